Background: an optimization exercise with open tools, aiming at small area. Do not read the settings as production practice.
At most, simulation tests tie the RTL to the original design; equivalence was not proved.
Order is by start time. A run may have started before the one above it ended, and the first run may already hold edits.
Some runs may be left out. An edit can pass the tests and still lose a function that they never use.
No functional check of the RTL was part of runs 1 and 2.

==> flow/design.v <==
`timescale 1ns / 1ps
module Compx_4_Mull(
input clk ,
input [24:0] ar,
input [24:0] ai,
input [15:0] br,
input [15:0] bi,
output [31:0] pr,    
output [31:0] pi
);
reg signed [24:0]	ar_d, ai_d;
reg signed [15:0]	br_d, bi_d;
always @(posedge clk)
  begin
    ar_d <= ar;
    ai_d <= ai;
    br_d <= br;
    bi_d <= bi;
  end
reg signed [40:0]	arbr;
reg signed [40:0]	arbi;
reg signed [40:0]	aibr;
reg signed [40:0]	aibi;
always @(posedge clk)
 begin
    arbr <= ar_d*br_d;
    arbi <= ar_d*bi_d;
    aibr <= ai_d*br_d;
    aibi <= ai_d*bi_d;
 end
reg signed [40:0]	Mulr;
reg signed [40:0]	Muli;
always @(posedge clk)
 begin
    Mulr <= arbr - aibi;
    Muli <= arbi + aibr;
 end
assign pr = Mulr[40:9];    
assign pi = Muli[40:9];
endmodule
`timescale 1ns / 1ps
module Multi_line(
input clk ,
input rstn,
  input   [127:0]M_AXIS_MM2S_0_tdata,
  input   M_AXIS_MM2S_0_tvalid,
  input [4:0] MemRDcount,
  input        SampleValid,
  input [63:0] Sampledata,
  input        CalcOn,
  output[31:0] OutSumr, 
  output[31:0] OutSumi 
    );
reg [31:0] LineMEM [0:64];
reg [31:0] Out_LineMEM;
reg [5:0] MemWRcount;
always @(posedge clk or negedge rstn)
	if (!rstn) MemWRcount <= 5'h00;
     else if (M_AXIS_MM2S_0_tvalid) MemWRcount <= MemWRcount + 1;	
always @(posedge clk) 
	if (M_AXIS_MM2S_0_tvalid) LineMEM[MemWRcount] <= M_AXIS_MM2S_0_tdata[31:0];
always @(posedge clk) 	
	Out_LineMEM <= LineMEM[MemRDcount];
reg [63:0] Sampledata1;
reg [63:0] Sampledata2;
always @(posedge clk or negedge rstn)
	if (!rstn) begin 
		 Sampledata1 <= 64'h0000000000000000;
		 Sampledata2 <= 64'h0000000000000000;
			end 
	 else  begin 
		 Sampledata1 <= Sampledata;
		 Sampledata2 <= Sampledata1;
			end 
wire [31:0] Mulr;	
wire [31:0] Muli;	
Compx_4_Mull Compx_4_Mull_inst(
.clk(clk) ,
.ar(Sampledata1[24: 0]),
.ai(Sampledata1[56:32]),
.br(Out_LineMEM[15: 0]),
.bi(Out_LineMEM[31:16]),
.pr(Mulr),    
.pi(Muli)
);
reg [31:0] Sumr;	
reg [31:0] Sumi;	
always @(posedge clk or negedge rstn)
    if (!rstn) begin 
         Sumr <= 32'h00000000;	
         Sumi <= 32'h00000000;	
            end
     else if (!(SampleValid || CalcOn)) begin 
         Sumr <= 32'h00000000;	
         Sumi <= 32'h00000000;	
            end
     else  begin 
         Sumr <= Sumr + Mulr;	
         Sumi <= Sumi + Muli;	
            end
  assign OutSumr = Sumr; 
  assign OutSumi = Sumi;
endmodule
==> flow/run.sh <==
#!/bin/bash
# synth_recipe.tcl (not shown) runs the flow's synth.tcl, then flattens the netlist and writes it again
# the make line also repeats each setting of config.mk as NAME=value (left out here)
make -C /OpenROAD-flow-scripts/flow DESIGN_CONFIG=/design/flow/config.mk WORK_HOME=/design/flow/orfs CLKGATE_MAP_FILE= SYNTH_SCRIPT=/design/flow/synth_recipe.tcl finish
==> flow/config.mk <==
export PLATFORM = sky130hd
export DESIGN_NAME = Multi_line
export DESIGN_NICKNAME = Multi_line
export VERILOG_FILES = /design/flow/design.v
export SDC_FILE = /design/flow/constraint.sdc
export NUM_CORES = 4
export LEC_CHECK = 0
export CAP_MARGIN = 20
export CORE_MARGIN = 2
export CORE_UTILIZATION = 40
export SLEW_MARGIN = 20
==> flow/constraint.sdc <==
create_clock -name core_clock -period 10.0 [get_ports {clk}]
set_input_delay 2.0000 -clock core_clock [delete_from_list [all_inputs] [get_ports {clk}]]
set_output_delay 2.0000 -clock core_clock [all_outputs]
set_load 0.01 [all_outputs]
==> results of run 1 <==
worst max path at each step:
stage / start / end / slack, ns / cells after the start
2_1_floorplan: Compx_4_Mull_inst.bi_d[7] / Compx_4_Mull_inst.arbi[37] / 3.63 / 26
3_3_place_gp: Compx_4_Mull_inst.bi_d[2] / Compx_4_Mull_inst.arbi[37] / 2.27 / 21
3_5_place_dp: Compx_4_Mull_inst.bi_d[2] / Compx_4_Mull_inst.arbi[37] / 2.23 / 21
4_1_cts: Compx_4_Mull_inst.bi_d[2] / Compx_4_Mull_inst.arbi[37] / 2.16 / 21
5_1_grt: Compx_4_Mull_inst.bi_d[3] / Compx_4_Mull_inst.arbi[37] / 1.74 / 21
6_report: Compx_4_Mull_inst.bi_d[3] / Compx_4_Mull_inst.arbi[37] / 2.05 / 21
per-layer routing:
layer  vias up  share of wire [%]  GRT usage, %  wire (microns)
li1      29830                  -             -               -
met1     35700                 41          25.5          115000
met2      1984                 50          34.7          140000
met3       498                6.6          3.48           18400
met4        20                2.6          5.47            7410
met5         -              0.046             0             128
Yosys cell counts (212+ instances only):
| cell type | count | area (sq um) |
|---|---|---|
| xnor2_1 | 212 | 1860 |
| inv_1 | 1841 | 6910 |
| dfxtp_1 | 342 | 6850 |
| nor2_1 | 294 | 1100 |
| nand2_1 | 986 | 3700 |
| edfxtp_1 | 1024 | 30700 |
| ha_1 | 541 | 6770 |
| mux4_2 | 320 | 7210 |
| a21oi_1 | 215 | 1080 |
| clkbuf_1 | 391 | 1470 |
| and2_1 | 648 | 4050 |
| fa_1 | 1554 | 31100 |
stage by stage:
stage | utilization, % | hold WS, ns | setup slack, ns
2_1_floorplan | - | 0.310 | 3.63
3_3_place_gp | 42.2 | 0.310 | 2.27
3_5_place_dp | 42.2 | 0.312 | 2.23
4_1_cts | 44.2 | 0.310 | 2.16
5_1_grt | 44.2 | 0.321 | 1.74
6_report | 44.2 | 0.317 | 2.05
state kept, by name (all words and copies together), names as in the netlist, 32 cells and up:
signal	count
LineMEM	1024
Out_LineMEM	32
Compx_4_Mull_inst.aibi	41
Compx_4_Mull_inst.arbi	41
Compx_4_Mull_inst.arbr	41
Sampledata1	50
Compx_4_Mull_inst.Muli	32
Sumi	32
Compx_4_Mull_inst.Mulr	32
Sumr	32
Compx_4_Mull_inst.aibr	41
area by class of cell:
cell class / instances / share of cell area, %
antenna: 6 / 0.0122
clock buffer: 211 / 3.74
clock inverter: 91 / 0.713
inverter: 1842 / 5.61
multi-input combinational: 5598 / 51.1
sequential: 1486 / 33.0
tap: 3724 / 3.78
timing repair buffer: 287 / 2.08
placed cells by master (no fill, tap or decap), types with 13 or more instances in the layout:
master	count
nand3_1	52
nor3_1	50
clkinv_1	20
fa_1	1554
a211oi_1	33
nand2_1	986
nor2b_1	24
o211ai_1	19
mux4_2	320
and2_1	648
mux2_2	33
xor2_1	77
clkdlybuf4s50_1	146
bufinv_16	13
ha_1	541
a21oi_1	215
o21a_1	29
dfxtp_1	311
a31oi_1	19
dfrtp_1	120
dfxtp_2	29
buf_4	131
nor2_1	261
o21ai_1	46
o21ai_0	74
nor2_4	33
edfxtp_1	1024
o21bai_1	37
inv_1	1841
clkinv_2	28
clkbuf_1	27
and3_1	21
a21o_1	112
nand4_1	25
clkbuf_16	176
nand2b_1	51
xnor2_1	212
kinds of logic (layout without fill, tap and decap cells):
| family | after synthesis | in the layout | synth area share, % |
|---|---|---|---|
| xor+xnor | 289 | 289 | 2.26 |
| mux | 354 | 354 | 6.79 |
| fa+ha+maj | 2095 | 2095 | 33.9 |
| other cells | 0 | 6 | 0 |
| buf+inv | 2255 | 2431 | 7.57 |
| compound gates | 673 | 673 | 3.88 |
| flops | 1486 | 1486 | 36.3 |
| simple gates | 2187 | 2187 | 9.30 |
==> results.cfg, run 1 <==
[yosys]
ys_warn_count = 2
syn_inst = 9339
ys_seq_area_share_pct = 36.3
synthDistinctLibCells = 77
postSynthAreaPerCell_sq_um = 12.0
synth_nets = 11636
synth_edf_count = 1024
synth-seq-cells = 1486
synth.cell_area_sq_um = 112000
async_flop_share_pct = 8.08
synthFlopType = edfxtp_1

[final_layout]
num-fill-cells = 25516
drive_above_1_share_pct = 8.82
design_area_sq_um = 123000
syn_to_final_growth_pct = 10.3
nets = 11685
multi_input_area_sq_um = 63000
seqCellArea_sq_um = 40600
finalNonFillerCells = 13245

[sta]
hold_viol = 0
tns_ns = 0
setup-violations-final = 0
rsz0062_at_grt = no
fin_crit_sh_pct = 79.5
finClkSkew_ns = 0.0950
drv_slew = 0
max-slew-margin-rel_pct = 23.7
fin_crit_ns = 7.95
max_freq_mhz = 126
worstMarginPinSlew_ns = 1.14

[worst_setup_path]
end_kind = flop
cp_common_cell = fa_1
path_cells = nand2_1 > fa_1 > fa_1 > fa_1 > inv_1 > fa_1 > fa_1 > inv_1 > fa_1 > inv_1 > ha_1 > nand4_1 > o22ai_1 > a221oi_1 > a31oi_1 > a221oi_1 > o21ai_1 > o21ai_2 > o21ai_1 > a221oi_1 > xnor2_1
critPathTopFamily = adder cells
r2r_end = Compx_4_Mull_inst.arbi[37]
timing.rr.start = Compx_4_Mull_inst.bi_d[3]
required_ns = 10.70
crit_fanout = 39
worst_path_max_delay_cell = dfxtp_2
critPathMaxStageDelay_ns = 1.05
crit_path_start_kind = flop
worst-setup-path-type = reg2reg
crit_arrival_ns = 8.65
crit_buf_inv = 3
reg2reg_slack_ns = 2.05
rr_worst_depth = 21

[hold_path]
hp-start = Out_LineMEM[12]
hp-class = reg2reg
whs_endpoint = Compx_4_Mull_inst.br_d[12]
hold_path_depth = 0

[detailed_routing]
drt_iter0_drc = 4650
drc_errors = 0
vias_per_cell = 5.14
vias = 68032
dr.pass1.iters = 6
totalWireLength_mm = 281
wl_per_cell_microns = 21.2
drtAntennaViolNets = 0

[clock_network]
cts_root_buffer = clkbuf_16
clkTransAtPathRegs_ns = 0.07
cts_buffer_depth = 4
clock_sinks = 1486
cts_resized = 0
cts_buffers = 173
postCtsSetupBuffers = 0
htree_levels = 4
cts_tree = built
holdBufCountCts = 0
clkLatencyLatePin_ns = 0.86

[floorplanning]
floorplan.rows = 194
start_util_pct = 40.1
core-area_sq_um = 279000
fp.dieH_microns = 533
ios = 266
die_area_sq_um = 284000
die_x_microns = 533

[global_routing]
grt_pass1_vias = 74394
antenna_found_initial = 28
grt_use_total_pct = 19.9
grt_max_degree = 137
gr-total-overflow = 0
grt_pass1_wl_mm = 434

[place]
gp_congestion = 0.890
dp_hpwl_mm = 202
placed_cells_incl_taps = 12935
place.port_buffers = 155
dpl_cell_area_sq_um = 118000

[run_status]
outcome = complete, no violations

[flow_run]
maxCapViolations = 0
Power of run 1 is not shown: default switching activity piles up to over one toggle a cycle in this logic, so the estimate is an artifact.
==> run 2: too many edits to list; what changed since run 1 <==
flow/design.v: 103 -> 9242 lines; modules unchanged: 0
  Compx_4_Mull: edited, 39 -> 9177 lines, shown in part
  Multi_line: edited, 62 -> 63 lines
==> module Compx_4_Mull, changes in run 2, first 102 of 9208 lines <==
@@ -1,39 +1,9177 @@
 module Compx_4_Mull(
-input clk ,
 input [24:0] ar,
 input [24:0] ai,
 input [15:0] br,
 input [15:0] bi,
-output [31:0] pr,    
+output [31:0] pr,
 output [31:0] pi
 );
-reg signed [24:0]	ar_d, ai_d;
-reg signed [15:0]	br_d, bi_d;
-always @(posedge clk)
-  begin
-    ar_d <= ar;
-    ai_d <= ai;
-    br_d <= br;
-    bi_d <= bi;
-  end
-reg signed [40:0]	arbr;
-reg signed [40:0]	arbi;
-reg signed [40:0]	aibr;
-reg signed [40:0]	aibi;
-always @(posedge clk)
- begin
-    arbr <= ar_d*br_d;
-    arbi <= ar_d*bi_d;
-    aibr <= ai_d*br_d;
-    aibi <= ai_d*bi_d;
- end
-reg signed [40:0]	Mulr;
-reg signed [40:0]	Muli;
-always @(posedge clk)
- begin
-    Mulr <= arbr - aibi;
-    Muli <= arbi + aibr;
- end
-assign pr = Mulr[40:9];    
+wire re0_p0_0;
+wire re0_p0_1;
+wire re0_p0_2;
+wire re0_p0_3;
+wire re0_p0_4;
+wire re0_p0_5;
+wire re0_p0_6;
+wire re0_p0_7;
+wire re0_p0_8;
+wire re0_p0_9;
+wire re0_p0_10;
+wire re0_p0_11;
+wire re0_p0_12;
+wire re0_p0_13;
+wire re0_p0_14;
+wire re0_p0_15;
+wire re0_p1_0;
+wire re0_p1_1;
+wire re0_p1_2;
+wire re0_p1_3;
+wire re0_p1_4;
+wire re0_p1_5;
+wire re0_p1_6;
+wire re0_p1_7;
+wire re0_p1_8;
+wire re0_p1_9;
+wire re0_p1_10;
+wire re0_p1_11;
+wire re0_p1_12;
+wire re0_p1_13;
+wire re0_p1_14;
+wire re0_p1_15;
+wire re0_p2_0;
+wire re0_p2_1;
+wire re0_p2_2;
+wire re0_p2_3;
+wire re0_p2_4;
+wire re0_p2_5;
+wire re0_p2_6;
+wire re0_p2_7;
+wire re0_p2_8;
+wire re0_p2_9;
+wire re0_p2_10;
+wire re0_p2_11;
+wire re0_p2_12;
+wire re0_p2_13;
+wire re0_p2_14;
+wire re0_p2_15;
+wire re0_p3_0;
+wire re0_p3_1;
+wire re0_p3_2;
+wire re0_p3_3;
+wire re0_p3_4;
+wire re0_p3_5;
+wire re0_p3_6;
+wire re0_p3_7;
+wire re0_p3_8;
+wire re0_p3_9;
+wire re0_p3_10;
+wire re0_p3_11;
+wire re0_p3_12;
+wire re0_p3_13;
+wire re0_p3_14;
==> module Multi_line as of run 2 <==
module Multi_line(
input clk ,
input rstn,
  input   [127:0]M_AXIS_MM2S_0_tdata,
  input   M_AXIS_MM2S_0_tvalid,
  input [4:0] MemRDcount,
  input        SampleValid,
  input [63:0] Sampledata,
  input        CalcOn,
  output[31:0] OutSumr,
  output[31:0] OutSumi
    );
reg [31:0] LineMEM [0:31];
reg [5:0] MemWRcount;
always @(posedge clk or negedge rstn)
	if (!rstn) MemWRcount <= 6'h00;
     else if (M_AXIS_MM2S_0_tvalid) MemWRcount <= MemWRcount + 1;
always @(posedge clk)
	if (M_AXIS_MM2S_0_tvalid && !MemWRcount[5]) LineMEM[MemWRcount[4:0]] <= M_AXIS_MM2S_0_tdata[31:0];
reg [49:0] Samp;
reg [31:0] Coef;
always @(posedge clk)
	Samp <= {Sampledata[56:32], Sampledata[24:0]};
always @(posedge clk or negedge rstn)
	if (!rstn) Coef <= 32'h00000000;
	else Coef <= LineMEM[MemRDcount];
wire [31:0] Mulr;
wire [31:0] Muli;
Compx_4_Mull Compx_4_Mull_inst(
.ar(Samp[24: 0]),
.ai(Samp[49:25]),
.br(Coef[15: 0]),
.bi(Coef[31:16]),
.pr(Mulr),
.pi(Muli)
);
reg [31:0] P2r, P2i;
always @(posedge clk) begin
	P2r <= Mulr; P2i <= Muli;
end
reg [31:0] P3r, P3i, P4r, P4i;
always @(posedge clk) begin
	P3r <= P2r; P3i <= P2i;
	P4r <= P3r; P4i <= P3i;
end
reg [31:0] Sumr;
reg [31:0] Sumi;
always @(posedge clk or negedge rstn)
    if (!rstn) begin
         Sumr <= 32'h00000000;
         Sumi <= 32'h00000000;
            end
     else if (!(SampleValid || CalcOn)) begin
         Sumr <= 32'h00000000;
         Sumi <= 32'h00000000;
            end
     else  begin
         Sumr <= Sumr + P4r;
         Sumi <= Sumi + P4i;
            end
  assign OutSumr = Sumr;
  assign OutSumi = Sumi;
endmodule
==> results.cfg, run 2 <==
[worst_setup_path]
worst-setup-path-type = reg2reg
required_ns = 10.67
end_kind = flop
crit_arrival_ns = 8.51
crit_path_start_kind = flop
crit_fanout = 27

[global_routing]
antenna_found_initial = 18
gr-total-overflow = 0
grt_use_total_pct = 23.0
grt_pass1_vias = 65706
grt_max_degree = 93
grt_pass1_wl_mm = 423

[detailed_routing]
vias = 60377
totalWireLength_mm = 282
drtAntennaViolNets = 0
drc_errors = 0
drt_iter0_drc = 5536
dr.pass1.iters = 6
vias_per_cell = 5.43
wl_per_cell_microns = 25.3

[floorplanning]
die_x_microns = 498
start_util_pct = 40.2
die_area_sq_um = 248000
fp.dieH_microns = 498
core-area_sq_um = 243000
floorplan.rows = 181
ios = 266

[sta]
finClkSkew_ns = 0.0778
max-slew-margin-rel_pct = 22.6
rsz0062_at_grt = no
worstMarginPinSlew_ns = 1.16
tns_ns = 0
worst_slack_ns = 2.16
setup-violations-final = 0
fin_crit_ns = 7.84
hold_viol = 0
fin_crit_sh_pct = 78.4
drv_slew = 0
max_freq_mhz = 128

[yosys]
synth_nets = 9626
synthTopCellsByArea = edfxtp_1 31%, fa_1 30%, mux4_2 7.4%
synth_common_cells = 1459 x inv_1, 1442 x fa_1, 1059 x nand2_1
async_flop_share_pct = 7.46
synth.cell_area_sq_um = 97700
synth_edf_count = 1024
ys_seq_area_share_pct = 39.1
synth.top_cell.area_share_pct = 31.5
yosysMostFrequentCell = inv_1
ys_warn_count = 1
synthDistinctLibCells = 87
syn_inst = 7793
yosys.area.top_type = edfxtp_1
postSynthAreaPerCell_sq_um = 12.5
synthFlopType = edfxtp_1
synth-seq-cells = 1368

[clock_network]
clkTransAtPathRegs_ns = 0.06
cts_buffers = 142
cts_resized = 0
postCtsSetupBuffers = 0
htree_levels = 4
cts_buffer_depth = 3
cts_tree = built
holdBufCountCts = 0
clock_sinks = 1368
cts_root_buffer = clkbuf_16
clkLatencyLatePin_ns = 0.84

[final_layout]
finalNonFillerCells = 11126
num-fill-cells = 21985
largest_reg_flops = 1024
post-route-util_pct = 44.4
nets = 9639
final_common_cell = inv_1
final_cell_mix = 1459 x inv_1, 1442 x fa_1, 1059 x nand2_1, 1024 x edfxtp_1, 638 x and2_1
syn_to_final_growth_pct = 10.4
drive_above_1_share_pct = 10.3

[run_status]
outcome = complete, no violations

[hold_path]
hp-class = reg2reg

[place]
gp_congestion = 0.889
place.port_buffers = 155
dp_hpwl_mm = 180
placed_cells_incl_taps = 10863
pre_cts_ws_ns = 2.22

[flow_run]
maxCapViolations = 0
[run 2: cell families (layout without fill, tap and decap cells)]
| kind of cell | count (synthesis) | after routing | synth area share (%) |
|---|---|---|---|
| xor+xnor | 108 | 108 | 0.968 |
| compound gates | 429 | 429 | 3.07 |
| simple gates | 2005 | 2005 | 9.79 |
| mux | 359 | 359 | 7.82 |
| fa+ha+maj | 1631 | 1631 | 32.0 |
| flops | 1368 | 1368 | 39.1 |
| buf+inv | 1893 | 2021 | 7.31 |
| other cells | 0 | 3 | 0 |
[run 2: worst paths after layout]
check                         start        to  slack (ns)  depth (start not counted)
setup / recovery           Coef[10]   P2i[30]        2.16                         23
hold / removal              P2r[21]   P3r[21]        0.27                          0
setup reg to reg           Coef[10]   P2i[30]        2.16                         23
hold reg to reg             P2r[21]   P3r[21]        0.27                          0
max in group asynchronous      rstn  Coef[19]        7.62                          2
min in group asynchronous      rstn  Sumr[11]        1.19                          1
[run 2: metrics by stage]
stage | hold slack, ns | area [sq um]
CTS | 0.279 | 108000
floorplan | 0.310 | 97700
global placement | 0.311 | 103000
global route | 0.278 | 108000
finish | 0.274 | 108000
detailed placement | 0.312 | 103000
[run 2: layer usage]
| layer | track usage, % | wire [microns] | up-vias |
|---|---|---|---|
| li1 | - | - | 24720 |
| met1 | 30.1 | 110000 | 32014 |
| met2 | 38.0 | 136000 | 2958 |
| met5 | 0 | 78 | - |
| met4 | 7.94 | 11100 | 12 |
| met3 | 4.72 | 24900 | 673 |
[run 2: worst max-delay path: stages (launching register included)]
cell and delay [ns]:
dfrtp_2 0.90, buf_4 0.58, nand2_1 0.16, fa_1 0.57, inv_1 0.06, fa_1 0.50
fa_1 0.52, inv_1 0.06, fa_1 0.54, inv_1 0.05, fa_1 0.38, fa_1 0.49
inv_1 0.05, fa_1 0.53, inv_1 0.06, ha_1 0.38, and3_1 0.25, and2b_1 0.24
a31oi_1 0.19, o211ai_1 0.15, a41oi_4 0.28, o21ai_4 0.13, a21o_1 0.22, a311o_1 0.35
[run 2: final cells by class]
cell class	instances	area, sq um	share of cell area (%)
Antenna cell	3	7.51	0.00696
Clock buffer	175	3710	3.44
Clock inverter	84	1120	1.04
Inverter	1459	5480	5.08
Multi-Input combinational cell	4532	52600	48.8
Sequential cell	1368	38200	35.4
Tap cell	3202	4010	3.72
Timing Repair Buffer	303	2680	2.49
Power of run 2 is left out for the same reason.
## Run 3: large edit since run 2, in outline
flow/design.v: 9242 -> 5070 lines; modules unchanged: 1
  Compx_4_Mull: edited, 9177 -> 5005 lines, shown in part
==> module Compx_4_Mull as of run 3, first 115 of 5005 lines <==
module Compx_4_Mull(
input [24:0] ar,
input [24:0] ai,
input [15:0] br,
input [15:0] bi,
output [31:0] pr,
output [31:0] pi
);
wire re0_0_one;
wire re0_0_two;
wire re0_0_neg;
wire re0_0_y0;
wire re0_0_y1;
wire re0_0_y2;
wire re0_0_y3;
wire re0_0_y4;
wire re0_0_y5;
wire re0_0_y6;
wire re0_0_y7;
wire re0_0_y8;
wire re0_0_y9;
wire re0_0_y10;
wire re0_0_y11;
wire re0_0_y12;
wire re0_0_y13;
wire re0_0_y14;
wire re0_0_y15;
wire re0_0_y16;
wire re0_0_y17;
wire re0_0_y18;
wire re0_0_y19;
wire re0_0_y20;
wire re0_0_y21;
wire re0_0_y22;
wire re0_0_y23;
wire re0_0_y24;
wire re0_0_y25;
wire re0_1_one;
wire re0_1_two;
wire re0_1_neg;
wire re0_1_y0;
wire re0_1_y1;
wire re0_1_y2;
wire re0_1_y3;
wire re0_1_y4;
wire re0_1_y5;
wire re0_1_y6;
wire re0_1_y7;
wire re0_1_y8;
wire re0_1_y9;
wire re0_1_y10;
wire re0_1_y11;
wire re0_1_y12;
wire re0_1_y13;
wire re0_1_y14;
wire re0_1_y15;
wire re0_1_y16;
wire re0_1_y17;
wire re0_1_y18;
wire re0_1_y19;
wire re0_1_y20;
wire re0_1_y21;
wire re0_1_y22;
wire re0_1_y23;
wire re0_1_y24;
wire re0_1_y25;
wire re0_2_one;
wire re0_2_two;
wire re0_2_neg;
wire re0_2_y0;
wire re0_2_y1;
wire re0_2_y2;
wire re0_2_y3;
wire re0_2_y4;
wire re0_2_y5;
wire re0_2_y6;
wire re0_2_y7;
wire re0_2_y8;
wire re0_2_y9;
wire re0_2_y10;
wire re0_2_y11;
wire re0_2_y12;
wire re0_2_y13;
wire re0_2_y14;
wire re0_2_y15;
wire re0_2_y16;
wire re0_2_y17;
wire re0_2_y18;
wire re0_2_y19;
wire re0_2_y20;
wire re0_2_y21;
wire re0_2_y22;
wire re0_2_y23;
wire re0_2_y24;
wire re0_2_y25;
wire re0_3_one;
wire re0_3_two;
wire re0_3_neg;
wire re0_3_y0;
wire re0_3_y1;
wire re0_3_y2;
wire re0_3_y3;
wire re0_3_y4;
wire re0_3_y5;
wire re0_3_y6;
wire re0_3_y7;
wire re0_3_y8;
wire re0_3_y9;
wire re0_3_y10;
wire re0_3_y11;
wire re0_3_y12;
wire re0_3_y13;
wire re0_3_y14;
wire re0_3_y15;
wire re0_3_y16;
--- a/flow/config.mk
+++ b/flow/config.mk
@@ -5,7 +5,9 @@
 export SDC_FILE = /design/flow/constraint.sdc
 export NUM_CORES = 4
 export LEC_CHECK = 0
+export ABC_AREA = 1
 export CAP_MARGIN = 20
 export CORE_MARGIN = 2
-export CORE_UTILIZATION = 40
+export CORE_UTILIZATION = 65
+export CTS_BUF_LIST = sky130_fd_sc_hd__clkbuf_8
 export SLEW_MARGIN = 20
==> results.cfg, run 3 <==
[hold_path]
hold_path_depth = 0
hp-class = reg2reg
hp-start = P3i[17]
whs_endpoint = P4i[17]

[final_layout]
nets = 10133
final_common_cell = inv_1
final_cell_mix = 1238 x inv_1, 1092 x nand2_1, 1024 x edfxtp_1, 826 x xor2_1, 813 x nor2_1
largest_reg_flops = 1024
syn_to_final_growth_pct = 7.74
post-route-util_pct = 70.6
drive_above_1_share_pct = 7.24

[floorplanning]
die_x_microns = 379
core-area_sq_um = 140000
die_area_sq_um = 144000
floorplan.rows = 137
ios = 266
fp.dieH_microns = 379
start_util_pct = 65.5

[detailed_routing]
drc_errors = 0
drt_iter0_drc = 8640
dr.pass1.iters = 9
vias_per_cell = 6.42
vias = 71032
totalWireLength_mm = 288
wl_per_cell_microns = 26.0
drtAntennaViolNets = 0

[worst_setup_path]
worst_path_max_delay_cell = dfrtp_1
crit_fanout = 35
end_kind = flop
worst-setup-path-type = reg2reg
r2r_end = P2i[14]
crit_path_start_kind = flop
path_cells = nor2_1 > nor2_2 > inv_2 > buf_4 > o22ai_1 > xor2_1 > fa_1 > inv_1 > fa_1 > fa_1 > fa_1 > inv_1 > fa_1 > fa_1 > inv_1 > ha_1 > a21oi_1 > o21ai_0 > a21oi_1 > nand3_1 > xor2_1
reg2reg_slack_ns = 2.21
cp_common_cell = fa_1
timing.rr.start = Coef[27]
rr_worst_depth = 21
required_ns = 10.79
critPathMaxStageDelay_ns = 1.03
crit_arrival_ns = 8.57

[clock_network]
cts_root_buffer = clkbuf_8
htree_levels = 4
cts_buffers = 214
cts_buffer_depth = 3
postCtsSetupBuffers = 0
cts_resized = 0
cts_tree = built
clock_sinks = 1368
clkLatencyLatePin_ns = 1.03
holdBufCountCts = 0
clkTransAtPathRegs_ns = 0.06

[global_routing]
grt_pass1_wl_mm = 430
antenna_found_initial = 13
grt_pass1_vias = 70399
grt_max_degree = 237
gr-total-overflow = 0
grt_use_total_pct = 40.1

[sta]
tns_ns = 0
max_freq_mhz = 128
worstMarginPinSlew_ns = 1.20
fin_crit_sh_pct = 77.9
fin_crit_ns = 7.79
max-slew-margin-rel_pct = 20.1
drv_slew = 0
rsz0062_at_grt = no
finClkSkew_ns = 0.130
hold_viol = 0
setup-violations-final = 0

[yosys]
ys_seq_area_share_pct = 41.7
synth.cell_area_sq_um = 91500
synth.top_cell.area_share_pct = 33.6
synth_nets = 10210
synth_edf_count = 1024
synthFlopType = edfxtp_1
yosysMostFrequentCell = inv_1
syn_inst = 9086
synthTopCellsByArea = edfxtp_1 34%, fa_1 15%, xor2_1 7.9%
synthDistinctLibCells = 45
synth_common_cells = 1164 x inv_1, 1097 x nand2_1, 1024 x edfxtp_1
ys_warn_count = 1
async_flop_share_pct = 7.46
postSynthAreaPerCell_sq_um = 10.1
synth-seq-cells = 1368
yosys.area.top_type = edfxtp_1

[place]
gp_congestion = 1.00
place.port_buffers = 155
dp_hpwl_mm = 182

[run_status]
outcome = complete, no violations

[flow_run]
maxCapViolations = 0
==> run 3: cell types whose count changed after synthesis, sizes merged, moves of 144 or more <==
cell and change:
nand3 +229, mux4 -320, xor2 +781, inv -275, nor2 +714, o21bai +261, o21ai +287, and2 -635
o22ai +769, o221ai +223, buf +337, fa -734, clkbuf -144
==> run 3: cells by family (layout without fill, tap and decap cells) <==
logic type,after synthesis,after routing,share of synthesized area (%)
xor gates and xnor gates,837,837,8.01
adders and majority gates,922,922,18.4
DFF,1368,1368,41.7
buffers and inverters,1813,1917,8.29
and+or+nand+nor,2260,2260,9.79
AOI/OAI and AO/OA,1886,1886,13.8
other,0,3,0
==> run 3: how the worst max path moves through the flow <==
stage,from,endpoint
global placement,Coef[27],P2i[27]
floorplan,Coef[21],P2i[29]
finish,Coef[27],P2i[14]
detailed placement,Coef[17],P2i[30]
CTS,Coef[17],P2i[30]
global route,Coef[27],P2i[19]
==> run 3: critical path, delay by kind of cell, from the launching register on <==
family	cells	cell delay, ns
simple gates	3	1.21
flops	1	1.03
fa+ha+maj	7	3.03
xor+xnor	2	0.39
compound gates	4	1.03
buf+inv	5	0.90
==> run 3: per-layer routing <==
metal | global-route usage, % | share of wire, %
met1 | 51.9 | 36
met2 | 59.8 | 44
met3 | 12.7 | 13
met4 | 23.1 | 7.0
met5 | 0.0343 | 0.023
==> run 3: layout make-up <==
class / count / area (sq um)
timing repair buffer: 334 / 2900
clock inverter: 158 / 1250
antenna: 3 / 7.51
sequential: 1368 / 38200
tap: 1876 / 2350
fill: 10538 / 41100
clock buffer: 239 / 3290
multi-input combinational: 5905 / 46200
inverter: 1186 / 4460
==> run 3: per-stage QoR <==
step           setup slack [ns]  hold slack [ns]  instance area, sq um  cells
2_1_floorplan              4.46            0.310                 91500   9086
3_3_place_gp               2.62            0.310                 94100  10668
3_5_place_dp               2.52            0.312                 94100  10668
4_1_cts                    2.54            0.244                 98600  11065
5_1_grt                    2.08            0.230                 98600  11068
6_report                   2.21            0.216                 98600  11069
Power of run 3 is left out for the same reason.
==> run 4, diff against run 3 <==
==> flow/flow/run.sh (new file) <==
#!/bin/bash
# Own flow: the standard layout (standard.sh), except that the synthesis maps
# the combinational logic with an area-oriented ABC script (flow/abc_area.script)
# instead of ORFS's delay-oriented one. Registers, FA extraction and every later
# step are ORFS's own.
set -euo pipefail
W=$(pwd)
rm -rf "$W/scripts_area"
cp -r "$FLOW_HOME/scripts" "$W/scripts_area"
cp "$W/flow/abc_area.script" "$W/scripts_area/abc_speed.script"
bash standard.sh SCRIPTS_DIR="$W/scripts_area" synth > "$W/flow_synth.log" 2>&1
bash standard.sh finish > "$W/flow_finish.log" 2>&1
==> flow/flow/abc_area.script (new file) <==
strash
dch
amap
==> flow/standard.sh (new file) <==
#!/bin/bash
# synth_recipe.tcl (not shown) runs the flow's synth.tcl, then flattens the netlist and writes it again
# the make line also repeats each setting of config.mk as NAME=value (left out here)
make -C /OpenROAD-flow-scripts/flow DESIGN_CONFIG=/design/flow/config.mk WORK_HOME=/design/flow/orfs CLKGATE_MAP_FILE= SYNTH_SCRIPT=/design/flow/synth_recipe.tcl "${@:-finish}"
==> flow/config.mk (replaced) <==
export PLATFORM = sky130hd
export DESIGN_NAME = Multi_line
export DESIGN_NICKNAME = Multi_line
export VERILOG_FILES = /design/flow/design.v
export SDC_FILE = /design/flow/constraint.sdc
export NUM_CORES = 4
export LEC_CHECK = 0
export CAP_MARGIN = 20
export CORE_MARGIN = 2
export CORE_UTILIZATION = 40
export SLEW_MARGIN = 20
removed: flow/run.sh
==> results.cfg, run 4 <==
[global_routing]
gr-total-overflow = 0
grt_use_total_pct = 28.2
grt_pass1_vias = 68984
grt_max_degree = 222
grt_pass1_wl_mm = 454
antenna_found_initial = 17

[detailed_routing]
dr.pass1.iters = 9
totalWireLength_mm = 307
drc_errors = 0
wl_per_cell_microns = 27.3
vias = 69739
drtAntennaViolNets = 0
drt_iter0_drc = 8623
vias_per_cell = 6.22

[final_layout]
num-fill-cells = 19459
final_common_cell = edfxtp_1
final_cell_mix = 1024 x edfxtp_1, 876 x clkinv_1, 831 x o21ai_0, 819 x o22ai_1, 708 x fa_1
nets = 9415
syn_to_final_growth_pct = 14.3
drive_above_1_share_pct = 6.38
largest_reg_flops = 1024

[floorplanning]
start_util_pct = 40.2
die_area_sq_um = 214000
core-area_sq_um = 209000
die_x_microns = 462
floorplan.rows = 168
ios = 266
fp.dieH_microns = 462

[worst_setup_path]
cp-startpoint = Coef[17]
end_kind = flop
crit_path_start_kind = flop
r2r_end = P2i[31]
worst_path_max_delay_cell = or2_2
critPathMaxStageDelay_ns = 0.82
worst-path-stages = 26
critPathTopFamily = adder cells
cp_common_cell = fa_1
crit_fanout = 37
rr_worst_depth = 26
timing.rr.start = Coef[17]
required_ns = 10.66
crit_arrival_ns = 9.25
worst-setup-path-type = reg2reg
reg2reg_slack_ns = 1.41
crit_buf_inv = 7

[sta]
fin_crit_sh_pct = 85.9
max_freq_mhz = 116
max-slew-margin-rel_pct = 13.7
hold_viol = 0
tns_ns = 0
drv_slew = 0
rsz0062_at_grt = no
worstMarginPinSlew_ns = 1.29
fin_crit_ns = 8.59
setup-violations-final = 0
finClkSkew_ns = 0.0404

[hold_path]
hp-start = P3r[27]
whs_endpoint = P4r[27]
hold_path_depth = 0
hp-class = reg2reg

[place]
place.port_buffers = 155
dp_hpwl_mm = 195
gp_congestion = 0.951

[clock_network]
clkLatencyLatePin_ns = 0.81
clock_sinks = 1368
cts_resized = 0
cts_buffers = 148
cts_tree = built
clkTransAtPathRegs_ns = 0.06
cts_buffer_depth = 3
cts_root_buffer = clkbuf_16
htree_levels = 4
holdBufCountCts = 0
postCtsSetupBuffers = 0

[yosys]
yosys.area.top_type = edfxtp_1
synth_nets = 8913
syn_inst = 7789
postSynthAreaPerCell_sq_um = 10.8
synthDistinctLibCells = 41
synth_common_cells = 1024 x edfxtp_1, 867 x clkinv_1, 833 x o22ai_1
ys_seq_area_share_pct = 45.4
async_flop_share_pct = 7.46
synth_edf_count = 1024
synthTopCellsByArea = edfxtp_1 37%, fa_1 17%, o22ai_1 6.2%
synthFlopType = edfxtp_1
ys_warn_count = 1
yosysMostFrequentCell = edfxtp_1
synth.cell_area_sq_um = 84100
synth.top_cell.area_share_pct = 36.6
synth-seq-cells = 1368

[run_status]
outcome = complete, no violations

[flow_run]
maxCapViolations = 0
run 4: cell types whose count changed after synthesis, sizes merged, moves of 245 or more:
cell | previous run | this run
nand2 | 1100 | 602
o21ai | 353 | 831
o21bai | 275 | 1
buf | 374 | 0
nand3 | 261 | 16
clkbuf | 253 | 0
a21oi | 173 | 518
a22oi | 1 | 378
inv | 1184 | 0
xor2 | 826 | 0
clkinv | 2 | 867
run 4: worst max path at each step:
| stage | to | slack (ns) |
|---|---|---|
| floorplan | P2r[31] | 0.48 |
| finish | P2i[31] | 1.41 |
| global placement | P2i[31] | 1.81 |
| global route | P2r[16] | 1.12 |
| detailed placement | P2i[31] | 1.80 |
| CTS | P2i[31] | 1.76 |
run 4: kinds of logic (layout without fill, tap and decap cells):
| kind of cell | Yosys count | in the layout | synth area share (%) |
|---|---|---|---|
| flip-flops | 1368 | 1368 | 45.4 |
| buffers and inverters | 867 | 1489 | 3.87 |
| AO/OA/AOI/OAI | 3164 | 3164 | 23.5 |
| adder cells (fa/ha/maj) | 922 | 922 | 20.0 |
| AND/OR/NAND/NOR | 1468 | 1468 | 7.18 |
| other | 0 | 5 | 0 |
run 4: worst reg2reg max path: cells and delay by family (launching register included):
kind            cells  cell delay (ns)
simple gates        7             2.15
buf+inv             7             1.47
fa+ha+maj           7             3.53
compound gates      5             0.93
flops               1             0.38
run 4: area by class of cell:
| class | instances | area (sq um) | area share, % |
|---|---|---|---|
| clock inverters | 93 | 972 | 1.01 |
| clock buffers | 177 | 3930 | 4.09 |
| diodes | 5 | 12.5 | 0.0130 |
| repair buffers | 352 | 3110 | 3.23 |
| multi-input cells | 5554 | 43100 | 44.9 |
| inverters | 867 | 3270 | 3.41 |
| well taps | 2805 | 3510 | 3.65 |
| flip-flops and latches | 1368 | 38200 | 39.7 |
run 4: layer usage:
metal	routed length [microns]	vias up	GRT usage, %
li1	-	30621	-
met1	116000	33932	35.2
met2	139000	4140	44.8
met3	31100	1030	6.58
met4	21200	16	16.2
met5	115	-	0
run 4: metrics by stage:
step / utilization [%] / hold slack [ns] / instances / setup slack [ns] / cell area, sq um
after CTS: 45.9 / 0.307 / 11215 / 1.76 / 96100
final: 45.9 / 0.307 / 11221 / 1.41 / 96100
after floorplan: - / 0.310 / 7789 / 0.483 / 84100
after detailed placement: 43.6 / 0.312 / 10945 / 1.80 / 91200
after global placement: 43.6 / 0.310 / 10944 / 1.81 / 91200
after global routing: 45.9 / 0.317 / 11217 / 1.12 / 96100
Power of run 4 is left out for the same reason.
==> run 5, diff against run 4 <==
==> flow/flow/run.sh (replaced) <==
#!/bin/bash
# Own flow: the standard layout (standard.sh) with these changes:
#  - synthesis maps the combinational logic with an area-oriented ABC script
#    (flow/abc_area.script) instead of ORFS's delay-oriented one;
#  - after Yosys extracts full adders, flow/fa_polarity.py flips adders (a full
#    adder is self-dual) so that fewer inverters are left between them;
#  - adders ($lcu) use Yosys's Sklansky prefix map instead of Kogge-Stone;
#  - ports are buffered with buf_1, and CTS uses small clock buffers and no
#    dummy loads.
# Registers (dfflibmap) and every other step are ORFS's own.
set -euo pipefail
W=$(pwd)
rm -rf "$W/scripts_area"
cp -r "$FLOW_HOME/scripts" "$W/scripts_area"
cp "$W/flow/abc_area.script" "$W/scripts_area/abc_speed.script"
python3 "$W/flow/patch_synth.py" "$W/scripts_area/synth.tcl" "$W/flow/fa_polarity.py"
bash standard.sh SCRIPTS_DIR="$W/scripts_area" \
  "SYNTH_OPERATIONS_ARGS=-extra-map +/choices/sklansky.v" synth > "$W/flow_synth.log" 2>&1
bash standard.sh \
  "BUFFER_PORTS_ARGS=-buffer_cell sky130_fd_sc_hd__buf_1" \
  "CTS_ARGS=-sink_clustering_enable -repair_clock_nets -dont_use_dummy_load -buf_list {sky130_fd_sc_hd__clkbuf_4 sky130_fd_sc_hd__clkbuf_8}" \
  finish > "$W/flow_finish.log" 2>&1
==> flow/flow/fa_polarity.py (new file) <==
#!/usr/bin/env python3
"""Choose the polarity of each extracted full adder ($fa) to save inverters.

A full adder is self-dual: FA(~a, ~b, ~c) = (~carry, ~sum). Yosys's
extract_fa picks each adder's polarity on its own, which leaves inverters
between adders that cannot be merged into anything. This pass flips adders
(complementing all three inputs and both outputs, which leaves the logic
unchanged) so that fewer inverters remain between them.

usage: fa_polarity.py IN.json OUT.json TOP
"""
import json, sys

src, dst, top = sys.argv[1], sys.argv[2], sys.argv[3]
d = json.load(open(src))
m = d["modules"][top]
cells = m["cells"]

next_bit = [max([b for n in m["netnames"].values() for b in n["bits"] if isinstance(b, int)] +
                [b for c in cells.values() for v in c["connections"].values() for b in v if isinstance(b, int)]) + 1]
def new_bit():
    b = next_bit[0]; next_bit[0] += 1
    return b

drv = {}
users = {}
for cn, c in cells.items():
    for p, bits in c["connections"].items():
        out = c.get("port_directions", {}).get(p) == "output"
        for b in bits:
            if not isinstance(b, int):
                continue
            if out:
                drv[b] = (cn, p)
            else:
                users.setdefault(b, []).append((cn, p))
portbits = set()
for pn, p in m["ports"].items():
    for b in p["bits"]:
        if isinstance(b, int):
            portbits.add(b)

fas = [cn for cn, c in cells.items() if c["type"] == "$fa" and int(str(c["parameters"].get("WIDTH", "1")), 2 if set(str(c["parameters"].get("WIDTH", "1"))) <= set("01") else 10) == 1]
faset = set(fas)
fa_out = {}
for cn in fas:
    c = cells[cn]
    fa_out[c["connections"]["X"][0]] = (cn, "X")
    fa_out[c["connections"]["Y"][0]] = (cn, "Y")

def resolve(b):
    inv = 0
    while isinstance(b, int) and b in drv and cells[drv[b][0]]["type"] == "$_NOT_":
        b = cells[drv[b][0]]["connections"]["A"][0]
        inv ^= 1
    return b, inv

# input literals of each adder
lit = {cn: {p: resolve(cells[cn]["connections"][p][0]) for p in "ABC"} for cn in fas}
EXT_LOGIC = 0.3   # an inversion at an edge to/from other logic is usually merged by ABC
EXT_HARD = 1.0

def is_hard(b):
    if b in portbits:
        return True
    if b in drv:
        t = cells[drv[b][0]]["type"]
        return t.startswith("$_DFF") or t.startswith("$_SDFF") or t.startswith("$_DLATCH") or "DFF" in t or t.startswith("$_ALDFF")
    return True

# outside consumers of each adder output (needing the true value)
def outside_users(b):
    res = []
    stack = [(b, 0)]
    seen = set()
    while stack:
        x, inv = stack.pop()
        if (x, inv) in seen:
            continue
        seen.add((x, inv))
        if x in portbits:
            res.append(("port", inv))
        for cn, p in users.get(x, []):
            t = cells[cn]["type"]
            if t == "$_NOT_":
                stack.append((cells[cn]["connections"]["Y"][0], inv ^ 1))
            elif cn in faset:
                pass
            else:
                hard = t.startswith("$_DFF") or "DFF" in t
                res.append(("hard" if hard else "logic", inv))
    return res

outs = {}
for b, (cn, p) in fa_out.items():
    u = outside_users(b)
    if u:
        outs.setdefault(cn, []).append(u)

fanout = {cn: [] for cn in fas}   # (consumer fa, pin)
for cn in fas:
    for p, (b, inv) in lit[cn].items():
        if b in fa_out:
            fanout[fa_out[b][0]].append((cn, p))

flip = {cn: 0 for cn in fas}

def fixed(cn):
    # an adder with a constant input is mapped to a half adder: keep it as it is
    return any(not isinstance(cells[cn]["connections"][p][0], int) for p in "ABC")

def edge_cost(cn, p):
    b, inv = lit[cn][p]
    if not isinstance(b, int):
        return 0.0
    if b in fa_out:
        g = fa_out[b][0]
        return 1.0 if (inv ^ flip[g] ^ flip[cn]) else 0.0
    if inv ^ flip[cn]:
        return EXT_HARD if is_hard(b) else EXT_LOGIC
    return 0.0

def out_cost(cn):
    s = 0.0
    for u in outs.get(cn, []):
        # one inverter serves all users of a net; count the worst
        need = [k for k, inv in u if (inv ^ flip[cn]) == 0 and flip[cn]] if False else None
        if flip[cn]:
            s += max((EXT_HARD if k != "logic" else EXT_LOGIC) for k, inv in u)
    return s

def local_cost(cn):
    s = sum(edge_cost(cn, p) for p in "ABC")
    s += sum(edge_cost(f, p) for f, p in fanout[cn])
    s += out_cost(cn)
    return s

def total():
    return sum(edge_cost(cn, p) for cn in fas for p in "ABC") + sum(out_cost(cn) for cn in fas)

before = total()
for it in range(50):
    changed = 0
    for cn in fas:
        if fixed(cn):
            continue
        c0 = local_cost(cn)
        flip[cn] ^= 1
        c1 = local_cost(cn)
        if c1 < c0 - 1e-9:
            changed += 1
        else:
            flip[cn] ^= 1
    if not changed:
        break
after = total()
sys.stderr.write(f"fa_polarity: {len(fas)} adders, {sum(flip.values())} flipped, cost {before:.1f} -> {after:.1f}\n")

# rewrite
phys = {}   # original output bit -> physical bit of the adder pin
notcache = {}
cnt = [0]
def add_not(a, y):
    cnt[0] += 1
    name = f"$fa_polarity$not{cnt[0]}"
    cells[name] = {"hide_name": 1, "type": "$_NOT_", "parameters": {}, "attributes": {},
                   "port_directions": {"A": "input", "Y": "output"},
                   "connections": {"A": [a], "Y": [y]}}
def not_of(b):
    if b not in notcache:
        y = new_bit()
        add_not(b, y)
        notcache[b] = y
    return notcache[b]

for cn in fas:
    if flip[cn]:
        c = cells[cn]
        for p in "XY":
            ob = c["connections"][p][0]
            pb = new_bit()
            c["connections"][p] = [pb]
            phys[ob] = pb
            add_not(pb, ob)   # keeps the original net's true value for other users
            notcache[pb] = ob
for cn in fas:
    c = cells[cn]
    for p in "ABC":
        b, inv = lit[cn][p]
        inv ^= flip[cn]
        if isinstance(b, int) and b in fa_out:
            g = fa_out[b][0]
            inv ^= flip[g]
            b = phys.get(b, b)
        if not isinstance(b, int):
            if inv and b in ("0", "1"):
                b = "1" if b == "0" else "0"
            c["connections"][p] = [b]
        else:
            c["connections"][p] = [not_of(b) if inv else b]
json.dump(d, open(dst, "w"))
==> flow/flow/patch_synth.py (new file) <==
#!/usr/bin/env python3
"""Insert the adder polarity pass after extract_fa in a copy of ORFS's synth.tcl.
usage: patch_synth.py SYNTH_TCL FA_POLARITY_PY"""
import sys
p, py = sys.argv[1], sys.argv[2]
t = open(p).read()
anchor = "  dont_use_lower_left_out_adders\n"
assert t.count(anchor) == 1
hook = anchor + f"""  write_json $::env(RESULTS_DIR)/fa_pre.json
  exec $::env(PYTHON_EXE) {py} $::env(RESULTS_DIR)/fa_pre.json $::env(RESULTS_DIR)/fa_post.json $::env(DESIGN_NAME) >@ stdout 2>@ stderr
  design -reset
  read_json $::env(RESULTS_DIR)/fa_post.json
  hierarchy -top $::env(DESIGN_NAME)
"""
open(p, "w").write(t.replace(anchor, hook))
--- a/flow/config.mk
+++ b/flow/config.mk
@@ -7,5 +7,6 @@
 export LEC_CHECK = 0
 export CAP_MARGIN = 20
 export CORE_MARGIN = 2
-export CORE_UTILIZATION = 40
+export CORE_UTILIZATION = 60
+export PLACE_DENSITY_LB_ADDON = 0.2
 export SLEW_MARGIN = 20
==> results.cfg, run 5 <==
[run_status]
outcome = complete, no violations

[floorplanning]
die_x_microns = 367
die_area_sq_um = 135000
floorplan.rows = 133
fp.dieH_microns = 367
ios = 266
core-area_sq_um = 131000
start_util_pct = 60.3

[final_layout]
design_area_sq_um = 86700
final_common_cell = edfxtp_1
nets = 8368
largest_reg_flops = 1024
drive_above_1_share_pct = 7.10
final_cell_mix = 1024 x edfxtp_1, 809 x o22ai_1, 809 x o21ai_0, 720 x fa_1, 575 x nor2_1
syn_to_final_growth_pct = 9.66

[yosys]
synth_common_cells = 1024 x edfxtp_1, 823 x o22ai_1, 809 x o21ai_0
async_flop_share_pct = 7.46
yosys.area.top_type = edfxtp_1
yosysMostFrequentCell = edfxtp_1
postSynthAreaPerCell_sq_um = 11.8
synthFlopType = edfxtp_1
synth-seq-cells = 1368
synth_edf_count = 1024
ys_warn_count = 1
synth_nets = 7820
synthTopCellsByArea = edfxtp_1 39%, fa_1 18%, o22ai_1 6.5%
synthDistinctLibCells = 40
synth.top_cell.area_share_pct = 38.9
ys_seq_area_share_pct = 48.2
syn_inst = 6684
synth.cell_area_sq_um = 79100

[place]
place.port_buffers = 155
gp_congestion = 1.02
dpl_cell_area_sq_um = 83800
dp_hpwl_mm = 158

[worst_setup_path]
reg2reg_slack_ns = 1.37
crit_path_start_kind = flop
crit_fanout = 45
rr_worst_depth = 27
end_kind = flop
crit_arrival_ns = 9.36
required_ns = 10.74
worst-setup-path-type = reg2reg

[hold_path]
hp-class = reg2reg
hold_path_depth = 0

[clock_network]
cts_buffers = 207
clkLatencyLatePin_ns = 0.99
cts_root_buffer = clkbuf_8
postCtsSetupBuffers = 0
clock_sinks = 1368
cts_tree = built
clkTransAtPathRegs_ns = 0.06
holdBufCountCts = 0
cts_buffer_depth = 3
htree_levels = 4
cts_resized = 0

[detailed_routing]
vias_per_cell = 7.09
drt_iter0_drc = 8772
dr.pass1.iters = 8
drtAntennaViolNets = 0
totalWireLength_mm = 253
wl_per_cell_microns = 28.2
drc_errors = 0
vias = 63757

[sta]
fin_crit_ns = 8.63
rsz0062_at_grt = no
drv_slew = 0
max-slew-margin-rel_pct = 2.95
setup-violations-final = 0
fin_crit_sh_pct = 86.3
worstMarginPinSlew_ns = 1.46
max_freq_mhz = 116
finClkSkew_ns = 0.167
tns_ns = 0
hold_viol = 0

[global_routing]
antenna_found_initial = 11
grt_pass1_wl_mm = 381
grt_pass1_vias = 63403
gr-total-overflow = 0
grt_max_degree = 220
grt_use_total_pct = 37.3

[flow_run]
maxCapViolations = 0
[run 5: changes by cell type after synthesis, sizes merged, moves of 12 or more]
cell,change
nand4,-75
a21oi,-106
nand2,-62
o21ai,-22
o32ai,+15
a221oi,-12
o21a,-93
nor2,-22
fa,+12
a22oi,-17
clkinv,-667
o31ai,-22
[run 5: cells by family after synthesis]
family / share of synthesized area (%)
DFF: 48.2
adders and majority gates: 21.6
AOI/OAI and AO/OA: 22.5
and+or+nand+nor: 6.75
buffers and inverters: 0.949
[run 5: final cells by class]
class	count	area, sq um
fillers	9700	44400
clock buffers	207	2850
multi-input cells	5116	40600
well taps	1755	2200
inverters	200	769
repair buffers	339	2110
diodes	3	7.51
flip-flops and latches	1368	38200
[run 5: stage by stage]
stage	cells	util (%)	setup slack [ns]	hold slack, ns
floorplan	6684	-	0.00508	0.310
global placement	8776	63.9	1.58	0.310
detailed placement	8778	63.9	1.50	0.312
CTS	8985	66.1	1.50	0.294
global route	8988	66.1	0.829	0.303
finish	8988	66.1	1.37	0.305
[run 5: worst paths after layout]
kind,from,to
max in group asynchronous,rstn,Coef[25]
max,Coef[19],P2i[24]
min,P2r[9],P3r[9]
min reg2reg,P2r[9],P3r[9]
max reg2reg,Coef[19],P2i[24]
min in group asynchronous,rstn,Sumr[3]
[run 5: worst max-delay path, stage by stage (launching register included)]
cell	delay, ns
dfrtp_2	0.61
buf_4	0.52
nor2_1	0.21
or2_2	0.58
o22ai_1	0.31
nor2_1	0.07
a21oi_1	0.18
fa_1	0.48
fa_1	0.54
fa_1	0.45
fa_1	0.44
fa_1	0.47
fa_1	0.40
ha_1	0.37
a21oi_1	0.21
nor2_1	0.07
a211oi_1	0.36
or3_1	0.16
nor3b_1	0.43
nor3_1	0.09
a2111oi_0	0.30
o21ai_0	0.15
a31oi_1	0.20
buf_4	0.22
clkinv_1	0.09
fa_1	0.39
nor2_1	0.12
a21oi_1	0.05
[run 5: routing by layer]
metal | track usage [%] | vias to the layer above | part of all wire, %
li1 | - | 27312 | -
met4 | 19.8 | 12 | 5.9
met1 | 47.0 | 30606 | 35
met5 | 0 | - | 0.032
met3 | 11.1 | 1151 | 13
met2 | 58.5 | 4676 | 46
Power of run 5 is left out for the same reason.
==> run 6: too many edits to list; what changed since run 5 <==
flow/design.v: 5070 -> 4482 lines; modules unchanged: 0
  Compx_4_Mull: edited, 5005 -> 4407 lines, shown in part
  Multi_line: edited, 63 -> 73 lines
==> module Compx_4_Mull, changes in run 6, first 104 of 8739 lines <==
@@ -1,907 +1,1001 @@
 module Compx_4_Mull(
-input [24:0] ar,
-input [24:0] ai,
-input [15:0] br,
-input [15:0] bi,
+input [24:0] ar,      
+input [25:0] sp,      
+input [25:0] sm,      
+input [15:0] br,      
+input [15:0] bi,      
+input [16:0] bt,      
 output [31:0] pr,
 output [31:0] pi
 );
-wire re0_0_one;
-wire re0_0_two;
-wire re0_0_neg;
-wire re0_0_y0;
-wire re0_0_y1;
-wire re0_0_y2;
-wire re0_0_y3;
-wire re0_0_y4;
-wire re0_0_y5;
-wire re0_0_y6;
-wire re0_0_y7;
-wire re0_0_y8;
-wire re0_0_y9;
-wire re0_0_y10;
-wire re0_0_y11;
-wire re0_0_y12;
-wire re0_0_y13;
-wire re0_0_y14;
-wire re0_0_y15;
-wire re0_0_y16;
-wire re0_0_y17;
-wire re0_0_y18;
-wire re0_0_y19;
-wire re0_0_y20;
-wire re0_0_y21;
-wire re0_0_y22;
-wire re0_0_y23;
-wire re0_0_y24;
-wire re0_0_y25;
-wire re0_1_one;
-wire re0_1_two;
-wire re0_1_neg;
-wire re0_1_y0;
-wire re0_1_y1;
-wire re0_1_y2;
-wire re0_1_y3;
-wire re0_1_y4;
-wire re0_1_y5;
-wire re0_1_y6;
-wire re0_1_y7;
-wire re0_1_y8;
-wire re0_1_y9;
-wire re0_1_y10;
-wire re0_1_y11;
-wire re0_1_y12;
-wire re0_1_y13;
-wire re0_1_y14;
-wire re0_1_y15;
-wire re0_1_y16;
-wire re0_1_y17;
-wire re0_1_y18;
-wire re0_1_y19;
-wire re0_1_y20;
-wire re0_1_y21;
-wire re0_1_y22;
-wire re0_1_y23;
-wire re0_1_y24;
-wire re0_1_y25;
-wire re0_2_one;
-wire re0_2_two;
-wire re0_2_neg;
-wire re0_2_y0;
-wire re0_2_y1;
-wire re0_2_y2;
-wire re0_2_y3;
-wire re0_2_y4;
-wire re0_2_y5;
-wire re0_2_y6;
-wire re0_2_y7;
-wire re0_2_y8;
-wire re0_2_y9;
-wire re0_2_y10;
-wire re0_2_y11;
-wire re0_2_y12;
-wire re0_2_y13;
-wire re0_2_y14;
-wire re0_2_y15;
-wire re0_2_y16;
-wire re0_2_y17;
-wire re0_2_y18;
-wire re0_2_y19;
-wire re0_2_y20;
-wire re0_2_y21;
-wire re0_2_y22;
-wire re0_2_y23;
-wire re0_2_y24;
-wire re0_2_y25;
-wire re0_3_one;
-wire re0_3_two;
==> module Multi_line, changes in run 6 <==
@@ -17,20 +17,30 @@
      else if (M_AXIS_MM2S_0_tvalid) MemWRcount <= MemWRcount + 1;
 always @(posedge clk)
 	if (M_AXIS_MM2S_0_tvalid && !MemWRcount[5]) LineMEM[MemWRcount[4:0]] <= M_AXIS_MM2S_0_tdata[31:0];
-reg [49:0] Samp;
-reg [31:0] Coef;
+wire signed [24:0] ar = Sampledata[24:0];
+wire signed [24:0] ai = Sampledata[56:32];
+wire signed [25:0] sp = ar + ai;
+wire signed [25:0] sm = ai - ar;
+wire [31:0] Rd = LineMEM[MemRDcount];
+wire signed [15:0] br = Rd[15:0];
+wire signed [15:0] bi = Rd[31:16];
+wire signed [16:0] bt = br + bi;
+reg [76:0] Samp;
+reg [48:0] Coef;
 always @(posedge clk)
-	Samp <= {Sampledata[56:32], Sampledata[24:0]};
+	Samp <= {ar, sp, sm};
 always @(posedge clk or negedge rstn)
-	if (!rstn) Coef <= 32'h00000000;
-	else Coef <= LineMEM[MemRDcount];
+	if (!rstn) Coef <= 49'h0;
+	else Coef <= {br, bi, bt};
 wire [31:0] Mulr;
 wire [31:0] Muli;
 Compx_4_Mull Compx_4_Mull_inst(
-.ar(Samp[24: 0]),
-.ai(Samp[49:25]),
-.br(Coef[15: 0]),
-.bi(Coef[31:16]),
+.ar(Samp[76:52]),
+.sp(Samp[51:26]),
+.sm(Samp[25:0]),
+.br(Coef[48:33]),
+.bi(Coef[32:17]),
+.bt(Coef[16:0]),
 .pr(Mulr),
 .pi(Muli)
 );
==> results.cfg, run 6 <==
[place]
place.port_buffers = 155
gp_congestion = 0.999
dp_hpwl_mm = 154
dpl_cell_area_sq_um = 82800
pre_cts_ws_ns = 0.821

[sta]
setup-violations-final = 0
drv_slew = 0
finClkSkew_ns = 0.152
tns_ns = 0
fin_crit_ns = 9.33
max-slew-margin-rel_pct = 24.8
fin_crit_sh_pct = 93.3
max_freq_mhz = 107
rsz0062_at_grt = no
worstMarginPinSlew_ns = 1.13
hold_viol = 0
worst_slack_ns = 0.672

[detailed_routing]
drtAntennaViolNets = 0
drt_iter0_drc = 7034
drc_errors = 0
wl_per_cell_microns = 26.9
dr.pass1.iters = 7
totalWireLength_mm = 237
vias = 59331
vias_per_cell = 6.73

[worst_setup_path]
critPathMaxStageDelay_ns = 0.89
end_kind = flop
timing.rr.start = Coef[5]
crit_arrival_ns = 9.99
reg2reg_slack_ns = 0.67
required_ns = 10.66
cp_common_cell = fa_1
critPathTopFamily = adder cells
rr_worst_depth = 30
r2r_end = P2r[23]
crit_path_start_kind = flop
worst_path_max_delay_cell = fa_1
crit_fanout = 37
worst-setup-path-type = reg2reg
crit_buf_inv = 9

[global_routing]
antenna_found_initial = 8
grt_pass1_wl_mm = 354
grt_pass1_vias = 58297
grt_use_total_pct = 35.6
gr-total-overflow = 0
grt_max_degree = 247

[clock_network]
htree_levels = 4
cts_resized = 0
cts_root_buffer = clkbuf_8
postCtsSetupBuffers = 0
clock_sinks = 1411
clkTransAtPathRegs_ns = 0.06
clkLatencyLatePin_ns = 0.94
cts_tree = built
cts_buffers = 211
cts_buffer_depth = 3
holdBufCountCts = 0

[flow_run]
maxCapViolations = 0

[hold_path]
hold_path_depth = 0
hp-class = reg2reg
hp-start = P3r[26]
whs_endpoint = P4r[26]

[yosys]
synth_top_family_by_area = adder cells
yosys.area.top_type = edfxtp_1
synth.cell_area_sq_um = 78300
async_flop_share_pct = 8.43
yosysMostFrequentCell = edfxtp_1
synthDistinctLibCells = 40
synthMuxAreaShare_pct = 0
ys_warn_count = 1
synth_nets = 7663
ys_seq_area_share_pct = 50.0
synthFlopType = edfxtp_1
synthAdderAreaFrac_pct = 21.1
synth_common_cells = 1024 x edfxtp_1, 699 x o21ai_0, 689 x o22ai_1
synthSimpleGateAreaFrac_pct = 6.62
postSynthAreaPerCell_sq_um = 12.0
synth-seq-cells = 1411
synthXorXnorAreaFrac_pct = 0.0672
synth_edf_count = 1024
synth_compound_area_share_pct = 20.7
synthTopCellsByArea = edfxtp_1 39%, fa_1 16%, dfxtp_1 6.9%
synth.top_cell.area_share_pct = 39.3
syn_inst = 6519

[floorplanning]
die_area_sq_um = 133000
fp.dieH_microns = 365
ios = 266
core-area_sq_um = 129000
floorplan.rows = 132
start_util_pct = 60.4
die_x_microns = 365

[final_layout]
final_common_cell = edfxtp_1
largest_reg_flops = 1024
drive_above_1_share_pct = 6.72
nets = 8210
design_area_sq_um = 85700
syn_to_final_growth_pct = 9.56
post-route-util_pct = 66.2
final_cell_mix = 1024 x edfxtp_1, 699 x o21ai_0, 674 x o22ai_1, 633 x fa_1, 557 x nor2_1

[run_status]
outcome = complete, no violations
==> run 6: changes by cell type in the layout (fill, tap and decap cells not counted), sizes merged, moves of 21 or more <==
cell	delta
o22ai	-134
clkinv	+120
o21ai	-110
nand2	-100
ha	+95
fa	-87
dfxtp	+26
o32ai	-21
==> run 6: how the worst max path moves through the flow <==
| stage | start | endpoint | depth (start not counted) |
|---|---|---|---|
| finish | Coef[5] | P2r[23] | 30 |
| global route | Coef[5] | P2r[23] | 30 |
| CTS | Coef[5] | P2r[23] | 30 |
| detailed placement | Coef[5] | P2r[23] | 30 |
| global placement | Coef[5] | P2r[23] | 30 |
| floorplan | MemRDcount[0] | Coef[16] | 19 |
==> run 6: metal layers <==
metal,GRT usage (%),wire length [microns],vias to the layer above
li1,-,-,26415
met1,44.3,86300,28747
met2,56.4,110000,3407
met3,7.21,22600,758
met4,24.7,18400,4
met5,0,31,-
==> run 6: worst register-to-register path: cells and delay by family, from the launching register on <==
kind / cells / cell delay [ns]
compound gates: 5 / 1.16
fa+ha+maj: 10 / 4.69
buf+inv: 9 / 2.07
flops: 1 / 0.32
simple gates: 6 / 0.93
==> run 6: through the flow <==
step	instances	hold slack (ns)
finish	8811	0.227
global route	8809	0.232
CTS	8806	0.252
detailed placement	8595	0.312
global placement	8594	0.310
floorplan	6519	0.310
==> run 6: area by class of cell <==
class,instances,area (sq um)
antenna,5,12.5
clock buffer,211,2900
fill,9740,43700
inverter,313,1190
multi-input combinational,4795,38300
sequential,1411,39100
tap,1742,2180
timing repair buffer,334,2020
==> run 6: kinds of logic after synthesis <==
logic type | count (synthesis)
fa+ha+maj | 942
xor+xnor | 6
buf+inv | 313
flops | 1411
simple gates | 1258
compound gates | 2589
Power of run 6 is left out for the same reason.
==> run 7, diff against run 6 <==
==> flow/design.v: back to that of run 3 <==
--- a/flow/flow/run.sh
+++ b/flow/flow/run.sh
@@ -5,7 +5,7 @@
 #  - after Yosys extracts full adders, flow/fa_polarity.py flips adders (a full
 #    adder is self-dual) so that fewer inverters are left between them;
 #  - adders ($lcu) use Yosys's Sklansky prefix map instead of Kogge-Stone;
-#  - ports are buffered with buf_1, and CTS uses small clock buffers and no
+#  - ports are buffered with buf_1, and CTS uses clkbuf_4 buffers and no
 #    dummy loads.
 # Registers (dfflibmap) and every other step are ORFS's own.
 set -euo pipefail
@@ -18,5 +18,5 @@
   "SYNTH_OPERATIONS_ARGS=-extra-map +/choices/sklansky.v" synth > "$W/flow_synth.log" 2>&1
 bash standard.sh \
   "BUFFER_PORTS_ARGS=-buffer_cell sky130_fd_sc_hd__buf_1" \
-  "CTS_ARGS=-sink_clustering_enable -repair_clock_nets -dont_use_dummy_load -buf_list {sky130_fd_sc_hd__clkbuf_4 sky130_fd_sc_hd__clkbuf_8}" \
+  "CTS_ARGS=-sink_clustering_enable -repair_clock_nets -dont_use_dummy_load -buf_list sky130_fd_sc_hd__clkbuf_4" \
   finish > "$W/flow_finish.log" 2>&1
--- a/flow/config.mk
+++ b/flow/config.mk
@@ -5,8 +5,8 @@
 export SDC_FILE = /design/flow/constraint.sdc
 export NUM_CORES = 4
 export LEC_CHECK = 0
-export CAP_MARGIN = 20
+export CAP_MARGIN = 10
 export CORE_MARGIN = 2
 export CORE_UTILIZATION = 60
 export PLACE_DENSITY_LB_ADDON = 0.2
-export SLEW_MARGIN = 20
+export SLEW_MARGIN = 10
==> results.cfg, run 7 <==
[run_status]
outcome = complete, no violations

[yosys]
synth-seq-cells = 1368
synthFlopType = edfxtp_1
ys_warn_count = 1
synthDistinctLibCells = 40
syn_inst = 6684
synth.top_cell.area_share_pct = 38.9
synth_nets = 7820
postSynthAreaPerCell_sq_um = 11.8
synth_edf_count = 1024
ys_seq_area_share_pct = 48.2
synth.cell_area_sq_um = 79100
yosysMostFrequentCell = edfxtp_1
yosys.area.top_type = edfxtp_1
synthTopCellsByArea = edfxtp_1 39%, fa_1 18%, o22ai_1 6.5%
synth_common_cells = 1024 x edfxtp_1, 823 x o22ai_1, 809 x o21ai_0
async_flop_share_pct = 7.46

[sta]
drv_slew = 0
rsz0062_at_grt = no
tns_ns = 0
max-slew-margin-rel_pct = 15.6
fin_crit_sh_pct = 87.8
fin_crit_ns = 8.78
setup-violations-final = 0
hold_viol = 0
finClkSkew_ns = 0.161
max_freq_mhz = 114
worstMarginPinSlew_ns = 1.27

[detailed_routing]
wl_per_cell_microns = 27.8
drtAntennaViolNets = 0
drc_errors = 0
vias = 64557
drt_iter0_drc = 8783
vias_per_cell = 7.07
dr.pass1.iters = 10
totalWireLength_mm = 254

[worst_setup_path]
critPathTopFamily = adder cells
worst-path-stages = 26
timing.rr.start = Coef[19]
reg2reg_slack_ns = 1.22
crit_fanout = 45
worst-setup-path-type = reg2reg
end_kind = flop
worst_path_max_delay_cell = o22ai_4
crit_buf_inv = 3
crit_end = P2i[24]
rr_worst_depth = 26
crit_arrival_ns = 9.91
r2r_end = P2i[24]
cp-startpoint = Coef[19]
crit_path_start_kind = flop
cp_common_cell = fa_1
critPathMaxStageDelay_ns = 0.68
required_ns = 11.13

[clock_network]
clock_sinks = 1368
cts_root_buffer = clkbuf_4
clkTransAtPathRegs_ns = 0.06
htree_levels = 5
cts_tree = built
cts_buffer_depth = 4
holdBufCountCts = 0
cts_buffers = 349
cts_resized = 0
clkLatencyLatePin_ns = 1.33
postCtsSetupBuffers = 0

[final_layout]
design_area_sq_um = 86500
largest_reg_flops = 1024
final_common_cell = edfxtp_1
drive_above_1_share_pct = 8.64
finalNonFillerCells = 9137
nets = 8512
final_cell_mix = 1024 x edfxtp_1, 809 x o22ai_1, 809 x o21ai_0, 720 x fa_1, 575 x nor2_1
num-fill-cells = 9918
syn_to_final_growth_pct = 9.36

[place]
dp_hpwl_mm = 158
dpl_cell_area_sq_um = 83800
gp_congestion = 1.02
place.port_buffers = 155
placed_cells_incl_taps = 8776

[floorplanning]
fp.dieH_microns = 367
core-area_sq_um = 131000
floorplan.rows = 133
die_area_sq_um = 135000
ios = 266
start_util_pct = 60.3
die_x_microns = 367

[global_routing]
grt_max_degree = 220
grt_pass1_wl_mm = 383
antenna_found_initial = 19
grt_pass1_vias = 64860
grt_use_total_pct = 37.5
gr-total-overflow = 0

[hold_path]
hp-class = reg2reg
hp-start = P2r[21]

[flow_run]
maxCapViolations = 0
==> run 7: cell count changes in the layout (fill, tap and decap cells not counted), moves of 21 or more <==
cell	delta
fa_1	+87
clkinv_1	-120
ha_1	-95
o22ai_1	+135
o32ai_1	+21
dfrtp_1	-31
dfxtp_1	-26
clkbuf_8	-211
o21ai_0	+110
clkbuf_4	+350
nand2_1	+100
or2_0	-21
==> run 7: routing by layer <==
layer | wire length, microns | vias up | global-route usage [%]
met5 | 162 | - | 0
li1 | - | 27749 | -
met2 | 115000 | 4944 | 58.1
met4 | 15700 | 22 | 21.3
met3 | 34300 | 1206 | 11.3
met1 | 88500 | 30636 | 47.0
==> run 7: logic make-up (layout without fill, tap and decap cells) <==
family / count (synthesis) / after routing / synth area share [%]
compound gates: 2854 / 2854 / 22.5
flops: 1368 / 1368 / 48.2
simple gates: 1328 / 1328 / 6.75
fa+ha+maj: 934 / 934 / 21.6
buf+inv: 200 / 890 / 0.949
other cells: 0 / 8 / 0
==> run 7: worst register-to-register path: cells and delay by family (launching register included) <==
| family | cells | cell delay, ns |
|---|---|---|
| AOI/OAI and AO/OA | 9 | 2.47 |
| adders and majority gates | 8 | 3.54 |
| buffers and inverters | 3 | 0.84 |
| DFF | 1 | 0.62 |
| and+or+nand+nor | 6 | 1.15 |
==> run 7: area by class of cell <==
cell class / instances / area (sq um) / area share (%)
antenna: 8 / 20.0 / 0.0231
clock buffer: 349 / 2620 / 3.03
inverter: 200 / 769 / 0.890
multi-input combinational: 5116 / 40600 / 47.0
sequential: 1368 / 38200 / 44.1
tap: 1755 / 2200 / 2.54
timing repair buffer: 341 / 2090 / 2.42
==> run 7: metrics by stage <==
stage	setup slack, ns	util (%)	hold slack, ns
finish	1.22	66.0	0.273
global route	0.796	66.0	0.262
CTS	1.47	65.9	0.265
detailed placement	1.51	63.9	0.312
global placement	1.58	63.9	0.310
floorplan	0.00508	-	0.310
==> run 7: worst min-delay path by stage <==
stage	depth (start not counted)	endpoint	slack, ns
floorplan	0	P3i[0]	0.31
global placement	0	P3r[1]	0.31
detailed placement	0	P3i[25]	0.31
CTS	0	P3r[21]	0.26
global route	0	P3r[21]	0.26
finish	0	P3r[21]	0.27
Power of run 7 is left out for the same reason.
==> run 8, diff against run 7 <==
==> flow/design.v: back to that of run 6 <==
==> flow/flow/abc_area.script (replaced) <==
strash
dc2
dc2
dch -f
amap
==> results.cfg, run 8 <==
[place]
place.port_buffers = 155
gp_congestion = 1.03
dpl_cell_area_sq_um = 84400
dp_hpwl_mm = 158

[sta]
fin_crit_ns = 10.47
finClkSkew_ns = 0.164
worstMarginPinSlew_ns = 1.40
max_freq_mhz = 95.5
hold_viol = 0
worst_slack_ns = -0.472
drv_slew = 0
fin_crit_sh_pct = 105
tns_ns = -2.76
rsz0062_at_grt = yes
max-slew-margin-rel_pct = 6.65
setup-violations-final = 8

[detailed_routing]
drc_errors = 0
dr.pass1.iters = 8
drtAntennaViolNets = 0
totalWireLength_mm = 241
vias = 61409
drt_iter0_drc = 8342
wl_per_cell_microns = 26.6
vias_per_cell = 6.78

[global_routing]
grt_use_total_pct = 36.4
gr-total-overflow = 0
grt_max_degree = 209
grt_pass1_wl_mm = 357
grt_pass1_vias = 59353
antenna_found_initial = 15

[floorplanning]
floorplan.rows = 131
fp.dieH_microns = 363
core-area_sq_um = 128000
die_x_microns = 363
die_area_sq_um = 131000
start_util_pct = 60.5
ios = 266

[clock_network]
clock_sinks = 1411
clkTransAtPathRegs_ns = 0.06
clkLatencyLatePin_ns = 1.28
cts_tree = built
cts_buffers = 357
htree_levels = 5
cts_buffer_depth = 4
cts_root_buffer = clkbuf_4

[yosys]
postSynthAreaPerCell_sq_um = 12.3
synth.top_cell.area_share_pct = 39.9
synth.cell_area_sq_um = 77100
syn_inst = 6284
ys_seq_area_share_pct = 50.7
synthDistinctLibCells = 40
yosysMostFrequentCell = edfxtp_1
synth-seq-cells = 1411
ys_warn_count = 1
synthTopCellsByArea = edfxtp_1 40%, fa_1 16%, dfxtp_1 7.0%
synth_edf_count = 1024
yosys.area.top_type = edfxtp_1
synth_common_cells = 1024 x edfxtp_1, 766 x nor2_1, 731 x o22ai_1
synthFlopType = edfxtp_1
async_flop_share_pct = 8.43
synth_nets = 7428

[worst_setup_path]
cp_common_cell = a21o_1
end_kind = flop
cp-startpoint = Coef[3]
worst-setup-path-type = reg2reg
crit_fanout = 8
crit_arrival_ns = 11.55
required_ns = 11.08
rr_worst_depth = 53
timing.rr.start = Coef[3]
critPathMaxStageDelay_ns = 0.53
crit_path_start_kind = flop
worst_path_max_delay_cell = fa_1

[final_layout]
design_area_sq_um = 88600
nets = 8529
largest_reg_flops = 1024
final_cell_mix = 1024 x edfxtp_1, 707 x nor2_1, 698 x o22ai_1, 606 x fa_1, 542 x buf_4
syn_to_final_growth_pct = 14.8
final_common_cell = edfxtp_1
drive_above_1_share_pct = 15.9

[run_status]
outcome = finished with violations
so.violations = setup timing

[flow_run]
maxCapViolations = 0

[hold_path]
hp-class = reg2reg
hold_path_depth = 0
hp-start = P2i[0]
run 8: logic make-up (layout without fill, tap and decap cells):
kind of cell | after synthesis | in the layout | synth area share, %
adders and majority gates | 942 | 942 | 21.4
DFF | 1411 | 1411 | 50.7
and+or+nand+nor | 1222 | 1222 | 6.34
other | 0 | 12 | 0
buffers and inverters | 273 | 1372 | 1.33
AOI/OAI and AO/OA | 2436 | 2436 | 20.2
run 8: area by class of cell:
cell class	count	area (sq um)
multi-input cells	4600	38100
repair buffers	742	5440
clock buffers	357	2680
flip-flops and latches	1411	39100
diodes	12	30.0
fillers	9117	38900
inverters	273	1090
well taps	1662	2080
run 8: worst paths after layout:
kind / to / slack (ns)
max in group asynchronous: Coef[13] / 7.49
worst min register to register: P3i[0] / 0.26
worst min-delay path: P3i[0] / 0.26
min in group asynchronous: Sumr[5] / 0.94
worst max register to register: P2r[31] / -0.47
worst max-delay path: P2r[31] / -0.47
run 8: what timing repair did:
item                                    CTS  global route
endpoints found under the setup margin    8            13
endpoints found under the hold margin     0             0
cloned                                    1             1
buffers inserted                         65            36
resized for setup                        69            85
pin swaps                                50            27
hold buffers                              0             0
run 8: per-stage QoR:
stage / setup WS [ns] / utilization [%] / cells / hold slack (ns)
after floorplan: -0.0157 / - / 6284 / 0.310
after global placement: -0.536 / 66.2 / 8588 / 0.310
after detailed placement: -0.614 / 66.2 / 8588 / 0.312
after CTS: -0.375 / 68.9 / 9011 / 0.273
after global routing: -0.910 / 69.5 / 9055 / 0.280
final: -0.472 / 69.5 / 9057 / 0.263
run 8: per-layer routing:
metal	wire length, microns	share of wire [%]	track usage [%]
met4	18500	7.7	23.9
met1	83300	35	45.8
met3	27900	12	8.63
met2	111000	46	56.8
met5	120	0.050	0
run 8: critical path, delay by kind of cell (launching register included):
family	cells	cell delay, ns
fa+ha+maj	9	3.83
compound gates	17	2.87
flops	1	0.52
simple gates	23	2.39
buf+inv	4	0.63
Power of run 8 is left out for the same reason.
==> run 9, diff against run 8 <==
==> flow/flow/abc_area.script (replaced) <==
strash
dch
amap
==> results.cfg, run 9 <==
[yosys]
synth-seq-cells = 1411
postSynthAreaPerCell_sq_um = 12.0
synthFlopType = edfxtp_1
synth_nets = 7663
yosys.area.top_type = edfxtp_1
synth_common_cells = 1024 x edfxtp_1, 699 x o21ai_0, 689 x o22ai_1
async_flop_share_pct = 8.43
synthDistinctLibCells = 40
ys_warn_count = 1
synth.cell_area_sq_um = 78300
syn_inst = 6519
synth.top_cell.area_share_pct = 39.3
yosysMostFrequentCell = edfxtp_1
ys_seq_area_share_pct = 50.0
synth_edf_count = 1024
synthTopCellsByArea = edfxtp_1 39%, fa_1 16%, dfxtp_1 6.9%

[sta]
drv_slew = 0
worstMarginPinSlew_ns = 1.21
hold_viol = 0
fin_crit_sh_pct = 93.0
hold_ws_ns = 0.263
max-slew-margin-rel_pct = 19.1
fin_crit_ns = 9.30
setup-violations-final = 0
rsz0062_at_grt = no
tns_ns = 0
max_freq_mhz = 108
finClkSkew_ns = 0.171

[detailed_routing]
wl_per_cell_microns = 26.6
drtAntennaViolNets = 0
dr.pass1.iters = 8
vias = 60358
totalWireLength_mm = 239
vias_per_cell = 6.73
drt_iter0_drc = 7111
drc_errors = 0

[worst_setup_path]
rr_worst_depth = 30
worst_path_max_delay_cell = fa_1
crit_path_start_kind = flop
critPathTopFamily = adder cells
crit_fanout = 37
crit_arrival_ns = 10.39
worst-setup-path-type = reg2reg
timing.rr.start = Coef[5]
cp_common_cell = fa_1
reg2reg_slack_ns = 0.70
crit_buf_inv = 9
critPathMaxStageDelay_ns = 0.93
end_kind = flop
r2r_end = P2r[23]
required_ns = 11.09

[final_layout]
drive_above_1_share_pct = 8.40
nets = 8361
final_cell_mix = 1024 x edfxtp_1, 699 x o21ai_0, 674 x o22ai_1, 633 x fa_1, 557 x nor2_1
syn_to_final_growth_pct = 9.31
post-route-util_pct = 66.1
final_common_cell = edfxtp_1
largest_reg_flops = 1024
num-fill-cells = 9812

[clock_network]
clkTransAtPathRegs_ns = 0.07
cts_buffer_depth = 4
holdBufCountCts = 0
cts_buffers = 360
cts_tree = built
clkLatencyLatePin_ns = 1.35
cts_resized = 0
cts_root_buffer = clkbuf_4
clock_sinks = 1411
postCtsSetupBuffers = 0
htree_levels = 5

[place]
dp_hpwl_mm = 154
place.port_buffers = 155
gp_congestion = 0.999

[global_routing]
grt_pass1_wl_mm = 357
grt_pass1_vias = 59675
antenna_found_initial = 11
grt_max_degree = 247
gr-total-overflow = 0
grt_use_total_pct = 36.0

[floorplanning]
start_util_pct = 60.4
floorplan.rows = 132
die_x_microns = 365
fp.dieH_microns = 365
core-area_sq_um = 129000
ios = 266
die_area_sq_um = 133000

[flow_run]
maxCapViolations = 0

[hold_path]
whs_endpoint = P3i[4]
hold_path_depth = 0
hp-start = P2i[4]
hp-class = reg2reg

[run_status]
outcome = complete, no violations
-- run 9: cell types whose count changed after synthesis, moves of 40 or more --
cell	previous run	this run
o221ai_1	108	258
clkinv_1	273	313
a21oi_1	496	415
o21ai_0	438	699
a31oi_1	76	4
a221oi_1	206	2
a22oi_1	111	374
o22ai_1	731	689
nand2_1	274	440
o32ai_1	69	26
nor2_1	766	590
-- run 9: layout make-up --
| class | count | area (sq um) | area share, % |
|---|---|---|---|
| timing repair buffer | 336 | 2010 | 2.35 |
| antenna | 10 | 25.0 | 0.0293 |
| sequential | 1411 | 39100 | 45.7 |
| clock buffer | 360 | 2700 | 3.16 |
| tap | 1742 | 2180 | 2.55 |
| multi-input combinational | 4795 | 38300 | 44.8 |
| inverter | 313 | 1190 | 1.40 |
-- run 9: metrics by stage --
stage,instances,area (sq um),setup WS [ns]
after floorplan,6519,78300,0.0154
after global placement,8594,82800,0.928
after detailed placement,8594,82800,0.819
after CTS,8954,85500,0.839
after global routing,8966,85500,0.179
final,8967,85500,0.702
-- run 9: worst register-to-register path, delay by kind of cell, from the launching register on --
| kind | cells | cell delay (ns) |
|---|---|---|
| AOI/OAI and AO/OA | 5 | 1.16 |
| adders and majority gates | 10 | 4.73 |
| buffers and inverters | 9 | 2.05 |
| DFF | 1 | 0.32 |
| and+or+nand+nor | 6 | 0.93 |
-- run 9: how the worst max path moves through the flow --
stage,startpoint,to,slack (ns),cells after the start
6_report,Coef[5],P2r[23],0.70,30
3_3_place_gp,Coef[5],P2r[23],0.93,30
4_1_cts,Coef[5],P2r[23],0.84,30
2_1_floorplan,MemRDcount[0],Coef[16],0.02,19
3_5_place_dp,Coef[5],P2r[23],0.82,30
5_1_grt,Coef[5],P2r[23],0.18,30
-- run 9: per-layer routing --
layer  vias up  global-route usage [%]  part of all wire [%]
li1      26843                       -                     -
met1     29168                    43.7                    36
met2      3537                    57.2                    47
met3       798                    8.38                   9.8
met4        12                    24.8                   7.5
met5         -                       0                 0.034
-- run 9: cell families (layout without fill, tap and decap cells) --
logic type	after synthesis	count (layout)	share of synthesized area, %
simple gates	1258	1258	6.62
flops	1411	1411	50.0
buf+inv	313	1009	1.50
other cells	0	10	0
compound gates	2589	2589	20.7
xor+xnor	6	6	0.0672
fa+ha+maj	942	942	21.1
Power of run 9 is left out for the same reason.
==> run 10, diff against run 9 <==
--- a/flow/config.mk
+++ b/flow/config.mk
@@ -7,6 +7,6 @@
 export LEC_CHECK = 0
 export CAP_MARGIN = 10
 export CORE_MARGIN = 2
-export CORE_UTILIZATION = 60
+export CORE_UTILIZATION = 70
 export PLACE_DENSITY_LB_ADDON = 0.2
 export SLEW_MARGIN = 10
==> results.cfg, run 10 <==
[yosys]
yosys.area.top_type = edfxtp_1
synth.top_cell.area_share_pct = 39.3
synth-seq-cells = 1411
synth_common_cells = 1024 x edfxtp_1, 699 x o21ai_0, 689 x o22ai_1
ys_seq_area_share_pct = 50.0
synthDistinctLibCells = 40
synthFlopType = edfxtp_1
postSynthAreaPerCell_sq_um = 12.0
syn_inst = 6519
async_flop_share_pct = 8.43
yosysMostFrequentCell = edfxtp_1
synth_edf_count = 1024
synthTopCellsByArea = edfxtp_1 39%, fa_1 16%, dfxtp_1 6.9%
synth.cell_area_sq_um = 78300
synth_nets = 7663
ys_warn_count = 1

[global_routing]
gr-total-overflow = 0
grt_use_total_pct = 41.4
grt_pass1_vias = 60688
grt_pass1_wl_mm = 357
antenna_found_initial = 15
grt_max_degree = 221

[worst_setup_path]
required_ns = 11.12
worst_path_max_delay_cell = fa_1
end_kind = flop
crit_path_start_kind = flop
crit_fanout = 44
cp_common_cell = fa_1
critPathMaxStageDelay_ns = 1.01
crit_arrival_ns = 10.58
worst-setup-path-type = reg2reg

[sta]
finClkSkew_ns = 0.162
fin_crit_ns = 9.46
setup-violations-final = 0
rsz0062_at_grt = no
tns_ns = 0
fin_crit_sh_pct = 94.6
max_freq_mhz = 106
drv_slew = 0
max-slew-margin-rel_pct = 14.9
worstMarginPinSlew_ns = 1.28
hold_viol = 0

[clock_network]
cts_buffer_depth = 4
htree_levels = 5
postCtsSetupBuffers = 0
holdBufCountCts = 0
cts_resized = 0
clkLatencyLatePin_ns = 1.35
cts_tree = built
cts_buffers = 354
cts_root_buffer = clkbuf_4
clkTransAtPathRegs_ns = 0.08
clock_sinks = 1411

[floorplanning]
ios = 266
fp.dieH_microns = 338
die_x_microns = 338
floorplan.rows = 122
die_area_sq_um = 114000
core-area_sq_um = 111000
start_util_pct = 70.6

[place]
dp_hpwl_mm = 157
place.port_buffers = 155
gp_congestion = 1.07

[final_layout]
largest_reg_flops = 1024
drive_above_1_share_pct = 8.35
nets = 8353
num-fill-cells = 7038
final_cell_mix = 1024 x edfxtp_1, 699 x o21ai_0, 674 x o22ai_1, 632 x fa_1, 557 x nor2_1
final_common_cell = edfxtp_1
syn_to_final_growth_pct = 8.89

[detailed_routing]
totalWireLength_mm = 237
wl_per_cell_microns = 27.1
drt_iter0_drc = 8166
dr.pass1.iters = 8
vias_per_cell = 7.04
drc_errors = 0
vias = 61396
drtAntennaViolNets = 0

[hold_path]
hp-class = reg2reg

[flow_run]
maxCapViolations = 0

[run_status]
outcome = complete, no violations
-- run 10: final cells by class --
class                           instances  area, sq um  share of cell area, %
Inverter                              313         1190                   1.40
Timing Repair Buffer                  334         2000                   2.34
Tap cell                             1488         1860                   2.19
Clock buffer                          354         2660                   3.12
Multi-Input combinational cell       4795        38400                   45.0
Sequential cell                      1411        39100                   45.9
Antenna cell                           21         52.6                 0.0617
-- run 10: path summary, 6_finish.rpt --
kind,startpoint,to,slack [ns],depth (start not counted)
max,Coef[3],P2i[24],0.54,29
min,P2i[3],P3i[3],0.23,0
max reg2reg,Coef[3],P2i[24],0.54,29
min reg2reg,P2i[3],P3i[3],0.23,0
max in group asynchronous,rstn,Sumi[27],7.63,3
min in group asynchronous,rstn,MemWRcount[5],0.90,2
-- run 10: logic make-up (layout without fill, tap and decap cells) --
logic type                 Yosys count  after routing  synth area share, %
AOI/OAI and AO/OA                 2589           2589                 20.7
DFF                               1411           1411                 50.0
and+or+nand+nor                   1258           1258                 6.62
adders and majority gates          942            942                 21.1
buffers and inverters              313           1001                 1.50
xor gates and xnor gates             6              6               0.0672
other                                0             21                    0
-- run 10: worst max-delay path, delay by kind of cell (launching register included) --
family                     cells  cell delay (ns)
adders and majority gates     10             5.10
AOI/OAI and AO/OA              6             1.05
DFF                            1             0.69
and+or+nand+nor                8             1.17
buffers and inverters          5             1.25
-- run 10: routing by layer --
metal / up-vias / global-route usage (%) / part of all wire [%]
met2: 4462 / 64.1 / 46
li1: 26830 / - / -
met3: 947 / 10.6 / 12
met5: - / 0 / 0.019
met4: 8 / 29.6 / 8.4
met1: 29149 / 51.3 / 34
-- run 10: through the flow --
stage                     std cells  area [sq um]  hold slack [ns]  util [%]  worst slack, ns
final                          8716         85200            0.234      76.9            0.538
after global placement         8340         82500            0.310      74.4            0.951
after CTS                      8694         85100            0.237      76.8            0.737
after global routing           8708         85200            0.255      76.9           0.0277
after detailed placement       8340         82500            0.312      74.4            0.813
after floorplan                6519         78300            0.310         -           0.0154
Power of run 10 is left out for the same reason.
## Run 11: large edit since run 10, in outline
flow/design.v: 4482 -> 4402 lines; modules unchanged: 1
  Compx_4_Mull: edited, 4407 -> 4327 lines, shown in part
==> module Compx_4_Mull, changes in run 11, first 126 of 3769 lines <==
@@ -268,52 +268,20 @@
 wire k1_8_y22;
 wire k1_8_y23;
 wire k1_8_y24;
-wire k1_hs0;
-wire k1_hc0;
-wire k1_hs1;
-wire k1_hc1;
-wire k1_hs2;
-wire k1_hc2;
-wire k1_hs3;
-wire k1_hc3;
-wire k1_hs4;
-wire k1_hc4;
-wire k1_hs5;
-wire k1_hc5;
-wire k1_hs6;
-wire k1_hc6;
-wire k1_hs7;
-wire k1_hc7;
-wire k1_hs8;
-wire k1_hc8;
 wire k1_s0;
 wire k1_c0;
-wire k1_hs9;
-wire k1_hc9;
-wire k1_hs10;
-wire k1_hc10;
-wire k1_hs11;
-wire k1_hc11;
 wire k1_s1;
 wire k1_c1;
-wire k1_hs12;
-wire k1_hc12;
 wire k1_s2;
 wire k1_c2;
-wire k1_hs13;
-wire k1_hc13;
 wire k1_s3;
 wire k1_c3;
 wire k1_s4;
 wire k1_c4;
-wire k1_hs14;
-wire k1_hc14;
 wire k1_s5;
 wire k1_c5;
 wire k1_s6;
 wire k1_c6;
-wire k1_hs15;
-wire k1_hc15;
 wire k1_s7;
 wire k1_c7;
 wire k1_s8;
@@ -344,42 +312,62 @@
 wire k1_c20;
 wire k1_s21;
 wire k1_c21;
+wire k1_hs0;
+wire k1_hc0;
 wire k1_s22;
 wire k1_c22;
 wire k1_s23;
 wire k1_c23;
+wire k1_hs1;
+wire k1_hc1;
 wire k1_s24;
 wire k1_c24;
 wire k1_s25;
 wire k1_c25;
+wire k1_hs2;
+wire k1_hc2;
 wire k1_s26;
 wire k1_c26;
 wire k1_s27;
 wire k1_c27;
+wire k1_hs3;
+wire k1_hc3;
 wire k1_s28;
 wire k1_c28;
 wire k1_s29;
 wire k1_c29;
+wire k1_hs4;
+wire k1_hc4;
 wire k1_s30;
 wire k1_c30;
 wire k1_s31;
 wire k1_c31;
+wire k1_hs5;
+wire k1_hc5;
 wire k1_s32;
 wire k1_c32;
 wire k1_s33;
 wire k1_c33;
+wire k1_hs6;
+wire k1_hc6;
 wire k1_s34;
 wire k1_c34;
 wire k1_s35;
 wire k1_c35;
+wire k1_hs7;
+wire k1_hc7;
 wire k1_s36;
 wire k1_c36;
 wire k1_s37;
 wire k1_c37;
+wire k1_hs8;
+wire k1_hc8;
 wire k1_s38;
 wire k1_c38;
 wire k1_s39;
 wire k1_c39;
+wire k1_hs9;
+wire k1_hc9;
 wire k1_s40;
 wire k1_c40;
 wire k1_s41;
@@ -390,32 +378,22 @@
 wire k1_c43;
 wire k1_s44;
 wire k1_c44;
-wire k1_hs16;
-wire k1_hc16;
+wire k1_hs10;
+wire k1_hc10;
 wire k1_s45;
 wire k1_c45;
--- a/flow/config.mk
+++ b/flow/config.mk
@@ -7,6 +7,6 @@
 export LEC_CHECK = 0
 export CAP_MARGIN = 10
 export CORE_MARGIN = 2
-export CORE_UTILIZATION = 70
+export CORE_UTILIZATION = 60
 export PLACE_DENSITY_LB_ADDON = 0.2
 export SLEW_MARGIN = 10
==> results.cfg, run 11 <==
[yosys]
yosys.area.top_type = edfxtp_1
ys_seq_area_share_pct = 50.2
async_flop_share_pct = 8.43
synthDistinctLibCells = 42
yosysMostFrequentCell = edfxtp_1
synthTopCellsByArea = edfxtp_1 39%, fa_1 16%, dfxtp_1 6.9%
postSynthAreaPerCell_sq_um = 11.9
syn_inst = 6525
synth.cell_area_sq_um = 77900
synth_edf_count = 1024
synth_nets = 7636
synth-seq-cells = 1411
ys_warn_count = 1
synth_common_cells = 1024 x edfxtp_1, 709 x o21ai_0, 695 x o22ai_1
synth.top_cell.area_share_pct = 39.5
synthFlopType = edfxtp_1

[worst_setup_path]
critPathMaxStageDelay_ns = 0.70
worst_path_max_delay_cell = fa_1
r2r_end = P2r[24]
required_ns = 11.14
crit_fanout = 47
worst-setup-path-type = reg2reg
critPathTopFamily = adder cells
rr_worst_depth = 29
crit_buf_inv = 5
cp_common_cell = fa_1
crit_path_start_kind = flop
crit_end = P2r[24]
cp-startpoint = Coef[5]
worst-path-stages = 29
timing.rr.start = Coef[5]
end_kind = flop
crit_arrival_ns = 10.44
reg2reg_slack_ns = 0.70

[clock_network]
clkTransAtPathRegs_ns = 0.06
cts_tree = built
htree_levels = 5
clock_sinks = 1411
cts_resized = 0
holdBufCountCts = 0
cts_buffer_depth = 4
cts_buffers = 362
cts_root_buffer = clkbuf_4
postCtsSetupBuffers = 0
clkLatencyLatePin_ns = 1.36

[global_routing]
antenna_found_initial = 11
grt_pass1_wl_mm = 354
grt_use_total_pct = 35.7
grt_pass1_vias = 59190
gr-total-overflow = 0
grt_max_degree = 199

[detailed_routing]
wl_per_cell_microns = 26.4
drt_iter0_drc = 7590
m1WireLength_mm = 83.9
wl_met2_mm = 109
dr.pass1.iters = 8
vias = 60466
drc_errors = 0
vias_per_cell = 6.75
routed.top_layer = met5
wl_met3_mm = 25.7
totalWireLength_mm = 236
drtAntennaViolNets = 0

[hold_path]
hp-class = reg2reg
hold_path_depth = 0

[floorplanning]
die_area_sq_um = 133000
core-area_sq_um = 129000
start_util_pct = 60.3
ios = 266
fp.dieH_microns = 364
die_x_microns = 364
floorplan.rows = 132

[run_status]
outcome = complete, no violations

[sta]
worstMarginPinSlew_ns = 1.24
setup-violations-final = 0
hold_viol = 0
rsz0062_at_grt = no
max_freq_mhz = 108
max-slew-margin-rel_pct = 17.3
drv_slew = 0
fin_crit_sh_pct = 93.0
fin_crit_ns = 9.30
finClkSkew_ns = 0.132
tns_ns = 0

[flow_run]
maxCapViolations = 0

[place]
dp_hpwl_mm = 149
gp_congestion = 1.01
place.port_buffers = 155

[final_layout]
syn_to_final_growth_pct = 9.22
largest_reg_flops = 1024
drive_above_1_share_pct = 8.18
num-fill-cells = 9758
final_cell_mix = 1024 x edfxtp_1, 709 x o21ai_0, 681 x o22ai_1, 621 x fa_1, 569 x nor2_1
final_common_cell = edfxtp_1
nets = 8315
run 11: layout make-up:
type | count | area, sq um | share of cell area (%)
diodes | 11 | 27.5 | 0.0324
clock buffers | 362 | 2720 | 3.19
inverters | 327 | 1250 | 1.46
multi-input cells | 4787 | 37900 | 44.6
flip-flops and latches | 1411 | 39100 | 45.9
well taps | 1742 | 2180 | 2.56
repair buffers | 315 | 1890 | 2.22
run 11: cell families after synthesis:
| logic type | share of synthesized area, % |
|---|---|
| buf+inv | 1.58 |
| fa+ha+maj | 20.6 |
| compound gates | 20.8 |
| xor+xnor | 0.0225 |
| flops | 50.2 |
| simple gates | 6.79 |
run 11: how the worst min path moves through the flow:
stage / start / endpoint / slack, ns
after detailed placement: P2r[7] / P3r[7] / 0.31
final: P2r[29] / P3r[29] / 0.26
after floorplan: P2i[0] / P3i[0] / 0.31
after global routing: P2r[0] / P3r[0] / 0.26
after global placement: P2r[17] / P3r[17] / 0.31
after CTS: P2i[28] / P3i[28] / 0.26
run 11: stage by stage:
step                hold WS (ns)  instances  worst slack, ns  utilization, %  area, sq um
CTS                        0.264       8943            0.930            65.8        85000
global placement           0.310       8581             1.02            63.7        82300
finish                     0.262       8955            0.703            65.9        85100
global route               0.262       8952            0.307            65.9        85100
floorplan                  0.310       6525           0.0154               -        77900
detailed placement         0.312       8581            0.907            63.7        82300
run 11: worst reg2reg max path, delay by kind of cell (launching register included):
kind	cells	cell delay, ns
simple gates	6	0.87
fa+ha+maj	10	4.78
buf+inv	5	1.69
compound gates	8	1.54
flops	1	0.32
run 11: routing by layer:
| layer | up-vias | global-route usage (%) |
|---|---|---|
| met3 | 832 | 9.19 |
| met4 | 12 | 24.6 |
| met1 | 29060 | 43.8 |
| met5 | - | 0 |
| li1 | 26827 | - |
| met2 | 3735 | 55.8 |
Power of run 11 is left out for the same reason.
==> run 12, diff against run 11 <==
--- a/flow/design.v
+++ b/flow/design.v
@@ -4350,7 +4350,14 @@
 wire signed [24:0] ai = Sampledata[56:32];
 wire signed [25:0] sp = ar + ai;
 wire signed [25:0] sm = ai - ar;
-wire [31:0] Rd = LineMEM[MemRDcount];
+wire [31:0] RdSel = 32'd1 << MemRDcount;
+reg [31:0] Rd;
+integer n;
+always @* begin
+	Rd = 32'h00000000;
+	for (n = 0; n < 32; n = n + 1)
+		Rd = Rd | (LineMEM[n] & {32{RdSel[n]}});
+end
 wire signed [15:0] br = Rd[15:0];
 wire signed [15:0] bi = Rd[31:16];
 wire signed [16:0] bt = br + bi;
==> results.cfg, run 12 <==
[place]
dp_hpwl_mm = 160
place.port_buffers = 155
gp_congestion = 1.02
pre_cts_ws_ns = -0.253

[worst_setup_path]
cp_common_cell = fa_1
r2r_end = P2i[31]
critPathTopFamily = adder cells
critPathMaxStageDelay_ns = 0.66
worst-setup-path-type = reg2reg
reg2reg_slack_ns = 0.68
rr_worst_depth = 33
end_kind = flop
crit_path_start_kind = flop
crit_arrival_ns = 10.41
timing.rr.start = Coef[5]
worst_path_max_delay_cell = fa_1
crit_fanout = 22
required_ns = 11.09
crit_buf_inv = 5

[final_layout]
syn_to_final_growth_pct = 10.3
nets = 8417
largest_reg_flops = 1024
num-fill-cells = 9649
final_common_cell = edfxtp_1
drive_above_1_share_pct = 10.0
final_cell_mix = 1024 x edfxtp_1, 670 x nand2_1, 634 x o22ai_1, 623 x fa_1, 584 x o21ai_0

[global_routing]
grt_max_degree = 69
grt_use_total_pct = 34.2
antenna_found_initial = 5
grt_pass1_vias = 58229
gr-total-overflow = 0
grt_pass1_wl_mm = 339

[yosys]
syn_inst = 6503
synth_common_cells = 1024 x edfxtp_1, 670 x nand2_1, 649 x o22ai_1
synthFlopType = edfxtp_1
ys_seq_area_share_pct = 50.9
yosys.area.top_type = edfxtp_1
synth-seq-cells = 1411
synthDistinctLibCells = 43
ys_warn_count = 1
postSynthAreaPerCell_sq_um = 11.8
yosysMostFrequentCell = edfxtp_1
async_flop_share_pct = 8.43
synthTopCellsByArea = edfxtp_1 40%, fa_1 16%, dfxtp_1 7.0%
synth.cell_area_sq_um = 76800
synth_nets = 7614
synth.top_cell.area_share_pct = 40.1
synth_edf_count = 1024

[clock_network]
clkLatencyLatePin_ns = 1.25
holdBufCountCts = 0
postCtsSetupBuffers = 0
htree_levels = 5
clock_sinks = 1411
cts_tree = built
cts_root_buffer = clkbuf_4
clkTransAtPathRegs_ns = 0.06
cts_buffers = 359
cts_buffer_depth = 4

[hold_path]
hp-start = P2r[9]
hp-class = reg2reg
hold_path_depth = 0
whs_endpoint = P3r[9]

[detailed_routing]
drt_iter0_drc = 5946
drc_errors = 0
wl_per_cell_microns = 24.7
vias = 57377
totalWireLength_mm = 222
dr.pass1.iters = 9
drtAntennaViolNets = 0
vias_per_cell = 6.39

[sta]
worst_slack_ns = 0.676
hold_viol = 0
worstMarginPinSlew_ns = 1.30
rsz0062_at_grt = no
tns_ns = 0
setup-violations-final = 0
fin_crit_ns = 9.32
max_freq_mhz = 107
fin_crit_sh_pct = 93.2
finClkSkew_ns = 0.135
drv_slew = 0
max-slew-margin-rel_pct = 13.4

[floorplanning]
core-area_sq_um = 127000
ios = 266
fp.dieH_microns = 362
start_util_pct = 60.3
die_area_sq_um = 131000
floorplan.rows = 131
die_x_microns = 362

[flow_run]
maxCapViolations = 0

[run_status]
outcome = complete, no violations
==> run 12: cell type report <==
class | count | area [sq um] | share of cell area [%]
well taps | 1662 | 2080 | 2.45
multi-input cells | 4649 | 36300 | 42.9
repair buffers | 442 | 2830 | 3.33
clock buffers | 359 | 2700 | 3.18
diodes | 8 | 20.0 | 0.0236
inverters | 443 | 1660 | 1.96
flip-flops and latches | 1411 | 39100 | 46.1
==> run 12: worst max-delay path by stage <==
stage                        from  endpoint  depth (start not counted)
floorplan           MemRDcount[2]  Coef[16]                         45
global placement    MemRDcount[1]  Coef[16]                         46
detailed placement  MemRDcount[2]  Coef[16]                         46
CTS                       Coef[5]   P2r[29]                         30
global route        MemRDcount[2]  Coef[16]                         46
finish                    Coef[5]   P2i[31]                         33
==> run 12: through the flow <==
| stage | area, sq um | utilization [%] | hold slack [ns] | instances |
|---|---|---|---|---|
| finish | 84700 | 66.5 | 0.271 | 8974 |
| global route | 84700 | 66.5 | 0.280 | 8974 |
| global placement | 82000 | 64.4 | 0.310 | 8607 |
| detailed placement | 82000 | 64.4 | 0.312 | 8607 |
| floorplan | 76800 | - | 0.310 | 6503 |
| CTS | 84700 | 66.5 | 0.263 | 8966 |
==> run 12: metal layers <==
layer / routed length (microns) / GRT usage (%) / part of all wire, %
met1: 77200 / 39.1 / 35
met2: 108000 / 57.4 / 49
met3: 19100 / 7.11 / 8.6
met4: 17800 / 24.8 / 8.0
met5: 0 / 0 / 0
==> run 12: cell families (layout without fill, tap and decap cells) <==
group           Yosys count  count (layout)  share of synthesized area (%)
compound gates         2260            2260                           18.1
xor+xnor                  2               2                         0.0228
fa+ha+maj               909             909                           20.9
buf+inv                 443            1244                           2.17
flops                  1411            1411                           50.9
other cells               0               8                              0
simple gates           1478            1478                           7.91
==> run 12: timing repair <==
| item | CTS | global route |
|---|---|---|
| hold endpoints to repair | 0 | 0 |
| setup endpoints to repair | 0 | 4 |
| resized for setup | 0 | 3 |
Power of run 12 is left out for the same reason.
==> run 13, diff against run 12 <==
==> flow/flow/abc_area.script (replaced) <==
strash
dc2
dch
amap
==> results.cfg, run 13 <==
[run_status]
outcome = finished with violations
so.violations = setup timing

[worst_setup_path]
worst-path-stages = 48
timing.rr.start = Coef[1]
cp-startpoint = Coef[1]
end_kind = flop
crit_end = P2i[26]
crit_arrival_ns = 11.27
r2r_end = P2i[26]
critPathMaxStageDelay_ns = 0.69
crit_buf_inv = 18
cp_common_cell = buf_4
required_ns = 11.10
crit_path_start_kind = flop
reg2reg_slack_ns = -0.16
crit_fanout = 11
rr_worst_depth = 48
critPathTopFamily = adder cells
worst-setup-path-type = reg2reg
worst_path_max_delay_cell = fa_2

[floorplanning]
floorplan.rows = 129
ios = 266
fp.dieH_microns = 357
die_x_microns = 357
core-area_sq_um = 124000
die_area_sq_um = 128000
start_util_pct = 60.6

[clock_network]
cts_buffers = 356
cts_buffer_depth = 4
cts_root_buffer = clkbuf_4
htree_levels = 5
cts_tree = built
clkTransAtPathRegs_ns = 0.06
clock_sinks = 1411
clkLatencyLatePin_ns = 1.34

[final_layout]
largest_reg_flops = 1024
final_cell_mix = 1024 x edfxtp_1, 605 x fa_1, 525 x o22ai_1, 491 x nor2_1, 490 x nand2_1
final_common_cell = edfxtp_1
drive_above_1_share_pct = 14.8
design_area_sq_um = 85200
nets = 8083
syn_to_final_growth_pct = 13.7
num-fill-cells = 8931
post-route-util_pct = 68.8
finalNonFillerCells = 8618

[yosys]
synth.top_cell.area_share_pct = 41.0
synthDistinctLibCells = 50
async_flop_share_pct = 8.43
synth-seq-cells = 1411
synthFlopType = edfxtp_1
synthTopCellsByArea = edfxtp_1 41%, fa_1 17%, dfxtp_1 7.2%
synth_edf_count = 1024
synth_common_cells = 1024 x edfxtp_1, 623 x fa_1, 580 x nor2_1
synth.cell_area_sq_um = 75000
synth_nets = 7112
syn_inst = 6001
ys_seq_area_share_pct = 52.1
postSynthAreaPerCell_sq_um = 12.5
ys_warn_count = 1
yosysMostFrequentCell = edfxtp_1
yosys.area.top_type = edfxtp_1

[sta]
fin_crit_ns = 10.16
max_freq_mhz = 98.4
worst_slack_ns = -0.165
max-slew-margin-rel_pct = 16.3
finClkSkew_ns = 0.174
tns_ns = -0.350
worstMarginPinSlew_ns = 1.26
drv_slew = 0
hold_viol = 0
setup-violations-final = 3
rsz0062_at_grt = yes
fin_crit_sh_pct = 102

[place]
dpl_cell_area_sq_um = 81500
dp_hpwl_mm = 168
gp_congestion = 1.05
place.port_buffers = 155
placed_cells_incl_taps = 8205

[flow_run]
maxCapViolations = 0

[detailed_routing]
drc_errors = 0
dr.pass1.iters = 7
drtAntennaViolNets = 0
vias_per_cell = 6.80
drt_iter0_drc = 8561
totalWireLength_mm = 254
wl_per_cell_microns = 29.5
vias = 58584

[global_routing]
grt_max_degree = 65
antenna_found_initial = 9
grt_pass1_wl_mm = 367
grt_use_total_pct = 39.9
gr-total-overflow = 0
grt_pass1_vias = 56984

[hold_path]
hp-class = reg2reg
-- run 13: cell count changes after synthesis, sizes merged, moves of 32 or more --
cell	before	now
nand4	32	64
a22oi	22	116
clkinv	443	316
a222oi	46	194
o32ai	10	45
a221o	102	7
o22ai	649	553
a21boi	122	2
a21o	61	25
nand2	670	496
o21ai	584	469
a21oi	523	367
-- run 13: through the flow --
step / setup WS (ns) / hold slack (ns)
after detailed placement: -0.264 / 0.312
after floorplan: 0.000801 / 0.310
final: -0.165 / 0.252
after global routing: -0.488 / 0.264
after CTS: -0.0933 / 0.244
after global placement: -0.0988 / 0.310
-- run 13: layout make-up --
class	instances	area, sq um	area share, %
inverter	316	1190	1.40
timing repair buffer	613	4270	5.02
clock buffer	356	2670	3.14
antenna	11	27.5	0.0323
sequential	1411	39100	45.9
multi-input combinational	4274	35900	42.1
tap	1637	2050	2.40
-- run 13: cells by family (layout without fill, tap and decap cells) --
logic type,after synthesis,after routing,synth area share [%]
AOI/OAI and AO/OA,1997,1997,17.2
adders and majority gates,909,909,21.4
and+or+nand+nor,1367,1367,7.65
other,0,11,0
buffers and inverters,316,1285,1.58
DFF,1411,1411,52.1
xor gates and xnor gates,1,1,0.0117
-- run 13: how the worst min path moves through the flow --
stage	cells after the start	start	slack, ns	end
floorplan	0	P2i[0]	0.31	P3i[0]
global placement	0	P3r[8]	0.31	P4r[8]
detailed placement	0	P2i[27]	0.31	P3i[27]
CTS	0	P3r[16]	0.24	P4r[16]
global route	0	P3i[17]	0.26	P4i[17]
finish	0	P3r[16]	0.25	P4r[16]
-- run 13: repair_timing --
action / in CTS / in global routing
gates resized for setup: 25 / 140
setup buffers: 14 / 31
pin swaps: 5 / 117
hold buffers: 0 / 0
setup endpoints to repair: 5 / 12
-- run 13: layer usage --
metal | wire length, microns | part of all wire, % | GRT usage [%] | vias up
met5 | 58 | 0.023 | 0.0370 | -
met4 | 23500 | 9.2 | 30.6 | 8
met3 | 30500 | 12 | 8.78 | 1110
met2 | 116000 | 46 | 62.3 | 4345
met1 | 84300 | 33 | 48.6 | 27917
li1 | - | - | - | 25204
Power of run 13 is left out for the same reason.
==> run 14, diff against run 13 <==
==> flow/flow/abc_area.script (replaced) <==
strash
dch
amap
strash
dch
amap
==> results.cfg, run 14 <==
[run_status]
outcome = complete, no violations

[final_layout]
syn_to_final_growth_pct = 9.54
nets = 8245
drive_above_1_share_pct = 9.20
final_common_cell = edfxtp_1
largest_reg_flops = 1024
num-fill-cells = 9403
finalNonFillerCells = 8787
final_cell_mix = 1024 x edfxtp_1, 698 x nor2_1, 650 x a21oi_1, 623 x fa_1, 585 x o22ai_1

[worst_setup_path]
critPathTopFamily = adder cells
critPathMaxStageDelay_ns = 0.64
worst-setup-path-type = reg2reg
end_kind = flop
crit_path_start_kind = flop
rr_worst_depth = 26
worst_path_max_delay_cell = fa_1
timing.rr.start = Coef[0]
reg2reg_slack_ns = 0.50
crit_fanout = 22
required_ns = 11.04
crit_arrival_ns = 10.54
cp_common_cell = fa_1
crit_buf_inv = 2
r2r_end = P2r[27]

[place]
gp_congestion = 0.995
dp_hpwl_mm = 155
place.port_buffers = 155
pre_cts_ws_ns = 0.124
placed_cells_incl_taps = 8420

[sta]
max-slew-margin-rel_pct = 12.8
rsz0062_at_grt = no
hold_viol = 0
worst_slack_ns = 0.500
fin_crit_ns = 9.50
setup-violations-final = 0
worstMarginPinSlew_ns = 1.29
finClkSkew_ns = 0.185
drv_slew = 0
hold_ws_ns = 0.243
tns_ns = 0
fin_crit_sh_pct = 95.0
max_freq_mhz = 105

[hold_path]
hold_path_depth = 0
hp-start = P2r[2]
whs_endpoint = P3r[2]
hp-class = reg2reg

[clock_network]
clock_sinks = 1411
cts_buffers = 362
holdBufCountCts = 0
clkLatencyLatePin_ns = 1.30
cts_tree = built
clkTransAtPathRegs_ns = 0.08
cts_resized = 0
postCtsSetupBuffers = 0
htree_levels = 5
cts_root_buffer = clkbuf_4
cts_buffer_depth = 4

[global_routing]
grt_pass1_wl_mm = 335
antenna_found_initial = 6
gr-total-overflow = 0
grt_max_degree = 65
grt_use_total_pct = 34.0
grt_pass1_vias = 56825

[floorplanning]
die_area_sq_um = 130000
die_x_microns = 361
core-area_sq_um = 126000
start_util_pct = 60.6
floorplan.rows = 130
ios = 266
fp.dieH_microns = 361

[flow_run]
maxCapViolations = 0

[yosys]
yosys.area.top_type = edfxtp_1
yosysMostFrequentCell = edfxtp_1
ys_warn_count = 1
synth_nets = 7519
synth_common_cells = 1024 x edfxtp_1, 759 x nor2_1, 650 x a21oi_1
syn_inst = 6408
ys_seq_area_share_pct = 51.1
synthDistinctLibCells = 48
synth_edf_count = 1024
synth.top_cell.area_share_pct = 40.2
synthFlopType = edfxtp_1
synthTopCellsByArea = edfxtp_1 40%, fa_1 16%, dfxtp_1 7.0%
async_flop_share_pct = 8.43
synth-seq-cells = 1411
synth.cell_area_sq_um = 76400
postSynthAreaPerCell_sq_um = 11.9

[detailed_routing]
dr.pass1.iters = 9
vias = 56573
vias_per_cell = 6.44
totalWireLength_mm = 219
wl_per_cell_microns = 25.0
drtAntennaViolNets = 0
drc_errors = 0
drt_iter0_drc = 6649
run 14: through the flow:
step	cell area, sq um	utilization, %
2_1_floorplan	76400	-
3_3_place_gp	81000	64.2
3_5_place_dp	81000	64.2
4_1_cts	83700	66.4
5_1_grt	83700	66.4
6_report	83700	66.4
run 14: area by class of cell:
cell class	instances	area, sq um	area share (%)
antenna	5	12.5	0.0149
clock buffer	362	2720	3.25
inverter	429	1610	1.93
multi-input combinational	4568	36100	43.1
sequential	1411	39100	46.7
tap	1650	2060	2.47
timing repair buffer	362	2180	2.60
run 14: cells by family after synthesis:
group,synth area share [%]
fa+ha+maj,21.0
compound gates,17.5
simple gates,8.23
xor+xnor,0.0115
flops,51.1
buf+inv,2.11
run 14: how the worst max path moves through the flow:
stage | startpoint | end | slack [ns] | cells past startpoint
floorplan | Coef[15] | P2i[29] | 0.53 | 29
global placement | MemRDcount[1] | Coef[16] | 0.23 | 45
detailed placement | MemRDcount[1] | Coef[16] | 0.12 | 43
CTS | Coef[0] | P2r[27] | 0.51 | 31
global route | Coef[11] | P2r[27] | 0.07 | 33
finish | Coef[0] | P2r[27] | 0.50 | 26
run 14: layer usage:
metal | vias to the layer above | part of all wire (%) | track usage (%)
li1 | 25602 | - | -
met1 | 27044 | 35 | 40.5
met4 | 4 | 8.7 | 26.8
met3 | 741 | 8.4 | 6.43
met5 | - | 0.015 | 0
met2 | 3182 | 48 | 54.8
Power of run 14 is left out for the same reason.
==> run 15, diff against run 14 <==
==> flow/flow/abc_area.script (replaced) <==
strash
dch
amap
strash
dch
amap
strash
dch
amap
==> results.cfg, run 15 <==
[clock_network]
clock_sinks = 1411
clkTransAtPathRegs_ns = 0.06
holdBufCountCts = 0
cts_root_buffer = clkbuf_4
htree_levels = 5
cts_buffers = 360
clkLatencyLatePin_ns = 1.25
cts_buffer_depth = 4
cts_tree = built

[sta]
worstMarginPinSlew_ns = 1.23
max-slew-margin-rel_pct = 18.1
finClkSkew_ns = 0.112
tns_ns = 0
max_freq_mhz = 105
setup-violations-final = 0
drv_slew = 0
worst_slack_ns = 0.431
fin_crit_sh_pct = 95.7
fin_crit_ns = 9.57
hold_viol = 0

[yosys]
syn_inst = 6318
synth.cell_area_sq_um = 76100
synthFlopType = edfxtp_1
synth_edf_count = 1024
synthTopCellsByArea = edfxtp_1 40%, fa_1 16%, dfxtp_1 7.0%
synth_common_cells = 1024 x edfxtp_1, 623 x fa_1, 610 x o22ai_1
synth.top_cell.area_share_pct = 40.4
yosysMostFrequentCell = edfxtp_1
yosys.area.top_type = edfxtp_1
ys_warn_count = 1
postSynthAreaPerCell_sq_um = 12.0
ys_seq_area_share_pct = 51.4
async_flop_share_pct = 8.43
synth_nets = 7429
synth-seq-cells = 1411
synthDistinctLibCells = 46

[worst_setup_path]
crit_arrival_ns = 10.66
worst_path_max_delay_cell = fa_2
crit_path_start_kind = flop
end_kind = flop
critPathMaxStageDelay_ns = 0.66
crit_fanout = 20
worst-setup-path-type = reg2reg
required_ns = 11.10

[final_layout]
syn_to_final_growth_pct = 10.4
nets = 8221
finalNonFillerCells = 8768
largest_reg_flops = 1024
final_common_cell = edfxtp_1
drive_above_1_share_pct = 10.8
final_cell_mix = 1024 x edfxtp_1, 618 x fa_1, 593 x o22ai_1, 548 x nand2_1, 537 x nor2_1

[detailed_routing]
wl_per_cell_microns = 25.4
vias = 55986
dr.pass1.iters = 8
vias_per_cell = 6.39
drt_iter0_drc = 5683
drtAntennaViolNets = 0
totalWireLength_mm = 223
drc_errors = 0

[global_routing]
antenna_found_initial = 13
gr-total-overflow = 0
grt_use_total_pct = 34.7
grt_pass1_vias = 56305
grt_max_degree = 67
grt_pass1_wl_mm = 338

[hold_path]
hp-class = reg2reg

[floorplanning]
floorplan.rows = 130
die_x_microns = 360
die_area_sq_um = 130000
core-area_sq_um = 126000
fp.dieH_microns = 360
start_util_pct = 60.5
ios = 266

[run_status]
outcome = complete, no violations

[place]
pre_cts_ws_ns = -0.120
placed_cells_incl_taps = 8388
place.port_buffers = 155
gp_congestion = 0.976
dp_hpwl_mm = 162

[flow_run]
maxCapViolations = 0
[run 15: worst max-delay path, delay by kind of cell (launching register included)]
family / cells / cell delay (ns)
fa+ha+maj: 5 / 2.41
simple gates: 13 / 1.50
compound gates: 14 / 3.76
buf+inv: 6 / 1.32
flops: 1 / 0.47
[run 15: metal layers]
layer / vias up / track usage [%] / part of all wire, %
met5: - / 0 / 0.024
met1: 26840 / 40.8 / 35
met2: 2967 / 56.9 / 48
met4: 10 / 25.5 / 8.2
li1: 25426 / - / -
met3: 743 / 7.23 / 8.3
[run 15: logic make-up after synthesis]
| family | after synthesis | share of synthesized area [%] |
|---|---|---|
| and+or+nand+nor | 1458 | 8.02 |
| DFF | 1411 | 51.4 |
| adders and majority gates | 909 | 21.1 |
| AOI/OAI and AO/OA | 2118 | 17.5 |
| buffers and inverters | 422 | 2.08 |
[run 15: cell type report]
class | count | area (sq um)
Inverter | 422 | 1590
Multi-Input combinational cell | 4485 | 35900
Sequential cell | 1411 | 39100
Antenna cell | 10 | 25.0
Timing Repair Buffer | 430 | 2690
Fill cell | 9377 | 41700
Clock buffer | 360 | 2700
Tap cell | 1650 | 2060
[run 15: repair_timing]
| item | 4_1_cts | 5_1_grt |
|---|---|---|
| setup endpoints to repair | 3 | 10 |
| resized for setup | 4 | 46 |
| buffers inserted | 0 | 10 |
| pin swaps | 0 | 6 |
[run 15: path summary, 6_finish.rpt]
kind	start	end	slack, ns	cells past startpoint
worst max register to register	Coef[36]	P2i[31]	0.43	38
worst min register to register	P2i[4]	P3i[4]	0.27	0
max in group asynchronous	rstn	Coef[38]	8.26	2
worst max-delay path	Coef[36]	P2i[31]	0.43	38
min in group asynchronous	rstn	Sumr[6]	0.62	1
worst min-delay path	P2i[4]	P3i[4]	0.27	0
[run 15: through the flow]
stage,hold slack (ns),cell area [sq um],utilization (%)
floorplan,0.310,76100,-
global placement,0.310,81100,64.5
detailed placement,0.312,81100,64.5
CTS,0.257,83800,66.7
global route,0.255,84100,66.9
finish,0.269,84100,66.9
Power of run 15 is left out for the same reason.

## static timing again, ports no longer ideal
Ports are ideal in the flow. The routed layouts listed here were re-timed in OpenROAD. Step 1, drivers: a clkbuf_16 drives clk and a buf_2 each remaining input, both assumed. Step 2, shift: input delay + t, output delay - t, t = (earliest + latest rising clock arrival at the registers) / 2. This alone moves slack from input paths to output paths. Three values: ideal, step 1, step 2; two values: the first two.
run | t (ns) | setup WS [ns] | hold WS [ns] | worst setup path after step 2 | worst slew at a driven data input, ns
run 1 | 0.907 | 2.049 / 2.049 / 2.049 | 0.317 / 0.317 / 0.317 | register to register | 0.18
run 2 | 0.902 | 2.161 / 2.161 / 2.161 | 0.274 / 0.274 / 0.274 | register to register | 0.14
run 3 | 1.040 | 2.214 / 2.214 / 2.214 | 0.216 / 0.216 / 0.216 | register to register | 0.12
run 4 | 0.885 | 1.409 / 1.409 / 1.409 | 0.307 / 0.307 / 0.307 | register to register | 0.16
run 5 | 0.982 | 1.372 / 1.372 / 1.372 | 0.305 / 0.305 / 0.305 | register to register | 0.09
run 6 | 0.940 | 0.672 / 0.672 / 0.672 | 0.227 / 0.227 / 0.227 | register to register | 0.15
run 7 | 1.325 | 1.221 / 1.221 / 1.221 | 0.273 / 0.273 / 0.273 | register to register | 0.09
run 8 | 1.287 | -0.472 / -0.472 / -0.472 | 0.263 / 0.263 / 0.263 | register to register | 0.19
run 9 | 1.340 | 0.702 / 0.702 / 0.702 | 0.263 / 0.263 / 0.263 | register to register | 0.16
run 10 | 1.345 | 0.538 / 0.538 / 0.538 | 0.234 / 0.234 / 0.234 | register to register | 0.18
run 11 | 1.357 | 0.703 / 0.703 / 0.703 | 0.262 / 0.262 / 0.262 | register to register | 0.13
run 12 | 1.251 | 0.676 / 0.676 / -0.317 | 0.271 / 0.271 / 0.271 | input to register | 0.17
run 13 | 1.331 | -0.165 / -0.165 / -0.165 | 0.252 / 0.252 / 0.252 | register to register | 0.13
run 14 | 1.278 | 0.500 / 0.500 / -0.052 | 0.243 / 0.243 / 0.243 | input to register | 0.12
run 15 | 1.275 | 0.431 / 0.431 / -0.166 | 0.269 / 0.269 / 0.269 | input to register | 0.16
Met with ideal ports but missed after step 2: setup timing in run 12, run 14 and run 15. The setup slack of run 12, which loses most, moves by 0.000 ns with the drivers and by -0.993 ns with both steps.
